From an optimization exercise on the open Yosys and OpenROAD flow, aimed at small area; shortcuts taken in it are not production practice. Function was checked by simulation only, so behaviour that the tests miss may differ from the original. Runs are listed by start time; runs that overlapped did not see each other's results, and the first one shown may already differ from the original design. Not every run is shown, and edits may drop behaviour that the tests do not exercise. Power and IR drop assume default switching activity.

[run.sh]
#!/bin/bash
# synth_recipe.tcl (not shown) runs the flow's synth.tcl, then flattens the netlist and writes it again
# the make line also repeats each setting of config.mk as NAME=value (left out here)
make -C /OpenROAD-flow-scripts/flow DESIGN_CONFIG=/design/flow/config.mk WORK_HOME=/design/flow/orfs CLKGATE_MAP_FILE= SYNTH_SCRIPT=/design/flow/synth_recipe.tcl finish
[config.mk]
export PLATFORM = sky130hd
export DESIGN_NAME = stopwatch
export DESIGN_NICKNAME = stopwatch
export VERILOG_FILES = /design/flow/design.v
export SDC_FILE = /design/flow/constraint.sdc
export NUM_CORES = 4
export LEC_CHECK = 0
export CAP_MARGIN = 20
export CORE_MARGIN = 2
export CORE_UTILIZATION = 40
export SLEW_MARGIN = 20
[constraint.sdc]
create_clock -name core_clock -period 20.0 [get_ports {clk}]
set_input_delay 4.0000 -clock core_clock [delete_from_list [all_inputs] [get_ports {clk}]]
set_output_delay 4.0000 -clock core_clock [all_outputs]
set_load 0.01 [all_outputs]
[design.v]
module stopwatch (
    clk,  
    KeyA,KeyB,KeyC,  
    HEX0,HEX1,HEX2,HEX3,HEX4,HEX5,HEX6,HEX7,  
    led_g,led_r1,led_r2  
);
    parameter time_min = 500_000;
    parameter _0 = 7'b100_0000, _1 = 7'b111_1001, _2 = 7'b010_0100,
        _3 = 7'b011_0000, _4 = 7'b001_1001, _5 = 7'b001_0010, _6 = 7'b000_0010,
        _7 = 7'b111_1000, _8 = 7'b000_0000, _9 = 7'b001_0000;
    input clk;
	wire rstn;  
    input KeyA;
    input KeyB;
	input KeyC;
	assign rstn = KeyC;
	integer i;
    reg [6:0] KeyA_press;
    reg [6:0] KeyB_press;
    reg KeyA_short;
    reg KeyA_long;
    reg KeyB_short;
    reg KeyB_long;
    reg [12:0] count;
    reg [12:0] display;
    reg [12:0] display2;
    reg [3:0] display_a,display_b,display_c,display_d;
    reg [3:0] display_e,display_f,display_g,display_h;
    output [6:0] HEX3,HEX2,HEX1,HEX0;
    reg [6:0] HEX3,HEX2,HEX1,HEX0;
    output [6:0] HEX7,HEX6,HEX5,HEX4;
    reg [6:0] HEX7,HEX6,HEX5,HEX4;
	reg [12:0] storage[0:8];
	reg [9:0] storage_count;
    reg [3:0] storage_display_count;
    reg [3:0] storage_sum;
    output [8:0] led_r1;
    reg [8:0] led_r1;
    output [8:0] led_r2;
    reg [8:0] led_r2;
    output [2:0] led_g;
    reg [2:0] led_g;
    reg on_off;
    reg reset;
    reg pause;
    localparam HALF_TICK = 4;
    reg [1:0] clk_count;
    always @(posedge clk or negedge rstn) begin
        if (!rstn) begin
            clk_count <= 'b0;
        end
        else if (clk_count==HALF_TICK-1) begin
            clk_count <= 'b0;
        end
        else begin
            clk_count <= clk_count + 1;
        end
    end
    reg clk_min;
    always @(posedge clk or negedge rstn) begin
        if (!rstn) begin
            clk_min <= 1'b0;
        end
        else if (clk_count==HALF_TICK-1) begin
            clk_min <= ~clk_min;
        end
    end
    wire tick = (clk_count==HALF_TICK-1) && !clk_min;
    always @(posedge clk or negedge rstn) begin
        if (!rstn) begin
            reset <= 1;
            on_off <= 0;
            pause <= 0;
            count <= 13'd0;
            KeyA_press <= 7'd0;
            KeyB_press <= 7'd0;
            KeyA_short <= 1'b0;
            KeyA_long <= 1'b0;
            KeyB_short <= 1'b0;
            KeyB_long <= 1'b0;
            display <= 13'd0;
            display2 <= 13'd0;
            storage_count <= 10'd0;
            storage_sum <= 4'd0;
            storage_display_count <= 4'd0;
        end
        else if (tick) begin
		    if (count==13'b1_0111_0111_0000) begin
                pause <= 1;
                storage_display_count <= 4'd0;
            end
            else if (reset) begin
                count <= 13'd0;
            end
            else if (pause) begin
                count <= count;
            end
            else if (on_off) begin
                count <= count + 1;
            end
            if (KeyA==0) begin
                if (KeyA_press<100) begin
                    KeyA_press <= KeyA_press + 1;
                end
                else if (KeyA_press==100) begin
                    KeyA_long <= 1;
                    KeyA_press <= KeyA_press + 1;
                end
            end
            else begin
                if (KeyA_press>99) begin
                    KeyA_press <= 7'd0;
                end
                else if (KeyA_press>1) begin
                    KeyA_short <= 1;
                    KeyA_press <= 7'd0;
                end
                else begin
                    KeyA_press <= 7'd0;
                end
            end
            if (KeyB==0) begin
                if (KeyB_press<100) begin
                    KeyB_press <= KeyB_press + 1;
                end
                else if (KeyB_press==100) begin
                    KeyB_long <= 1;
                    KeyB_press <= KeyB_press + 1;
                end
            end
            else begin
                if (KeyB_press>99) begin
                    KeyB_press <= 7'd0;
                end
                else if (KeyB_press>1) begin
                    KeyB_short <= 1;
                    KeyB_press <= 7'd0;
                end
                else begin
                    KeyB_press <= 7'd0;
                end
            end
            if (reset) begin
                if (KeyA_short) begin
                    reset <= 0;
                    on_off <= 1;
                    KeyA_short <= ~KeyA_short;
                end
            end
            else if (on_off) begin
                if (KeyA_short) begin
                    on_off <= 0;
                    pause <= 1;
                    storage_display_count <= 4'd0;
                    KeyA_short <= ~KeyA_short;
                end
                else if (KeyA_long) begin
                    on_off <= 0;
                    reset <= 1;
                    KeyA_long <= ~KeyA_long;
                end
                else if (KeyB_short) begin
                    case (storage_count)
                        10'd0:storage_sum <= 4'd1;
                        10'd1:storage_sum <= 4'd2;
                        10'd2:storage_sum <= 4'd3;
                        10'd3:storage_sum <= 4'd4;
                        10'd4:storage_sum <= 4'd5;
                        10'd5:storage_sum <= 4'd6;
                        10'd6:storage_sum <= 4'd7;
                        10'd7:storage_sum <= 4'd8;
                        10'd8:storage_sum <= 4'd9;
                        default:storage_sum <= 4'd9;
                    endcase
                    storage_count <= storage_count + 1;
                    KeyB_short <= ~KeyB_short;
                end
            end
            else if (pause) begin
                if (KeyA_short) begin
                    pause <= 0;
                    on_off <= 1;
                    KeyA_short <= ~KeyA_short;
                end
                else if (KeyA_long) begin
                    pause <= 0;
                    reset <= 1;
                    KeyA_long <= ~KeyA_long;
                end
                else if (KeyB_short) begin
                    if (storage_display_count==storage_sum) begin
                        storage_display_count <= 4'd0;
                    end
                    else begin
                        storage_display_count <= storage_display_count + 1;
                    end
                    KeyB_short <= ~KeyB_short;
                end
                else if (KeyB_long) begin
                    if (!storage_count) begin
                        KeyB_long <= ~KeyB_long;
                    end
                    else begin
                        case (storage_count)
                            10'd1:storage_display_count <= 4'd1;
                            10'd2:storage_display_count <= 4'd1;
                            10'd3:storage_display_count <= 4'd1;
                            10'd4:storage_display_count <= 4'd1;
                            10'd5:storage_display_count <= 4'd1;
                            10'd6:storage_display_count <= 4'd1;
                            10'd7:storage_display_count <= 4'd1;
                            10'd8:storage_display_count <= 4'd1;
                            10'd9:storage_display_count <= 4'd1;
                            default:storage_display_count <= storage_count%9+1;
                        endcase
                        KeyB_long <= ~KeyB_long;
                    end
                end
            end
            if (reset) begin
                display <= 13'd0;
				display2 <= 13'd0;
                storage_count <= 10'd0;
                storage_sum <= 4'd0;
                storage_display_count <= 4'd0;
            end
            if (on_off) begin
                display <= count;
            end
            if (pause) begin
                case (storage_display_count)
                    4'd0:display2 <= 13'd0;
                    4'd1:display2 <= storage[0];
                    4'd2:display2 <= storage[1];
                    4'd3:display2 <= storage[2];
                    4'd4:display2 <= storage[3];
                    4'd5:display2 <= storage[4];
                    4'd6:display2 <= storage[5];
                    4'd7:display2 <= storage[6];
                    4'd8:display2 <= storage[7];
                    4'd9:display2 <= storage[8];
                    default:storage_display_count <= 4'd0;
                endcase
            end
		end
    end
    always @(posedge clk) begin
        if (rstn && tick) begin
            if (reset) begin
                for(i=0;i<9;i=i+1) begin
                    storage[i] <= 13'd0;
                end
            end
            else if (on_off && !KeyA_short && !KeyA_long && KeyB_short) begin
                storage[storage_count%9] <= count;
            end
        end
    end
    always @(display) begin
        display_a = display/1000;
        case (display_a)
            4'd0:HEX3 = _0;
            4'd1:HEX3 = _1;
            4'd2:HEX3 = _2;
            4'd3:HEX3 = _3;
            4'd4:HEX3 = _4;
            4'd5:HEX3 = _5;
            4'd6:HEX3 = _6;
            default:HEX3 = _0;
        endcase    
    end
    always @(display) begin
        display_b = (display/100)%10;
        case (display_b)
            4'd0:HEX2 = _0;
            4'd1:HEX2 = _1;
            4'd2:HEX2 = _2;
            4'd3:HEX2 = _3;
            4'd4:HEX2 = _4;
            4'd5:HEX2 = _5;
            4'd6:HEX2 = _6;
            4'd7:HEX2 = _7;
            4'd8:HEX2 = _8;
            4'd9:HEX2 = _9;
            default:HEX2 = _0;
        endcase
    end
    always @(display) begin
        display_c = (display/10)%10;
        case (display_c)
            4'd0:HEX1 = _0;
            4'd1:HEX1 = _1;
            4'd2:HEX1 = _2;
            4'd3:HEX1 = _3;
            4'd4:HEX1 = _4;
            4'd5:HEX1 = _5;
            4'd6:HEX1 = _6;
            4'd7:HEX1 = _7;
            4'd8:HEX1 = _8;
            4'd9:HEX1 = _9;
            default:HEX1 = _0;
        endcase
    end
    always @(display) begin
        display_d = display%10;
        case (display_d)
            4'd0:HEX0 = _0;
            4'd1:HEX0 = _1;
            4'd2:HEX0 = _2;
            4'd3:HEX0 = _3;
            4'd4:HEX0 = _4;
            4'd5:HEX0 = _5;
            4'd6:HEX0 = _6;
            4'd7:HEX0 = _7;
            4'd8:HEX0 = _8;
            4'd9:HEX0 = _9;
            default:HEX0 = _0;
        endcase
    end
    always @(display2) begin
        display_e = display2/1000;
        case (display_e)
            4'd0:HEX7 = _0;
            4'd1:HEX7 = _1;
            4'd2:HEX7 = _2;
            4'd3:HEX7 = _3;
            4'd4:HEX7 = _4;
            4'd5:HEX7 = _5;
            4'd6:HEX7 = _6;
            default:HEX7 = _0;
        endcase    
    end
    always @(display2) begin
        display_f = (display2/100)%10;
        case (display_f)
            4'd0:HEX6 = _0;
            4'd1:HEX6 = _1;
            4'd2:HEX6 = _2;
            4'd3:HEX6 = _3;
            4'd4:HEX6 = _4;
            4'd5:HEX6 = _5;
            4'd6:HEX6 = _6;
            4'd7:HEX6 = _7;
            4'd8:HEX6 = _8;
            4'd9:HEX6 = _9;
            default:HEX6 = _0;
        endcase
    end
    always @(display2) begin
        display_g = (display2/10)%10;
        case (display_g)
            4'd0:HEX5 = _0;
            4'd1:HEX5 = _1;
            4'd2:HEX5 = _2;
            4'd3:HEX5 = _3;
            4'd4:HEX5 = _4;
            4'd5:HEX5 = _5;
            4'd6:HEX5 = _6;
            4'd7:HEX5 = _7;
            4'd8:HEX5 = _8;
            4'd9:HEX5 = _9;
            default:HEX5 = _0;
        endcase
    end
    always @(display2) begin
        display_h = display2%10;
        case (display_h)
            4'd0:HEX4 = _0;
            4'd1:HEX4 = _1;
            4'd2:HEX4 = _2;
            4'd3:HEX4 = _3;
            4'd4:HEX4 = _4;
            4'd5:HEX4 = _5;
            4'd6:HEX4 = _6;
            4'd7:HEX4 = _7;
            4'd8:HEX4 = _8;
            4'd9:HEX4 = _9;
            default:HEX4 = _0;
        endcase
    end
    always @(reset or on_off or pause) begin
        if (reset) begin
            led_g = 3'b100;
        end
        else if (on_off) begin
            led_g = 3'b010;
        end
        else if (pause) begin
            led_g = 3'b001;
        end
        else begin
            led_g = 3'b000;
        end
    end
    always @(storage_sum) begin
        case (storage_sum)
            4'd0:led_r1 = 9'b0_0000_0000;
            4'd1:led_r1 = 9'b1_0000_0000;
            4'd2:led_r1 = 9'b0_1000_0000;
            4'd3:led_r1 = 9'b0_0100_0000;
            4'd4:led_r1 = 9'b0_0010_0000;
            4'd5:led_r1 = 9'b0_0001_0000;
            4'd6:led_r1 = 9'b0_0000_1000;
            4'd7:led_r1 = 9'b0_0000_0100;
            4'd8:led_r1 = 9'b0_0000_0010;
            4'd9:led_r1 = 9'b0_0000_0001;
            default:led_r1 = 9'b0_0000_0000;
        endcase
    end
    always @(storage_display_count) begin
        case (storage_display_count)
            4'd0:led_r2 = 9'b0_0000_0000;
            4'd1:led_r2 = 9'b1_0000_0000;
            4'd2:led_r2 = 9'b0_1000_0000;
            4'd3:led_r2 = 9'b0_0100_0000;
            4'd4:led_r2 = 9'b0_0010_0000;
            4'd5:led_r2 = 9'b0_0001_0000;
            4'd6:led_r2 = 9'b0_0000_1000;
            4'd7:led_r2 = 9'b0_0000_0100;
            4'd8:led_r2 = 9'b0_0000_0010;
            4'd9:led_r2 = 9'b0_0000_0001;
            default:led_r2 = 9'b0_0000_0000;
        endcase
    end
endmodule  
==> results of run 1 <==
-- layer usage --
layer / track usage / vias up / part of all wire
li1: - / 11900 / -
met1: 0.313 / 11800 / 0.45
met2: 0.400 / 872 / 0.47
met3: 0.0204 / 108 / 0.055
met4: 0.0666 / 0 / 0.025
met5: 0 / - / 0
-- final timing paths --
path | endpoint | depth (start not counted) | startpoint
max | HEX5[4] | 30 | display2[11]
min | clk_count[0] | 1 | clk_count[0]
max reg2reg | storage[8][7] | 34 | storage_count[7]
min reg2reg | clk_count[0] | 1 | clk_count[0]
max in group asynchronous | display[0] | 2 | KeyC
min in group asynchronous | KeyB_press[2] | 1 | KeyC
-- final cells by class --
| type | instances | share of cell area |
|---|---|---|
| Clock buffer | 19 | 0.0171 |
| Timing Repair Buffer | 113 | 0.0405 |
| Sequential cell | 198 | 0.214 |
| Tap cell | 782 | 0.0378 |
| Inverter | 112 | 0.0166 |
| Multi-Input combinational cell | 2663 | 0.669 |
| Clock inverter | 13 | 0.00455 |
-- Yosys cell counts (all sizes together), types with 40 or more instances --
master	number
a211oi	50
o21ai	219
nor3	111
o31ai	54
mux2i	40
and3	43
nor2	321
buf	73
and2	161
a21oi	192
nand2	279
nand3	113
clkbuf	142
o211ai	52
a31oi	56
dfrtp	80
edfxtp	117
ha	84
inv	101
nand2b	41
xnor2	92
-- state kept, by name, summed over array words and instances (netlist names), 2 cells and up --
signal,cells
storage,117
storage_count,10
storage_display_count,4
KeyB_press,7
storage_sum,4
display,13
count,13
clk_count,2
KeyA_press,7
display2,13
-- per-stage QoR --
step	instances	hold slack, ps	instance area, sq um	setup slack, ps	utilization
4_1_cts	3900	440	25900	4250	0.430
5_1_grt	3900	460	25900	2970	0.430
6_report	3900	433	25900	4120	0.430
3_3_place_gp	3868	414	25300	5070	0.421
2_1_floorplan	3188	403	24200	7470	-
3_5_place_dp	3868	429	25300	4790	0.421
-- critical path: cells and delay by family (launching register included) --
family | cells | cell delay [ps]
buffers and inverters | 3 | 880
DFF | 1 | 700
adders and majority gates | 2 | 770
and+or+nand+nor | 10 | 4250
xor gates and xnor gates | 1 | 360
muxes | 4 | 1370
AOI/OAI and AO/OA | 10 | 3080
-- logic make-up after synthesis --
logic type | count (synthesis)
buffers and inverters | 327
multiplexers | 57
flip-flops | 198
adder cells (fa/ha/maj) | 105
AND/OR/NAND/NOR | 1300
XOR/XNOR | 127
AO/OA/AOI/OAI | 1074
==> impl_metrics.ini, run 1 <==
[synth]
synth_xor_area_frac = 0.0486
synth_mux_area_frac = 0.0251
synth_area_leaders = edfxtp_1, dfrtp_1, nor2_1
synth_seq_cells = 198
synth_fp_nets = 3276
synth_top_family_by_area = compound AO/OA/AOI/OAI gates
async_reset_ff_frac = 0.409
synth-simple-area-share = 0.272
synth-edff-count = 117
synth-main-ff-cell = edfxtp_1
synthAdderAreaFrac = 0.0522
yosysWarnings = 1
synthCells = 3188
synth_top_area_frac = 0.145
syn_area_sq_um = 24200
synth_largest_area_cell = edfxtp_1
synth_compound_area_frac = 0.316
seq_area_frac_synth = 0.229
avgSynthCellArea_sq_um = 7.60
synth_cell_types = 130

[final_layout]
drive_gt1_frac = 0.0645
regArea_sq_um = 5540
final_cell_mix = nor2_1, nand2_1, o21ai_0
multi_input_area_sq_um = 17300
final_common_cell = nor2_1
area_growth_pct = 6.73
antenna-diode-count = 0
fin_nets = 3193
num-fill-cells = 6142

[sta]
hold_viol_final = 0
worstMarginPinSlew_ps = 1010
rsz0062_at_grt = no
setup_violations = 0
fin_worst_skew_ps = 11.4
tns_ps = 0
slew_viol_final = 0
slew-limit-headroom = 0.326
period_share = 0.794
fmax_ghz = 0.0630
finalCriticalPeriod_ps = 15880

[global_route]
gr-total-overflow = 0
grt_start_max_net_pins = 51
antenna_found_initial = 0
grt_pass1_vias = 23200
grt_usage = 0.233
grt_first_pass_wirelength_mm = 123

[critical_path]
worstSetupEndpointType = primary output
critPathMaxStageDelay_ps = 860
slowest_stage = nor4b_4
cp.required_ps = 16000
ff2ff_setup_slack_ps = 9570
start_kind = flip-flop
cp.arrival_ps = 11880
critPathMaxFanout = 29
worst-setup-path-type = reg -> out

[drt]
drc_errors = 0
wl_per_cell_um = 19.4
vias = 24700
vias_per_cell = 6.33
antenna_left = 0
dr.pass1.iters = 8
routed_wl_mm = 75.6
drt_iter0_drc = 2359

[clock_network]
cts_buffers = 17
cts.path.max_buffers = 2
htreeDepth = 4
clock-root-buffer = clkbuf_16
cts_setup_buffers = 0
cts_resized = 0
insertion_delay_ps = 440
cts_sinks = 198
cts_tree = done
hold_buffers = 0
clk_pin_slew_ps = 70

[job]
maxCapViolCount = 0

[placement]
port_buffers = 80
gp_congestion = 0.942
place_hpwl_mm = 55.5

[outcome]
status = complete, no violations

[floorplan]
io-pin-count = 81
die_w_um = 250
placement_rows = 90
coreArea_sq_um = 60100
start_util = 0.403
fp.dieH_um = 250
die_area_sq_um = 62500

[min_path]
hp-class = reg -> reg
Power of run 1 is not shown: the default activity estimate is doubtful for this run.
==> inputs of run 2 (changes only) <==
==> design.v (replaced) <==
module stopwatch (
    clk,
    KeyA, KeyB, KeyC,
    HEX0, HEX1, HEX2, HEX3, HEX4, HEX5, HEX6, HEX7,
    led_g, led_r1, led_r2
);
    input clk;
    input KeyA;
    input KeyB;
    input KeyC;
    output [6:0] HEX0, HEX1, HEX2, HEX3, HEX4, HEX5, HEX6, HEX7;
    output [2:0] led_g;
    output [8:0] led_r1;
    output [8:0] led_r2;
    wire rstn = KeyC;
    function [6:0] seg;
        input [3:0] d;
        case (d)
            4'd0: seg = 7'b100_0000;
            4'd1: seg = 7'b111_1001;
            4'd2: seg = 7'b010_0100;
            4'd3: seg = 7'b011_0000;
            4'd4: seg = 7'b001_1001;
            4'd5: seg = 7'b001_0010;
            4'd6: seg = 7'b000_0010;
            4'd7: seg = 7'b111_1000;
            4'd8: seg = 7'b000_0000;
            4'd9: seg = 7'b001_0000;
            default: seg = 7'bxxx_xxxx;
        endcase
    endfunction
    reg [2:0] ph;
    always @(posedge clk or negedge rstn)
        if (!rstn) ph <= 3'd0;
        else ph <= ph + 3'd1;
    wire tick = (ph == 3'd3);
    reg reset, on_off, pause;
    reg [6:0] pa, pb;
    reg as, al, bs, bl;
    reg [14:0] P;      
    reg L;             
    reg Bk;            
    reg [14:0] D2;     
    reg [6:0] q;       
    reg [3:0] r;
    reg W;             
    reg [3:0] dc;      
    reg [14:0] ring [0:7];
    reg [14:0] S8;
    reg [14:0] RB;     
    reg wp;            
    wire [3:0] p0 = P[3:0], p1 = P[7:4], p2 = P[11:8];
    wire [2:0] p3 = P[14:12];
    wire c0 = L & (p0 == 4'd9);
    wire c1 = c0 & (p1 == 4'd9);
    wire c2 = c1 & (p2 == 4'd9);
    wire [3:0] i0 = c0 ? 4'd0 : p0 + {3'd0, L};
    wire [3:0] i1 = c1 ? 4'd0 : p1 + {3'd0, c0};
    wire [3:0] i2 = c2 ? 4'd0 : p2 + {3'd0, c1};
    wire [2:0] i3 = p3 + {2'd0, c2};
    wire [14:0] cnt = {i3, i2, i1, i0};
    wire c6000 = i3[2] & i3[1];
    wire cz = (q == 7'd0) & (r == 4'd0);
    wire [3:0] sum = (q != 7'd0) ? 4'd9 : (r != 4'd0) ? r : (W ? 4'd9 : 4'd0);
    wire a_dn = !KeyA, b_dn = !KeyB;
    wire a_long_set  = a_dn & (pa == 7'd100);
    wire b_long_set  = b_dn & (pb == 7'd100);
    wire a_short_set = !a_dn & (pa > 7'd1) & (pa < 7'd100);
    wire b_short_set = !b_dn & (pb > 7'd1) & (pb < 7'd100);
    wire r_as   = reset & as;
    wire o_as   = !reset & on_off & as;
    wire o_al   = !reset & on_off & !as & al;
    wire o_bs   = !reset & on_off & !as & !al & bs;
    wire pp     = !reset & !on_off & pause;
    wire p_as   = pp & as;
    wire p_al   = pp & !as & al;
    wire p_bs   = pp & !as & !al & bs;
    wire p_bl   = pp & !as & !al & !bs & bl;
    always @(posedge clk or negedge rstn) begin
        if (!rstn) begin
            reset <= 1'b1; on_off <= 1'b0; pause <= 1'b0;
            pa <= 7'd0; pb <= 7'd0;
            as <= 1'b0; al <= 1'b0; bs <= 1'b0; bl <= 1'b0;
            P <= 15'd0; L <= 1'b0; Bk <= 1'b0; D2 <= 15'd0;
            q <= 7'd0; r <= 4'd0; W <= 1'b0; dc <= 4'd0;
        end else if (tick) begin
            if (a_dn) begin
                if (pa != 7'd101) pa <= pa + 7'd1;
            end else
                pa <= 7'd0;
            if (b_dn) begin
                if (pb != 7'd101) pb <= pb + 7'd1;
            end else
                pb <= 7'd0;
            if (r_as | o_as | p_as) as <= 1'b0;
            else if (a_short_set) as <= 1'b1;
            if (o_al | p_al) al <= 1'b0;
            else if (a_long_set) al <= 1'b1;
            if (o_bs | p_bs) bs <= 1'b0;
            else if (b_short_set) bs <= 1'b1;
            if (p_bl) bl <= 1'b0;
            else if (b_long_set) bl <= 1'b1;
            if (r_as) begin reset <= 1'b0; on_off <= 1'b1; end
            if (o_as) begin on_off <= 1'b0; pause <= 1'b1; end
            if (o_al) begin on_off <= 1'b0; reset <= 1'b1; end
            if (p_as) begin on_off <= 1'b1; end
            if (p_al) begin reset <= 1'b1; end
            if (p_as | p_al) pause <= 1'b0;
            else if (c6000) pause <= 1'b1;
            if (on_off) begin
                P <= cnt; L <= !c6000 & !pause; Bk <= 1'b0;
            end else if (reset) begin
                P <= c6000 ? cnt : 15'd0; L <= 1'b0; Bk <= 1'b1;
            end
            if (reset) begin
                q <= 7'd0; r <= 4'd0; W <= 1'b0;
            end else if (o_bs) begin
                if (q == 7'd113 && r == 4'd6) begin
                    q <= 7'd0; r <= 4'd0; W <= 1'b1;
                end else if (r == 4'd8) begin
                    q <= q + 7'd1; r <= 4'd0;
                end else
                    r <= r + 4'd1;
            end
            if (reset | o_as | (c6000 & !p_bs & !p_bl))
                dc <= 4'd0;
            else if (p_bs)
                dc <= (dc == sum) ? 4'd0 : dc + 4'd1;
            else if (p_bl & !cz)
                dc <= (q == 7'd0) ? 4'd1 : r + 4'd1;
            if (pause)
                D2 <= (dc == 4'd0) ? 15'd0 : (dc == 4'd9) ? S8 : RB;
            else if (reset)
                D2 <= 15'd0;
        end
    end
    reg [3:0] dc_n;
    always @* begin
        dc_n = dc;
        if (reset | o_as | (c6000 & !p_bs & !p_bl))
            dc_n = 4'd0;
        else if (p_bs)
            dc_n = (dc == sum) ? 4'd0 : dc + 4'd1;
        else if (p_bl & !cz)
            dc_n = (q == 7'd0) ? 4'd1 : r + 4'd1;
    end
    wire [3:0] ws = (r != 4'd0) ? r - 4'd1 : (q == 7'd0 && W) ? 4'd6 : 4'd8;
    wire [2:0] rs = ~ph;
    wire wr = wp & !ws[3] & (ws[2:0] == rs);
    wire [14:0] fb = wr ? P : ring[7];
    wire [3:0] tgt = tick ? dc_n : dc;
    integer j;
    always @(posedge clk) begin
        ring[0] <= fb;
        for (j = 1; j < 8; j = j + 1) ring[j] <= ring[j-1];
        if (wp & ws[3]) S8 <= P;
        if (tgt - 4'd1 == {1'b0, rs}) RB <= fb;
        if (tick) wp <= o_bs;
    end
    wire [14:0] Pd = Bk ? 15'd0 : P;
    assign HEX0 = seg(Pd[3:0]);
    assign HEX1 = seg(Pd[7:4]);
    assign HEX2 = seg(Pd[11:8]);
    assign HEX3 = seg({1'b0, Pd[14:12]});
    assign HEX4 = seg(D2[3:0]);
    assign HEX5 = seg(D2[7:4]);
    assign HEX6 = seg(D2[11:8]);
    assign HEX7 = seg({1'b0, D2[14:12]});
    assign led_g = reset ? 3'b100 : on_off ? 3'b010 : pause ? 3'b001 : 3'b000;
    wire [3:0] s = sum;
    assign led_r1 = (s == 4'd0) ? 9'd0 : (9'b1_0000_0000 >> (s - 4'd1));
    assign led_r2 = (dc == 4'd0) ? 9'd0 : (9'b1_0000_0000 >> (dc - 4'd1));
endmodule
--- a/config.mk
+++ b/config.mk
@@ -6,4 +6,5 @@
 export NUM_CORES = 4
 export LEC_CHECK = 0
+export ABC_AREA = 1
 export CAP_MARGIN = 20
 export CORE_MARGIN = 2
==> run 2 against run 1 <==
Flip-flop and latch count rose by 25. Sequential share of layout area rose by 24 points. First-iteration DRC count fell by 82%. Count of clock-buffer cells in the layout rose by 12. Final area fell by 56%. Global-route usage fell by 7.6 points. Synthesized area fell by 62%. Non-clock buffer count fell by 28. Still clean. Fmax rose by 130%. Utilization rose by 6.4 points. Critical path type unchanged. Worst hold slack got worse by 110 ps.
==> impl_metrics.ini, run 2 <==
[outcome]
status = complete, no violations

[synth]
synth_largest_area_cell = dfxtp_1
synth_cell_types = 51
synth_area_leaders = dfxtp_1, dfrtp_1, edfxtp_1
syn_area_sq_um = 9320
yosysMostFrequentCell = inv_1
synth-main-ff-cell = dfxtp_1
async_reset_ff_frac = 0.323
seq_area_frac_synth = 0.551
synth_top_area_frac = 0.258
synthCells = 988
synth_seq_cells = 223
ys_top_cells_by_count = inv_1, nor2_1, nand2_1
avgSynthCellArea_sq_um = 9.43
synth_fp_nets = 1059
synth-edff-count = 31
yosysWarnings = 2

[sta]
fmax_ghz = 0.143
rsz0062_at_grt = no
fin_worst_skew_ps = 10.5
worstMarginPinSlew_ps = 968
slew_viol_final = 0
tns_ps = 0
period_share = 0.349
slew-limit-headroom = 0.354
setup_violations = 0
hold_viol_final = 0
finalCriticalPeriod_ps = 6980

[final_layout]
num-fill-cells = 2102
antenna-diode-count = 0
final_cell_mix = inv_1, nor2_1, nand2_1
area_growth_pct = 20.8
largest_reg_flops = 120
drive_gt1_frac = 0.0865
top_register = ring
final_common_cell = inv_1
fin_nets = 1152

[critical_path]
critPathMaxFanout = 8
worstSetupEndpointType = primary output
start_kind = flip-flop
slowest_stage = clkdlybuf4s50_1
critPathMaxStageDelay_ps = 540
cp.required_ps = 16000
worst-setup-path-type = reg -> out
cp.arrival_ps = 2980
path_cells = inv_1 > ha_1 > nand2_4 > nand2_2 > nand3_2 > nor2_1 > nand2_1 > o21ai_0 > inv_1 > a21oi_1 > nand2_1 > nor2_1 > clkdlybuf4s50_1

[global_route]
grt_first_pass_wirelength_mm = 31.6
grt_usage = 0.158
grt_pass1_vias = 6436
grt_start_max_net_pins = 73
gr-total-overflow = 0
antenna_found_initial = 0

[drt]
dr.pass1.iters = 5
vias_per_cell = 4.67
wl_per_cell_um = 13.2
routed_wl_mm = 18.6
drt_iter0_drc = 421
vias = 6586
drc_errors = 0
antenna_left = 0

[floorplan]
start_util = 0.409
coreArea_sq_um = 22800
die_w_um = 157
io-pin-count = 81
placement_rows = 55
die_area_sq_um = 24500
fp.dieH_um = 157

[clock_network]
cts_setup_buffers = 0
clk_pin_slew_ps = 60
cts_resized = 0
cts_buffers = 23
cts_tree = done
hold_buffers = 0
htreeDepth = 1
insertion_delay_ps = 510
clock-root-buffer = clkbuf_16
cts_sinks = 223
cts.path.max_buffers = 3

[min_path]
hp-class = reg -> reg

[placement]
place_hpwl_mm = 13.1
gp_congestion = 0.837
port_buffers = 80

[job]
maxCapViolCount = 0
run 2: cell count changes after synthesis, moves of 78 or more:
cell | previous run | this run
a21oi_1 | 185 | 45
and2_1 | 155 | 1
clkbuf_1 | 142 | 13
dfxtp_1 | 0 | 120
edfxtp_1 | 117 | 31
nand2_1 | 276 | 127
nand3_1 | 113 | 35
nor2_1 | 319 | 129
nor3_1 | 107 | 22
o21ai_0 | 197 | 61
xnor2_1 | 87 | 5
run 2: cell type report:
class,instances,area (sq um),area share
flip-flops and latches,223,5140,0.456
multi-input cells,598,3530,0.314
repair buffers,85,836,0.0743
clock buffers,31,732,0.0650
inverters,150,568,0.0505
well taps,313,392,0.0348
clock inverters,11,61.3,0.00545
run 2: worst paths after layout:
check	startpoint	endpoint	slack, ps	depth (start not counted)
min in group asynchronous	KeyC	pb[2]	3650	1
max	r[0]	led_r1[7]	13020	13
min reg2reg	ring[0][12]	ring[1][12]	320	0
min	ring[0][12]	ring[1][12]	320	0
max in group asynchronous	KeyC	D2[9]	15730	1
max reg2reg	P[2]	RB[12]	16300	22
run 2: metal layers:
metal  track usage  wire, um
met3        0.0249       730
met2         0.252      8180
met5             0         0
met4        0.0389       293
met1         0.224      9400
run 2: logic make-up after synthesis:
group | share of synthesized area
and+or+nand+nor | 0.175
DFF | 0.551
xor gates and xnor gates | 0.0150
buffers and inverters | 0.0698
adders and majority gates | 0.0900
AOI/OAI and AO/OA | 0.0992
run 2: per-stage QoR:
step | hold WS (ps) | cell area [sq um] | setup slack (ps) | cells | utilization
final | 319 | 11300 | 13020 | 1411 | 0.494
after global routing | 328 | 11300 | 12750 | 1411 | 0.494
after CTS | 321 | 11300 | 12990 | 1411 | 0.494
after detailed placement | 312 | 10500 | 13550 | 1369 | 0.459
after global placement | 310 | 10500 | 13600 | 1369 | 0.459
after floorplan | 310 | 9320 | 14220 | 988 | -
run 2: critical path, delay by kind of cell, from the launching register on:
family | cells | cell delay, ps
AO/OA/AOI/OAI | 2 | 220
adder cells (fa/ha/maj) | 1 | 300
buffers and inverters | 3 | 770
flip-flops | 1 | 470
AND/OR/NAND/NOR | 7 | 740
Power of run 2 is not shown: the default activity estimate is doubtful for this run.
==> inputs of run 3 (changes only) <==
==> design.v (replaced) <==
module stopwatch (
    clk,
    KeyA, KeyB, KeyC,
    HEX0, HEX1, HEX2, HEX3, HEX4, HEX5, HEX6, HEX7,
    led_g, led_r1, led_r2
);
    input clk;
    input KeyA;
    input KeyB;
    input KeyC;
    output [6:0] HEX0, HEX1, HEX2, HEX3, HEX4, HEX5, HEX6, HEX7;
    output [2:0] led_g;
    output [8:0] led_r1;
    output [8:0] led_r2;
    wire rstn = KeyC;
    localparam [14:0] ZERO = 15'b000100110011001;
    function [6:0] seg;
        input [3:0] x;
        case (x)
            4'd0: seg = 7'b0000101;
            4'd1: seg = 7'b0000010;
            4'd2: seg = 7'b0011001;
            4'd3: seg = 7'b0011010;
            4'd4: seg = 7'b0100100;
            4'd5: seg = 7'b0000010;
            4'd6: seg = 7'b0110000;
            4'd7: seg = 7'b0010010;
            4'd8: seg = 7'b1000101;
            4'd9: seg = 7'b1000000;
            4'd10: seg = 7'b1111001;
            4'd11: seg = 7'b1111000;
            4'd12: seg = 7'b0100100;
            4'd13: seg = 7'b0000000;
            4'd14: seg = 7'b0110000;
            4'd15: seg = 7'b0010000;
        endcase
    endfunction
    function [3:0] tg;
        input [3:0] x;
        case (x)
            4'd0: tg = 4'b1000;
            4'd1: tg = 4'b1010;
            4'd2: tg = 4'b0101;
            4'd3: tg = 4'b0111;
            4'd4: tg = 4'b1000;
            4'd5: tg = 4'b1010;
            4'd6: tg = 4'b0100;
            4'd7: tg = 4'b0110;
            4'd8: tg = 4'b0011;
            4'd9: tg = 4'b0011;
            4'd10: tg = 4'b0110;
            4'd11: tg = 4'b0110;
            4'd12: tg = 4'b1010;
            4'd13: tg = 4'b0010;
            4'd14: tg = 4'b0110;
            4'd15: tg = 4'b0110;
        endcase
    endfunction
    function [0:0] l9;
        input [3:0] x;
        case (x)
            4'd0: l9 = 1'b0;
            4'd1: l9 = 1'b0;
            4'd2: l9 = 1'b0;
            4'd3: l9 = 1'b0;
            4'd4: l9 = 1'b0;
            4'd5: l9 = 1'b0;
            4'd6: l9 = 1'b0;
            4'd7: l9 = 1'b0;
            4'd8: l9 = 1'b0;
            4'd9: l9 = 1'b0;
            4'd10: l9 = 1'b0;
            4'd11: l9 = 1'b0;
            4'd12: l9 = 1'b0;
            4'd13: l9 = 1'b0;
            4'd14: l9 = 1'b1;
            4'd15: l9 = 1'b1;
        endcase
    endfunction
    function [6:0] seg3;
        input [2:0] x;
        case (x)
            3'd0: seg3 = 7'b1000000;
            3'd1: seg3 = 7'b1111001;
            3'd2: seg3 = 7'b0100100;
            3'd3: seg3 = 7'b0110000;
            3'd4: seg3 = 7'b0011001;
            3'd5: seg3 = 7'b0010010;
            3'd6: seg3 = 7'b0000010;
            3'd7: seg3 = 7'b0010010;
        endcase
    endfunction
    function [2:0] tg3;
        input [2:0] x;
        case (x)
            3'd0: tg3 = 3'b001;
            3'd1: tg3 = 3'b011;
            3'd2: tg3 = 3'b001;
            3'd3: tg3 = 3'b111;
            3'd4: tg3 = 3'b001;
            3'd5: tg3 = 3'b011;
            3'd6: tg3 = 3'b000;
            3'd7: tg3 = 3'b110;
        endcase
    endfunction
    function [0:0] l6;
        input [2:0] x;
        case (x)
            3'd0: l6 = 1'b0;
            3'd1: l6 = 1'b0;
            3'd2: l6 = 1'b0;
            3'd3: l6 = 1'b0;
            3'd4: l6 = 1'b0;
            3'd5: l6 = 1'b0;
            3'd6: l6 = 1'b1;
            3'd7: l6 = 1'b1;
        endcase
    endfunction
    reg [2:0] ph;
    always @(posedge clk or negedge rstn)
        if (!rstn) ph <= 3'd0;
        else ph <= ph + 3'd1;
    wire tick = (ph == 3'd3);
    reg reset, on_off, pause;
    reg [6:0] pa, pb;        
    reg as, al, bs, bl;      
    reg [14:0] P;            
    reg L;                   
    reg Bk;                  
    reg [14:0] D2;           
    reg [6:0] q;             
    reg [3:0] r;
    reg W;                   
    reg [3:0] dc;            
    reg [14:0] ring [0:7];
    reg [14:0] S8;
    reg [14:0] RB;           
    reg wp;                  
    wire c0 = L;
    wire c1 = c0 & l9(P[3:0]);
    wire c2 = c1 & l9(P[7:4]);
    wire c3 = c2 & l9(P[11:8]);
    wire [14:0] cnt = P ^ {{3{c3}} & tg3(P[14:12]), {4{c2}} & tg(P[11:8]),
                           {4{c1}} & tg(P[7:4]), {4{c0}} & tg(P[3:0])};
    wire c6000 = l6(cnt[14:12]);
    wire qz = (q == 7'd0);
    wire rz = (r == 4'd0);
    wire cz = qz & rz;
    wire [3:0] sum = !qz ? 4'd9 : !rz ? r : W ? 4'd9 : 4'd0;
    wire a_dn = !KeyA, b_dn = !KeyB;
    wire a_long_set  = a_dn & (pa == 7'd100);
    wire b_long_set  = b_dn & (pb == 7'd100);
    wire a_short_set = !a_dn & (pa > 7'd1) & (pa < 7'd100);
    wire b_short_set = !b_dn & (pb > 7'd1) & (pb < 7'd100);
    wire r_as = reset & as;
    wire o_as = !reset & on_off & as;
    wire o_al = !reset & on_off & !as & al;
    wire o_bs = !reset & on_off & !as & !al & bs;
    wire pp   = !reset & !on_off & pause;
    wire p_as = pp & as;
    wire p_al = pp & !as & al;
    wire p_bs = pp & !as & !al & bs;
    wire p_bl = pp & !as & !al & !bs & bl;
    reg [3:0] dc_n;
    always @* begin
        dc_n = dc;
        if (reset | o_as | (c6000 & !p_bs & !p_bl))
            dc_n = 4'd0;
        else if (p_bs)
            dc_n = (dc == sum) ? 4'd0 : dc + 4'd1;
        else if (p_bl & !cz)
            dc_n = qz ? 4'd1 : r + 4'd1;
    end
    always @(posedge clk or negedge rstn) begin
        if (!rstn) begin
            reset <= 1'b1; on_off <= 1'b0; pause <= 1'b0;
            pa <= 7'd0; pb <= 7'd0;
            as <= 1'b0; al <= 1'b0; bs <= 1'b0; bl <= 1'b0;
            P <= ZERO; L <= 1'b0; D2 <= ZERO;
            q <= 7'd0; r <= 4'd0; W <= 1'b0; dc <= 4'd0;
        end else if (tick) begin
            if (a_dn) begin
                if (pa != 7'd101) pa <= pa + 7'd1;
            end else
                pa <= 7'd0;
            if (b_dn) begin
                if (pb != 7'd101) pb <= pb + 7'd1;
            end else
                pb <= 7'd0;
            if (r_as | o_as | p_as) as <= 1'b0;
            else if (a_short_set) as <= 1'b1;
            if (o_al | p_al) al <= 1'b0;
            else if (a_long_set) al <= 1'b1;
            if (o_bs | p_bs) bs <= 1'b0;
            else if (b_short_set) bs <= 1'b1;
            if (p_bl) bl <= 1'b0;
            else if (b_long_set) bl <= 1'b1;
            if (r_as) begin reset <= 1'b0; on_off <= 1'b1; end
            if (o_as) begin on_off <= 1'b0; pause <= 1'b1; end
            if (o_al) begin on_off <= 1'b0; reset <= 1'b1; end
            if (p_as) on_off <= 1'b1;
            if (p_al) reset <= 1'b1;
            if (p_as | p_al) pause <= 1'b0;
            else if (c6000) pause <= 1'b1;
            if (on_off) begin
                P <= cnt; L <= !c6000 & !pause;
            end else if (reset) begin
                P <= c6000 ? cnt : ZERO; L <= 1'b0;
            end
            if (reset) begin
                q <= 7'd0; r <= 4'd0; W <= 1'b0;
            end else if (o_bs) begin
                if (q == 7'd113 && r == 4'd6) begin
                    q <= 7'd0; r <= 4'd0; W <= 1'b1;
                end else if (r == 4'd8) begin
                    q <= q + 7'd1; r <= 4'd0;
                end else
                    r <= r + 4'd1;
            end
            dc <= dc_n;
            if (pause)
                D2 <= (dc == 4'd0) ? ZERO : (dc == 4'd9) ? S8 : RB;
            else if (reset)
                D2 <= ZERO;
        end
    end
    wire w9 = rz & !(qz & W);
    wire [2:0] wk = rz ? 3'd7 : r[2:0];
    wire [2:0] rs = ~ph;
    wire wr = wp & !w9 & (wk == rs);
    wire [14:0] fb = wr ? P : ring[7];
    wire [3:0] tgt = tick ? dc_n : dc;
    integer j;
    always @(posedge clk) begin
        ring[0] <= fb;
        for (j = 1; j < 8; j = j + 1) ring[j] <= ring[j-1];
        if (wp & w9) S8 <= P;
        if (tgt[2:0] == rs) RB <= fb;
        if (tick) begin
            wp <= o_bs;
            if (on_off) Bk <= 1'b0;
            else if (reset) Bk <= 1'b1;
        end
    end
    wire [14:0] Pd = Bk ? ZERO : P;
    assign HEX0 = seg(Pd[3:0]);
    assign HEX1 = seg(Pd[7:4]);
    assign HEX2 = seg(Pd[11:8]);
    assign HEX3 = seg3(Pd[14:12]);
    assign HEX4 = seg(D2[3:0]);
    assign HEX5 = seg(D2[7:4]);
    assign HEX6 = seg(D2[11:8]);
    assign HEX7 = seg3(D2[14:12]);
    assign led_g = reset ? 3'b100 : on_off ? 3'b010 : pause ? 3'b001 : 3'b000;
    assign led_r1[0] = !qz | (rz & W);
    genvar k;
    generate
        for (k = 1; k <= 8; k = k + 1) begin : leds
            assign led_r1[9-k] = qz & (r == k);
            assign led_r2[9-k] = (dc == k);
        end
    endgenerate
    assign led_r2[0] = (dc == 4'd9);
endmodule
==> flow/run.sh (new file) <==
#!/bin/bash
# The standard layout (standard.sh), with three changes to how it is made:
#  - the buffers buffer_ports puts on every input and output port are buf_1,
#    the smallest buffer cell, in place of the default choice;
#  - clock tree synthesis uses clkbuf_8 buffers driving clusters of at most
#    15 flip-flops within 60 um (flip-flop clock-pin slew stays near 100 ps);
#  - no dummy loads are added to balance the clock tree.
# make's full output goes to flow.log here; each ORFS step logs to orfs/logs/.
set -euo pipefail
CTS="-sink_clustering_enable -repair_clock_nets -sink_clustering_size 15"
CTS="$CTS -sink_clustering_max_diameter 60 -buf_list sky130_fd_sc_hd__clkbuf_8"
CTS="$CTS -dont_use_dummy_load"
bash standard.sh \
    "BUFFER_PORTS_ARGS=-buffer_cell sky130_fd_sc_hd__buf_1" \
    "CTS_ARGS=$CTS" \
    finish > flow.log 2>&1
==> standard.sh (new file) <==
#!/bin/bash
# synth_recipe.tcl (not shown) runs the flow's synth.tcl, then flattens the netlist and writes it again
# the make line also repeats each setting of config.mk as NAME=value (left out here)
make -C /OpenROAD-flow-scripts/flow DESIGN_CONFIG=/design/flow/config.mk WORK_HOME=/design/flow/orfs CLKGATE_MAP_FILE= SYNTH_SCRIPT=/design/flow/synth_recipe.tcl "${@:-finish}"
--- a/config.mk
+++ b/config.mk
@@ -9,4 +9,4 @@
 export CAP_MARGIN = 20
 export CORE_MARGIN = 2
-export CORE_UTILIZATION = 40
+export CORE_UTILIZATION = 60
 export SLEW_MARGIN = 20
removed: run.sh
==> run 3 against run 2 <==
Non-clock buffer count grew 1. Wire length shrank 4.1%. Synthesized area is 11% lower. Register-to-register slack gained 820 ps. Critical endpoint is now led_r1[4]. Sequential share of layout area up 11 points. Worst hold slack better by 6.8 ps. Highest routed layer unchanged. Via count decreased by 8.7%. Count of clock-buffer cells in the layout is 12 lower. Clock skew is 23 ps higher. Flip-flop and latch count did not move. Synthesized cell count fell by 14%. Still clean. Utilization up 18 points.
==> impl_metrics.ini, run 3 <==
[outcome]
status = complete, no violations

[synth]
ys_top_cells_by_count = dfxtp_1, inv_1, nor2_1
syn_area_sq_um = 8300
yosysMostFrequentCell = dfxtp_1
async_reset_ff_frac = 0.318
synth_seq_cells = 223
avgSynthCellArea_sq_um = 9.76
synth-edff-count = 32
seq_area_frac_synth = 0.621
synth_area_leaders = dfxtp_1, dfrtp_1, edfxtp_1
synth-main-ff-cell = dfxtp_1
synth_top_area_frac = 0.289
synth_fp_nets = 874
synthCells = 851
yosysWarnings = 2
synth_cell_types = 48
synth_largest_area_cell = dfxtp_1

[final_layout]
drive_gt1_frac = 0.0620
final_cell_mix = dfxtp_1, inv_1, nor2_1
top_register = ring
final_common_cell = dfxtp_1
antenna-diode-count = 0
multi_input_area_sq_um = 2590
regArea_sq_um = 5160
num-fill-cells = 1055
post-route-util = 0.674
fin_nets = 960
largest_reg_flops = 120
finish.instance_area_sq_um = 9030
area_growth_pct = 8.80

[floorplan]
coreArea_sq_um = 13400
start_util = 0.620
die_w_um = 122
placement_rows = 42
fp.dieH_um = 122
io-pin-count = 81
die_area_sq_um = 14800

[drt]
wl_per_cell_um = 16.1
drt_iter0_drc = 478
antenna_left = 0
vias_per_cell = 5.41
drc_errors = 0
dr.pass1.iters = 5
vias = 6012
routed_wl_mm = 17.8

[clock_network]
clk_pin_slew_ps = 100
cts_resized = 0
cts_sinks = 223
clock-root-buffer = clkbuf_8
cts_buffers = 19
insertion_delay_ps = 500
cts.path.max_buffers = 3
cts_tree = done
htreeDepth = 1
cts_setup_buffers = 0
hold_buffers = 0

[critical_path]
worstSetupEndpointType = primary output
start_kind = flip-flop
path_cells = inv_1 > ha_1 > nand2_1 > nor2_4 > inv_2 > nor3_1 > buf_1
cp.arrival_ps = 2070
cp.required_ps = 16000
worst-setup-path-type = reg -> out
critPathMaxFanout = 14
slowest_stage = dfrtp_1
critPathMaxStageDelay_ps = 420

[sta]
fmax_ghz = 0.165
hold_viol_final = 0
fin_hold_ws_ps = 326
finalCriticalPeriod_ps = 6070
rsz0062_at_grt = no
slew_viol_final = 0
setup_violations = 0
fin_ws_ps = 13930
worstMarginPinSlew_ps = 966
period_share = 0.303
slew-limit-headroom = 0.356
tns_ps = 0
fin_worst_skew_ps = 33.4

[global_route]
antenna_found_initial = 0
gr-total-overflow = 0
grt_usage = 0.249
grt_first_pass_wirelength_mm = 29.4
grt_start_max_net_pins = 72
grt_pass1_vias = 6128

[placement]
port_buffers = 80
place_ws_ps = 14460
place_hpwl_mm = 12.6
place_area_sq_um = 8760
gp_congestion = 0.905

[job]
maxCapViolCount = 0

[pwr]
p_per_area_nw_per_um2 = 75.5
p_leak_nw = 4.00
vdd_drop_max_mv = 0.0464

[min_path]
hp-class = reg -> reg
[run 3: cell types whose count changed after synthesis, moves of 7 or more]
cell      previous run  this run
ha_1                67        19
o21ai_0             61        31
inv_1              139       118
nand2_1            127       110
nor2_1             129       115
dfrtp_1             71        58
o32ai_1             15         2
dfstp_2              1        13
o21bai_1             0         9
o22ai_1             10        17
[run 3: per-stage QoR]
step,std cells,power (mW)
final,1111,0.682
after global routing,1111,0.708
after CTS,1110,0.689
after detailed placement,1091,0.475
after global placement,1091,0.474
after floorplan,851,0.470
[run 3: final cells by class]
cell class | instances | area share
Sequential cell | 223 | 0.571
Multi-Input combinational cell | 485 | 0.287
Inverter | 122 | 0.0507
Timing Repair Buffer | 86 | 0.0384
Clock buffer | 19 | 0.0289
Tap cell | 176 | 0.0244
[run 3: critical path, delay by kind of cell (launching register included)]
family,cells,cell delay (ps)
buffers and inverters,3,440
flip-flops,1,420
adder cells (fa/ha/maj),1,150
AND/OR/NAND/NOR,3,550
[run 3: cell families (layout without fill, tap and decap cells)]
kind of cell | Yosys count | after routing | synth area share
and+or+nand+nor | 315 | 315 | 0.168
AOI/OAI and AO/OA | 135 | 135 | 0.0970
xor gates and xnor gates | 16 | 16 | 0.0169
buffers and inverters | 143 | 227 | 0.0684
DFF | 223 | 223 | 0.621
adders and majority gates | 19 | 19 | 0.0286
[run 3: layer usage]
layer / GRT usage / wire (um) / part of all wire / up-vias
li1: - / - / - / 2926
met2: 0.435 / 8740 / 0.49 / 175
met3: 0.0360 / 930 / 0.052 / 25
met4: 0.0668 / 301 / 0.017 / 0
met1: 0.326 / 7860 / 0.44 / 2886
met5: 0 / 0 / 0 / -
[run 3: where the power goes]
group | total (mW) | internal [mW] | switching (mW)
registers | 0.457 | 0.456 | 0.000791
logic | 0.00815 | 0.00204 | 0.00611
clock network | 0.217 | 0.0855 | 0.132
[run 3: final timing paths]
kind / slack [ps] / startpoint / cells after the start / end
worst max register to register: 17120 / r[0] / 20 / RB[12]
worst max-delay path: 13930 / q[0] / 7 / led_r1[4]
min in group asynchronous: 3690 / KeyC / 2 / q[2]
worst min-delay path: 330 / ring[6][4] / 0 / ring[7][4]
worst min register to register: 330 / ring[6][4] / 0 / ring[7][4]
max in group asynchronous: 15620 / KeyC / 2 / as
==> inputs of run 4 (changes only) <==
==> flow/run.sh (replaced) <==
#!/bin/bash
# The standard layout (standard.sh) with these changes to how it is made:
#  - after the standard synthesis, the combinational logic between the
#    flip-flops is re-mapped for area by ABC (flow/reopt.tcl, flow/area.abc);
#    the flip-flops, their names and cell types are those of the standard
#    synthesis;
#  - the buffers buffer_ports puts on every port are buf_1 cells;
#  - clock tree synthesis uses clkbuf_8 buffers driving clusters of at most
#    15 flip-flops within 60 um, with no dummy loads.
# Each tool's output goes to a log of its own here: synth.log, reopt.log,
# layout.log (and ORFS's per-step logs under orfs/logs/).
set -euo pipefail
HERE=$(pwd)
RES=$HERE/orfs/results/$FLOW_PLATFORM/stopwatch/base
bash standard.sh synth > synth.log 2>&1
cp $RES/1_2_yosys.v $HERE/standard_synth.v
LIB=$FLOW_HOME/platforms/sky130hd/lib/sky130_fd_sc_hd__tt_025C_1v80.lib \
IN_V=$HERE/standard_synth.v OUT_V=$HERE/reopt.v TOP=$FLOW_TOP \
DU=$HERE/flow/dont_use.txt CONSTR=$HERE/flow/abc.constr \
ABC_SCRIPT=$HERE/flow/area.abc \
    yosys -c $HERE/flow/reopt.tcl > reopt.log 2>&1
cp $HERE/reopt.v $RES/1_2_yosys.v
rm -f $RES/1_synth.odb $RES/1_synth.sdc
CTS="-sink_clustering_enable -repair_clock_nets -sink_clustering_size 15"
CTS="$CTS -sink_clustering_max_diameter 60 -buf_list sky130_fd_sc_hd__clkbuf_8"
CTS="$CTS -dont_use_dummy_load"
bash standard.sh \
    "BUFFER_PORTS_ARGS=-buffer_cell sky130_fd_sc_hd__buf_1" \
    "CTS_ARGS=$CTS" \
    finish > layout.log 2>&1
==> flow/abc.constr (new file) <==
set_driving_cell sky130_fd_sc_hd__buf_1
set_load 5
==> flow/area.abc (new file) <==
strash
&get -n
&deepsyn -I 4 -J 200
&put
dch -f
amap
topo
==> flow/dont_use.txt (new file) <==
-dont_use sky130_fd_sc_hd__probe_p_8 -dont_use sky130_fd_sc_hd__probec_p_8 -dont_use sky130_fd_sc_hd__lpflow_bleeder_1 -dont_use sky130_fd_sc_hd__lpflow_clkbufkapwr_1 -dont_use sky130_fd_sc_hd__lpflow_clkbufkapwr_16 -dont_use sky130_fd_sc_hd__lpflow_clkbufkapwr_2 -dont_use sky130_fd_sc_hd__lpflow_clkbufkapwr_4 -dont_use sky130_fd_sc_hd__lpflow_clkbufkapwr_8 -dont_use sky130_fd_sc_hd__lpflow_clkinvkapwr_1 -dont_use sky130_fd_sc_hd__lpflow_clkinvkapwr_16 -dont_use sky130_fd_sc_hd__lpflow_clkinvkapwr_2 -dont_use sky130_fd_sc_hd__lpflow_clkinvkapwr_4 -dont_use sky130_fd_sc_hd__lpflow_clkinvkapwr_8 -dont_use sky130_fd_sc_hd__lpflow_decapkapwr_12 -dont_use sky130_fd_sc_hd__lpflow_decapkapwr_3 -dont_use sky130_fd_sc_hd__lpflow_decapkapwr_4 -dont_use sky130_fd_sc_hd__lpflow_decapkapwr_6 -dont_use sky130_fd_sc_hd__lpflow_decapkapwr_8 -dont_use sky130_fd_sc_hd__lpflow_inputiso0n_1 -dont_use sky130_fd_sc_hd__lpflow_inputiso0p_1 -dont_use sky130_fd_sc_hd__lpflow_inputiso1n_1 -dont_use sky130_fd_sc_hd__lpflow_inputiso1p_1 -dont_use sky130_fd_sc_hd__lpflow_inputisolatch_1 -dont_use sky130_fd_sc_hd__lpflow_isobufsrc_1 -dont_use sky130_fd_sc_hd__lpflow_isobufsrc_16 -dont_use sky130_fd_sc_hd__lpflow_isobufsrc_2 -dont_use sky130_fd_sc_hd__lpflow_isobufsrc_4 -dont_use sky130_fd_sc_hd__lpflow_isobufsrc_8 -dont_use sky130_fd_sc_hd__lpflow_isobufsrckapwr_16 -dont_use sky130_fd_sc_hd__lpflow_lsbuf_lh_hl_isowell_tap_1 -dont_use sky130_fd_sc_hd__lpflow_lsbuf_lh_hl_isowell_tap_2 -dont_use sky130_fd_sc_hd__lpflow_lsbuf_lh_hl_isowell_tap_4 -dont_use sky130_fd_sc_hd__lpflow_lsbuf_lh_isowell_4 -dont_use sky130_fd_sc_hd__lpflow_lsbuf_lh_isowell_tap_1 -dont_use sky130_fd_sc_hd__lpflow_lsbuf_lh_isowell_tap_2 -dont_use sky130_fd_sc_hd__lpflow_lsbuf_lh_isowell_tap_4 
==> flow/reopt.tcl (new file) <==
# Re-maps the combinational logic of the standard synthesis netlist for area.
# The flip-flops (instances of the library's sequential cells) are kept as
# they are, with their names; only the logic between them is re-mapped.
set lib $::env(LIB)
yosys read_liberty -ignore_miss_func $lib
yosys read_verilog $::env(IN_V)
yosys hierarchy -top $::env(TOP)
yosys setattr -mod -set keep_hierarchy 1 sky130_fd_sc_hd__*df*
yosys flatten
yosys opt_clean
set du [string trim [read [open $::env(DU)]]]
yosys abc -script $::env(ABC_SCRIPT) -liberty $lib {*}$du -constr $::env(CONSTR) -D 20000
yosys opt_clean -purge
yosys hilomap -singleton -hicell sky130_fd_sc_hd__conb_1 HI -locell sky130_fd_sc_hd__conb_1 LO
yosys splitnets
yosys opt_clean -purge
yosys select $::env(TOP)
yosys write_verilog -selected -noattr -nohex -nodec $::env(OUT_V)
yosys select -clear
yosys tee -o $::env(OUT_V).stat stat -liberty $lib
==> run 4 against run 3 <==
Sequential share of layout area rose by 5.2 points. Flip-flop and latch count did not move. Power fell by 1.4%. Wire length fell by 17%. Largest cell class unchanged. Synthesized area fell by 10%. Utilization rose by 1.2 points. Register-to-register slack got worse by 1400 ps. Critical path type unchanged. Worst hold slack got worse by 29 ps. Via count fell by 12%. Clock power fell by 5%.
==> impl_metrics.ini, run 4 <==
[synth]
syn_area_sq_um = 7440
avgSynthCellArea_sq_um = 10.4
synthCells = 716
yosysWarnings = 2
synth_fp_nets = 720

[pwr]
sw_frac_of_total = 0.197
p_clk_frac = 0.307
power_mw = 0.672
p_leak_nw = 3.30
vdd_drop_max_mv = 0.0806
intPower_mw = 0.540
p_per_area_nw_per_um2 = 81.2
p_seq_frac = 0.682
power_frac_comb = 0.011
p_switching_mw = 0.132

[global_route]
grt_usage = 0.233
grt_pass1_vias = 5174
gr-total-overflow = 0
grt_start_max_net_pins = 72
antenna_found_initial = 0
grt_first_pass_wirelength_mm = 24.9

[floorplan]
start_util = 0.617
die_w_um = 115
die_area_sq_um = 13300
fp.dieH_um = 115
coreArea_sq_um = 12100
placement_rows = 40
io-pin-count = 81

[clock_network]
cts_tree = done
hold_buffers = 0
cts_resized = 0
cts_sinks = 223
htreeDepth = 1
insertion_delay_ps = 500
cts_buffers = 18
clock-root-buffer = clkbuf_8
clk_pin_slew_ps = 90
cts.path.max_buffers = 3
cts_setup_buffers = 0

[drt]
dr.pass1.iters = 5
vias = 5299
vias_per_cell = 5.35
wl_per_cell_um = 15.0
drc_errors = 0
antenna_left = 0
drt_iter0_drc = 445
routed_wl_mm = 14.9

[placement]
dp.cells = 972
gp_congestion = 0.944
port_buffers = 80
place_hpwl_mm = 10.5
place_ws_ps = 13890

[sta]
worstMarginPinSlew_ps = 937
tns_ps = 0
slew_viol_final = 0
period_share = 0.334
finalCriticalPeriod_ps = 6680
setup_violations = 0
fin_ws_ps = 13320
fin_worst_skew_ps = 60.3
slew-limit-headroom = 0.375
rsz0062_at_grt = no
hold_viol_final = 0
fin_hold_ws_ps = 297
fmax_ghz = 0.150

[final_layout]
final_cell_mix = nor2_1, dfxtp_1, clkinv_1
final_cells = 990
top_register = ring
antenna-diode-count = 0
area_growth_pct = 11.2
final_common_cell = nor2_1
fin_nets = 828
largest_reg_flops = 120
drive_gt1_frac = 0.0523

[critical_path]
reg2reg_depth = 17
critPathMaxFanout = 5
start_kind = flip-flop
cp.arrival_ps = 2680
regToRegStartpoint = q[2]
crit_path_start = q[2]
rr_endpoint = RB[9]
endpoint = led_r1[0]
cp.required_ps = 16000
ff2ff_setup_slack_ps = 15730
worstSetupEndpointType = primary output
worst-setup-path-type = reg -> out

[job]
maxCapViolCount = 0

[min_path]
hp-class = reg -> reg

[outcome]
status = complete, no violations
[run 4: power by group through the flow]
| stage | logic (mW) | clock network, mW | registers [mW] |
|---|---|---|---|
| detailed placement | 0.00777 | 0 | 0.469 |
| global route | 0.00878 | 0.229 | 0.459 |
| CTS | 0.00776 | 0.212 | 0.459 |
| finish | 0.00746 | 0.206 | 0.459 |
| global placement | 0.00739 | 0 | 0.468 |
| floorplan | 0.00354 | 0 | 0.468 |
[run 4: worst max-delay path, cell delays in order (launching register included)]
cell      delay (ps)
dfrtp_1          410
or3_1            400
nor3_1           650
clkinv_1         280
nor2_1           220
clkinv_1         110
buf_1            140
[run 4: final cells by class]
| type | count | area (sq um) |
|---|---|---|
| clock buffers | 18 | 248 |
| inverters | 97 | 364 |
| multi-input cells | 396 | 1940 |
| repair buffers | 88 | 362 |
| fillers | 953 | 3780 |
| flip-flops and latches | 223 | 5160 |
| well taps | 168 | 210 |
[run 4: metrics by stage]
stage          instance area [sq um]   util
4_1_cts                         8280  0.687
6_report                        8280  0.687
3_3_place_gp                    8030  0.666
3_5_place_dp                    8030  0.666
5_1_grt                         8280  0.687
2_1_floorplan                   7440      -
[run 4: worst min-delay path by stage]
stage	startpoint	endpoint	slack, ps	depth (start not counted)
after floorplan	ring[0][0]	ring[1][0]	310	0
after global placement	ring[2][1]	ring[3][1]	310	0
after detailed placement	ring[1][2]	ring[2][2]	310	0
after CTS	ring[4][7]	ring[5][7]	300	0
after global routing	ring[4][7]	ring[5][7]	300	0
final	ring[4][7]	ring[5][7]	300	0
[run 4: metal layers]
metal | vias to the layer above | track usage | routed length [um] | share of wire
li1 | 2624 | - | - | -
met3 | 28 | 0.0369 | 759 | 0.051
met5 | - | 0 | 0 | 0
met2 | 141 | 0.390 | 7170 | 0.48
met1 | 2506 | 0.320 | 6670 | 0.45
met4 | 0 | 0.0618 | 277 | 0.019
==> inputs of run 5 (changes only) <==
--- a/design.v
+++ b/design.v
@@ -14,24 +14,24 @@
     output [8:0] led_r2;
     wire rstn = KeyC;
-    localparam [14:0] ZERO = 15'b000100110011001;
+    localparam [14:0] ZERO = 15'b000000000000000;
     function [6:0] seg;
         input [3:0] x;
         case (x)
-            4'd0: seg = 7'b0000101;
-            4'd1: seg = 7'b0000010;
-            4'd2: seg = 7'b0011001;
-            4'd3: seg = 7'b0011010;
-            4'd4: seg = 7'b0100100;
-            4'd5: seg = 7'b0000010;
-            4'd6: seg = 7'b0110000;
-            4'd7: seg = 7'b0010010;
-            4'd8: seg = 7'b1000101;
-            4'd9: seg = 7'b1000000;
-            4'd10: seg = 7'b1111001;
-            4'd11: seg = 7'b1111000;
-            4'd12: seg = 7'b0100100;
-            4'd13: seg = 7'b0000000;
-            4'd14: seg = 7'b0110000;
-            4'd15: seg = 7'b0010000;
+            4'd0: seg = 7'b1000000;
+            4'd1: seg = 7'b1000101;
+            4'd2: seg = 7'b0000000;
+            4'd3: seg = 7'b0100100;
+            4'd4: seg = 7'b1111000;
+            4'd5: seg = 7'b1111001;
+            4'd6: seg = 7'b0010000;
+            4'd7: seg = 7'b0110000;
+            4'd8: seg = 7'b0000010;
+            4'd9: seg = 7'b0000101;
+            4'd10: seg = 7'b0000010;
+            4'd11: seg = 7'b0100100;
+            4'd12: seg = 7'b0011010;
+            4'd13: seg = 7'b0011001;
+            4'd14: seg = 7'b0010010;
+            4'd15: seg = 7'b0110000;
         endcase
     endfunction
@@ -39,20 +39,20 @@
         input [3:0] x;
         case (x)
-            4'd0: tg = 4'b1000;
-            4'd1: tg = 4'b1010;
-            4'd2: tg = 4'b0101;
-            4'd3: tg = 4'b0111;
-            4'd4: tg = 4'b1000;
-            4'd5: tg = 4'b1010;
-            4'd6: tg = 4'b0100;
+            4'd0: tg = 4'b0101;
+            4'd1: tg = 4'b1101;
+            4'd2: tg = 4'b0100;
+            4'd3: tg = 4'b1100;
+            4'd4: tg = 4'b0110;
+            4'd5: tg = 4'b0110;
+            4'd6: tg = 4'b0110;
             4'd7: tg = 4'b0110;
-            4'd8: tg = 4'b0011;
-            4'd9: tg = 4'b0011;
-            4'd10: tg = 4'b0110;
-            4'd11: tg = 4'b0110;
-            4'd12: tg = 4'b1010;
-            4'd13: tg = 4'b0010;
+            4'd8: tg = 4'b1100;
+            4'd9: tg = 4'b1000;
+            4'd10: tg = 4'b0100;
+            4'd11: tg = 4'b1000;
+            4'd12: tg = 4'b0111;
+            4'd13: tg = 4'b0011;
             4'd14: tg = 4'b0110;
-            4'd15: tg = 4'b0110;
+            4'd15: tg = 4'b0010;
         endcase
     endfunction
@@ -66,6 +66,6 @@
             4'd4: l9 = 1'b0;
             4'd5: l9 = 1'b0;
-            4'd6: l9 = 1'b0;
-            4'd7: l9 = 1'b0;
+            4'd6: l9 = 1'b1;
+            4'd7: l9 = 1'b1;
             4'd8: l9 = 1'b0;
             4'd9: l9 = 1'b0;
@@ -74,6 +74,6 @@
             4'd12: l9 = 1'b0;
             4'd13: l9 = 1'b0;
-            4'd14: l9 = 1'b1;
-            4'd15: l9 = 1'b1;
+            4'd14: l9 = 1'b0;
+            4'd15: l9 = 1'b0;
         endcase
     endfunction
@@ -130,6 +130,5 @@
     reg [14:0] D2;           
     reg [6:0] q;             
-    reg [3:0] r;
-    reg W;                   
+    reg [3:0] r;             
     reg [3:0] dc;            
     reg [14:0] ring [0:7];
@@ -146,6 +145,7 @@
     wire qz = (q == 7'd0);
     wire rz = (r == 4'd0);
-    wire cz = qz & rz;
-    wire [3:0] sum = !qz ? 4'd9 : !rz ? r : W ? 4'd9 : 4'd0;
+    wire r9 = (r == 4'd9);
+    wire cz = qz & (rz | r9);
+    wire [3:0] sum = qz ? r : 4'd9;
     wire a_dn = !KeyA, b_dn = !KeyB;
     wire a_long_set  = a_dn & (pa == 7'd100);
@@ -178,5 +178,5 @@
             as <= 1'b0; al <= 1'b0; bs <= 1'b0; bl <= 1'b0;
             P <= ZERO; L <= 1'b0; D2 <= ZERO;
-            q <= 7'd0; r <= 4'd0; W <= 1'b0; dc <= 4'd0;
+            q <= 7'd0; r <= 4'd0; dc <= 4'd0;
         end else if (tick) begin
             if (a_dn) begin
@@ -209,11 +209,13 @@
             end
             if (reset) begin
-                q <= 7'd0; r <= 4'd0; W <= 1'b0;
+                q <= 7'd0; r <= 4'd0;
             end else if (o_bs) begin
-                if (q == 7'd113 && r == 4'd6) begin
-                    q <= 7'd0; r <= 4'd0; W <= 1'b1;
+                if (q == 7'd25 && r == 4'd6) begin
+                    q <= 7'd0; r <= 4'd9;
                 end else if (r == 4'd8) begin
-                    q <= q + 7'd1; r <= 4'd0;
-                end else
+                    q <= {q[5:0], q[6] ~^ q[5]}; r <= 4'd0;
+                end else if (r9)
+                    r <= 4'd1;
+                else
                     r <= r + 4'd1;
             end
@@ -225,6 +227,6 @@
         end
     end
-    wire w9 = rz & !(qz & W);
-    wire [2:0] wk = rz ? 3'd7 : r[2:0];
+    wire w9 = rz;
+    wire [2:0] wk = r9 ? 3'd7 : r[2:0];
     wire [2:0] rs = ~ph;
     wire wr = wp & !w9 & (wk == rs);
@@ -253,5 +255,5 @@
     assign HEX7 = seg3(D2[14:12]);
     assign led_g = reset ? 3'b100 : on_off ? 3'b010 : pause ? 3'b001 : 3'b000;
-    assign led_r1[0] = !qz | (rz & W);
+    assign led_r1[0] = !qz | r9;
     genvar k;
     generate
==> run 5 against run 4 <==
Utilization fell by 0.68 points. Cell count fell by 4.5%. Flip-flop and latch count fell by 1. Die area fell by 0.87%. Critical path type unchanged. Worst hold slack improved by 34 ps. Non-clock buffer count fell by 3. Count of clock-buffer cells in the layout did not move.
==> impl_metrics.ini, run 5 <==
[outcome]
status = complete, no violations

[critical_path]
crit_top_cell = clkinv_1
cp_top_family = simple AND/OR/NAND/NOR gates
critPathBufInv = 3
crit_path_start = r[3]
path_cells = clkinv_1 > nor3_1 > clkinv_1 > o21ai_0 > nor2_1 > buf_1
slowest_stage = nor3_1
worst-setup-path-type = reg -> out
cp.required_ps = 16000
regToRegStartpoint = ph[0]
worstSetupEndpointType = primary output
start_kind = flip-flop
critPathMaxStageDelay_ps = 490
critPathMaxFanout = 6
cp.arrival_ps = 2270

[final_layout]
post-route-util = 0.680
final_cell_mix = nor2_1, dfxtp_1, clkinv_1
multi_input_area_sq_um = 1900
drive_gt1_frac = 0.0351
final_common_cell = nor2_1
final_cells = 945
regArea_sq_um = 5120
fin_nets = 804
antenna-diode-count = 0
area_growth_pct = 10.7
num-fill-cells = 960
top_register = ring
largest_reg_flops = 120

[clock_network]
cts_setup_buffers = 0
hold_buffers = 0
cts_resized = 0
cts_tree = done
cts.path.max_buffers = 3
cts_buffers = 18
htreeDepth = 1
insertion_delay_ps = 490
clock-root-buffer = clkbuf_8
clk_pin_slew_ps = 90
cts_sinks = 222

[min_path]
min_from = ring[0][0]
hp-class = reg -> reg

[drt]
drc_errors = 0
drt_iter0_drc = 344
dr.pass1.iters = 5
vias_per_cell = 5.56
routed_wl_mm = 14.7
wl_per_cell_um = 15.6
antenna_left = 0
vias = 5255

[floorplan]
placement_rows = 40
die_area_sq_um = 13200
io-pin-count = 81
die_w_um = 115
start_util = 0.614
coreArea_sq_um = 12000
fp.dieH_um = 115

[sta]
period_share = 0.314
fin_ws_ps = 13730
tns_ps = 0
slew_viol_final = 0
worstMarginPinSlew_ps = 907
rsz0062_at_grt = no
fin_worst_skew_ps = 32.0
hold_viol_final = 0
setup_violations = 0
slew-limit-headroom = 0.395
fmax_ghz = 0.159
finalCriticalPeriod_ps = 6270

[placement]
place_ws_ps = 14300
gp_congestion = 0.936
port_buffers = 80
dp.cells = 927
place_hpwl_mm = 10.3

[synth]
synth_fp_nets = 699
syn_area_sq_um = 7380
synthCells = 695
yosysWarnings = 2
avgSynthCellArea_sq_um = 10.6

[global_route]
grt_pass1_vias = 4956
gr-total-overflow = 0
grt_first_pass_wirelength_mm = 24.1
antenna_found_initial = 0
grt_start_max_net_pins = 71
grt_usage = 0.229

[job]
maxCapViolCount = 0
## run 5: area by class of cell
class                      count  share of cell area
clock buffer                  18              0.0303
inverter                     100              0.0460
multi-input combinational    373               0.233
sequential                   222               0.627
tap                          147              0.0225
timing repair buffer          85              0.0415
## run 5: final timing paths
path | to | slack [ps] | cells after the start
worst max-delay path | led_r1[1] | 13730 | 6
worst min-delay path | ring[1][0] | 330 | 0
worst max register to register | RB[11] | 16080 | 16
worst min register to register | ring[1][0] | 330 | 0
max in group asynchronous | D2[10] | 15680 | 2
min in group asynchronous | q[2] | 3720 | 2
## run 5: per-layer routing
layer	track usage	part of all wire	vias up
li1	-	-	2570
met1	0.338	0.47	2483
met2	0.363	0.46	182
met3	0.0348	0.056	20
met4	0.0506	0.013	0
met5	0	0	-
## run 5: worst reg2reg max path, delay by kind of cell, from the launching register on
family / cells / cell delay [ps]
buffers and inverters: 4 / 890
and+or+nand+nor: 8 / 1580
DFF: 1 / 420
AOI/OAI and AO/OA: 4 / 690
## run 5: per-stage QoR
step	hold slack [ps]	cell area (sq um)
final	331	8170
after global routing	333	8170
after CTS	331	8170
after detailed placement	312	7920
after global placement	310	7920
after floorplan	310	7380
Power of run 5 is not shown: the default activity estimate is doubtful for this run.
==> inputs of run 6 (changes only) <==
==> flow/area.abc (replaced) <==
strash
&get -n
&deepsyn -I 4 -J 200
&put
dch -f
amap -F 10 -A 30
topo
==> run 6 against run 5 <==
Still clean. Utilization barely moved. Flip-flop and latch count is the same. Via count decreased by 2.7%. Clock skew up 21 ps. Cell count is 4.0% lower. Final area is 0.87% lower. Sequential share of layout area grew 0.55 points. Worst hold slack worse by 37 ps. Non-clock buffer count shrank 1. Count of clock-buffer cells in the layout grew 1. First-iteration DRC count grew 47%.
==> impl_metrics.ini, run 6 <==
[outcome]
status = complete, no violations

[final_layout]
final_common_cell = dfxtp_1
area_growth_pct = 11.0
drive_gt1_frac = 0.0382
largest_reg_flops = 120
top_register = ring
antenna-diode-count = 0
num-fill-cells = 932
fin_nets = 766
final_cell_mix = dfxtp_1, nor2_1, clkinv_1

[sta]
tns_ps = 0
period_share = 0.326
fmax_ghz = 0.154
setup_violations = 0
hold_viol_final = 0
finalCriticalPeriod_ps = 6510
worstMarginPinSlew_ps = 918
slew-limit-headroom = 0.388
rsz0062_at_grt = no
fin_worst_skew_ps = 52.6
slew_viol_final = 0

[critical_path]
start_kind = flip-flop
critPathMaxFanout = 16
worst-setup-path-type = reg -> out
worstSetupEndpointType = primary output
cp.arrival_ps = 2510
critPathMaxStageDelay_ps = 730
path_cells = clkinv_1 > o21ai_0 > nor2_1 > nor3_1 > buf_1
cp.required_ps = 16000
slowest_stage = edfxtp_1

[global_route]
grt.busiest_layer = met2
antenna_found_initial = 0
gr-total-overflow = 0
grt_first_pass_wirelength_mm = 24.8
grtUsageMet3 = 0.0376
grt_usage = 0.240
grt_start_max_net_pins = 71
grt_pass1_vias = 5040
use_met1 = 0.360
met2_usage = 0.362

[clock_network]
cts_sinks = 222
cts_setup_buffers = 0
clock-root-buffer = clkbuf_8
clk_pin_slew_ps = 90
htreeDepth = 1
hold_buffers = 0
cts.path.max_buffers = 3
cts_resized = 0
insertion_delay_ps = 520
cts_tree = done
cts_buffers = 19

[floorplan]
io-pin-count = 81
die_w_um = 114
placement_rows = 40
fp.dieH_um = 114
die_area_sq_um = 13000
coreArea_sq_um = 11900
start_util = 0.612

[placement]
port_buffers = 80
place_hpwl_mm = 10.1
gp_congestion = 0.885

[synth]
syn_area_sq_um = 7290
synthCells = 657
yosysWarnings = 2
avgSynthCellArea_sq_um = 11.1
synth_fp_nets = 661

[drt]
drt_iter0_drc = 505
vias = 5112
antenna_left = 0
drc_errors = 0
vias_per_cell = 5.64
dr.pass1.iters = 5
wl_per_cell_um = 16.6
routed_wl_mm = 15.1

[job]
maxCapViolCount = 0

[min_path]
hp-class = reg -> reg
-- run 6: worst paths after layout --
| kind | to | startpoint | slack (ps) | cells after the start |
|---|---|---|---|---|
| min in group asynchronous | ph[1] | KeyC | 3710 | 2 |
| setup reg to reg | RB[5] | P[2] | 15910 | 12 |
| setup / recovery | HEX3[0] | Bk | 13490 | 5 |
| hold reg to reg | ring[6][5] | ring[5][5] | 290 | 0 |
| hold / removal | ring[6][5] | ring[5][5] | 290 | 0 |
| max in group asynchronous | pa[4] | KeyC | 15650 | 2 |
-- run 6: final cells by class --
cell class	count	area, sq um	area share
Clock buffer	19	262	0.0323
Sequential cell	222	5120	0.632
Multi-Input combinational cell	350	1880	0.232
Inverter	85	319	0.0394
Tap cell	147	184	0.0227
Timing Repair Buffer	84	332	0.0410
-- run 6: critical path: cells and delay by family, from the launching register on --
kind	cells	cell delay, ps
compound gates	1	240
simple gates	2	440
flops	1	730
buf+inv	2	580
-- run 6: layer usage --
metal / up-vias / part of all wire / wire (um)
li1: 2511 / - / -
met1: 2425 / 0.47 / 7070
met2: 155 / 0.46 / 6930
met3: 21 / 0.055 / 837
met4: 0 / 0.017 / 257
met5: - / 0 / 0
-- run 6: metrics by stage --
step	std cells	setup slack, ps	instance area [sq um]	hold slack, ps	util
2_1_floorplan	657	14400	7290	310	-
3_3_place_gp	888	14180	7820	310	0.657
3_5_place_dp	888	14060	7830	312	0.658
4_1_cts	907	13480	8090	299	0.680
5_1_grt	907	13300	8090	304	0.680
6_report	907	13490	8090	295	0.680
Power of run 6 is not shown: the default activity estimate is doubtful for this run.
==> inputs of run 7 (changes only) <==
--- a/flow/run.sh
+++ b/flow/run.sh
@@ -6,6 +6,6 @@
 #    synthesis;
 #  - the buffers buffer_ports puts on every port are buf_1 cells;
-#  - clock tree synthesis uses clkbuf_8 buffers driving clusters of at most
-#    15 flip-flops within 60 um, with no dummy loads.
+#  - clock tree synthesis uses clkbuf_4 buffers driving clusters of at most
+#    10 flip-flops within 40 um, with no dummy loads.
 # Each tool's output goes to a log of its own here: synth.log, reopt.log,
 # layout.log (and ORFS's per-step logs under orfs/logs/).
@@ -22,6 +22,6 @@
 cp $HERE/reopt.v $RES/1_2_yosys.v
 rm -f $RES/1_synth.odb $RES/1_synth.sdc
-CTS="-sink_clustering_enable -repair_clock_nets -sink_clustering_size 15"
-CTS="$CTS -sink_clustering_max_diameter 60 -buf_list sky130_fd_sc_hd__clkbuf_8"
+CTS="-sink_clustering_enable -repair_clock_nets -sink_clustering_size 10"
+CTS="$CTS -sink_clustering_max_diameter 40 -buf_list sky130_fd_sc_hd__clkbuf_4"
 CTS="$CTS -dont_use_dummy_load"
 bash standard.sh \
==> run 7 against run 6 <==
First-iteration DRC count fell by 26%. Fmax shrank 0.78%. Worst setup slack worse by 51 ps. Wire length shrank 0.79%. Count of clock-buffer cells in the layout rose by 8. Global-route usage fell by 0.15 points. Worst hold slack gained 26 ps. Utilization fell by 0.49 points.
==> impl_metrics.ini, run 7 <==
[synth]
synthCells = 657
yosysWarnings = 2
syn_area_sq_um = 7290
synth_fp_nets = 661
avgSynthCellArea_sq_um = 11.1

[floorplan]
coreArea_sq_um = 11900
fp.dieH_um = 114
start_util = 0.612
die_area_sq_um = 13000
io-pin-count = 81
placement_rows = 40
die_w_um = 114

[final_layout]
final_common_cell = dfxtp_1
num-fill-cells = 949
drive_gt1_frac = 0.0482
top_register = ring
multi_input_area_sq_um = 1880
largest_reg_flops = 120
fin_nets = 774
antenna-diode-count = 0
regArea_sq_um = 5120
final_cell_mix = dfxtp_1, nor2_1, clkinv_1
area_growth_pct = 10.2

[critical_path]
cp.required_ps = 16000
regToRegStartpoint = P[2]
critPathMaxFanout = 16
cp.arrival_ps = 2570
worst-setup-path-type = reg -> out
reg2reg_depth = 12
rr_endpoint = RB[9]
worstSetupEndpointType = primary output
ff2ff_setup_slack_ps = 15980
start_kind = flip-flop

[drt]
drt_iter0_drc = 375
routed_wl_mm = 15.0
dr.pass1.iters = 5
antenna_left = 0
vias_per_cell = 5.63
drc_errors = 0
wl_per_cell_um = 16.4
vias = 5155

[clock_network]
cts_setup_buffers = 0
clk_pin_slew_ps = 110
hold_buffers = 0
htreeDepth = 1
clock-root-buffer = clkbuf_4
insertion_delay_ps = 610
cts.path.max_buffers = 3
cts_sinks = 222
cts_resized = 0
cts_buffers = 27
cts_tree = done

[sta]
setup_violations = 0
rsz0062_at_grt = no
slew_viol_final = 0
fmax_ghz = 0.152
hold_viol_final = 0
finalCriticalPeriod_ps = 6570
tns_ps = 0
slew-limit-headroom = 0.381
fin_hold_ws_ps = 320
worstMarginPinSlew_ps = 928
fin_worst_skew_ps = 42.6
period_share = 0.328

[placement]
gp_congestion = 0.885
port_buffers = 80
place_hpwl_mm = 10.1

[job]
maxCapViolCount = 0

[min_path]
holdPathEnd = ring[2][9]
min_path_cells = 0
hp-class = reg -> reg
min_from = ring[1][9]

[global_route]
grt_start_max_net_pins = 71
grt_pass1_vias = 5057
antenna_found_initial = 0
gr-total-overflow = 0
grt_usage = 0.238
grt_first_pass_wirelength_mm = 24.8

[outcome]
status = complete, no violations
## run 7: cell type report
class,count,area share
multi-input cells,350,0.234
well taps,147,0.0229
inverters,85,0.0397
clock buffers,27,0.0252
repair buffers,84,0.0413
flip-flops and latches,222,0.637
## run 7: worst max-delay path, cell delays in order (launching register included)
cell,delay [ps]
edfxtp_1,720
clkinv_1,390
o21ai_0,240
nor2_1,90
nor3_1,350
buf_1,200
## run 7: through the flow
stage / cells / setup slack (ps) / util / cell area, sq um
2_1_floorplan: 657 / 14400 / - / 7290
3_3_place_gp: 888 / 14180 / 0.657 / 7820
3_5_place_dp: 888 / 14060 / 0.658 / 7830
4_1_cts: 915 / 13410 / 0.675 / 8040
5_1_grt: 915 / 13230 / 0.675 / 8040
6_report: 915 / 13430 / 0.675 / 8040
## run 7: worst max-delay path by stage
stage / startpoint / cells after the start / to / slack, ps
final: Bk / 5 / HEX3[0] / 13430
after global routing: Bk / 5 / HEX3[0] / 13230
after CTS: Bk / 5 / HEX3[0] / 13410
after detailed placement: Bk / 5 / HEX3[0] / 14060
after global placement: Bk / 5 / HEX3[3] / 14180
after floorplan: Bk / 4 / HEX3[0] / 14400
## run 7: metal layers
layer,share of wire,vias up,GRT usage
li1,-,2543,-
met1,0.47,2426,0.356
met2,0.45,167,0.363
met3,0.059,19,0.0424
met4,0.016,0,0.0667
met5,0,-,0
Power of run 7 is not shown: the default activity estimate is doubtful for this run.

[separate check: timing with driven ports]
Ports are ideal in the flow. The routed layouts listed here were re-timed in OpenROAD.
Step 1 (the two cells are an assumption about what drives the block):
set clk [get_ports {clk}]
set_driving_cell -lib_cell sky130_fd_sc_hd__clkbuf_16 $clk
set_driving_cell -lib_cell sky130_fd_sc_hd__buf_2 [delete_from_list [all_inputs] $clk]
Step 2 moves the port delays by t, midway between the first and last clock arrival at a register: inputs arrive t later, outputs are due t later. That takes back most of the time a late clock gives input paths.
Three values: ideal, step 1, step 2; two values: the first two.
| run | shift t [ns] | slack for setup (ns) | latest minus earliest clock arrival (ns) |
|---|---|---|---|
| run 1 | 0.486 | 4.117 / 4.066 / 4.553 | 0.013 / 0.013 |
| run 2 | 0.550 | 13.017 / 12.971 / 13.520 | 0.012 / 0.013 |
| run 3 | 0.524 | 13.933 / 13.895 / 14.419 | 0.033 / 0.033 |
| run 4 | 0.506 | 13.323 / 13.288 / 13.795 | 0.062 / 0.061 |
| run 5 | 0.511 | 13.728 / 13.691 / 14.202 | 0.032 / 0.032 |
| run 6 | 0.524 | 13.486 / 13.448 / 13.972 | 0.058 / 0.057 |
| run 7 | 0.619 | 13.435 / 13.404 / 14.023 | 0.042 / 0.043 |
After both steps setup and hold are still met in every run listed.
